Context: an optimization exercise on an open-source flow, tuned for small area. The choices shown serve that exercise and are no tape-out recipe.
The RTL was checked by simulation tests, not by an equivalence proof against the original design.
The runs stand in the order in which they began. Some may have run side by side, so a run need not build on the results above it, and the first need not be the original design.
Some runs may be left out. An edit can pass the tests and still lose a function that they never use.
The clock port is modelled as an ideal driver; clocking choices that lean on that would not hold on a real chip.
No activity file was given, so power comes from the tool's default toggle rates.

### design/flow/run.sh
#!/bin/bash
# synth_recipe.tcl (not shown) runs the flow's synth.tcl, then flattens the netlist and writes it again
# the make line also repeats each setting of config.mk as NAME=value (left out here)
make -C /OpenROAD-flow-scripts/flow DESIGN_CONFIG=/design/flow/config.mk WORK_HOME=/design/flow/orfs CLKGATE_MAP_FILE= SYNTH_SCRIPT=/design/flow/synth_recipe.tcl finish
### design/flow/config.mk
export PLATFORM = sky130hd
export DESIGN_NAME = davis_240
export DESIGN_NICKNAME = davis_240
export VERILOG_FILES = /design/flow/design.v
export SDC_FILE = /design/flow/constraint.sdc
export NUM_CORES = 4
export LEC_CHECK = 0
export CAP_MARGIN = 20
export CORE_MARGIN = 2
export CORE_UTILIZATION = 40
export SLEW_MARGIN = 20
### design/flow/constraint.sdc
create_clock -name core_clock -period 5.0 [get_ports {clk}]
set_input_delay 1.0000 -clock core_clock [delete_from_list [all_inputs] [get_ports {clk}]]
set_output_delay 1.0000 -clock core_clock [all_outputs]
set_load 0.01 [all_outputs]
### design/flow/design.v
module davis_240(
input wire clk,
input wire rst,
input wire[8:0]AER_bus,
input wire REQ,
input wire SEL,
input wire ts_load,
input wire [31:0]ts_value,
output wire ACK,
output reg [31:0]data_out,
output reg [31:0]data_out_time
    );
parameter TIMESTAMP_RESOLUTION = 100; 
parameter  X_DELAY_TIME    = 40; 
parameter  Y_DELAY_TIME    = 40;
parameter  X_EXTEND_TIME    = 10;
parameter  Y_EXTEND_TIME    = 10;
parameter  ACK_HOLD_TIME    = 10;
wire [7:0]AER_Y;
wire [8:0]AER_X;
reg ack;
reg [8:0]X_addr_p;
reg [7:0]Y_addr;
reg [31:0] y_delay_counter;
reg [31:0] x_delay_counter;
reg [31:0] ack_hold_counter;
reg [31:0] time_stamp;
reg [31:0] time_register;
parameter WAIT_REQ = 0;
parameter DELAY_Y = 1;
parameter GET_Y = 2;
parameter SEND_ACK = 3;
parameter DELAY_X = 4;
parameter GET_X = 5;
reg [3:0] state;
reg y_done;
reg x_done;
assign ACK = ack;
assign AER_Y[0] = AER_bus[0];
assign AER_Y[1] = AER_bus[1];
assign AER_Y[2] = AER_bus[2];
assign AER_Y[3] = AER_bus[3];
assign AER_Y[4] = AER_bus[4];
assign AER_Y[5] = AER_bus[5];
assign AER_Y[6] = AER_bus[6];
assign AER_Y[7] = AER_bus[7];
assign AER_X[0] = AER_bus[0];
assign AER_X[1] = AER_bus[1];
assign AER_X[2] = AER_bus[2];
assign AER_X[3] = AER_bus[3];
assign AER_X[4] = AER_bus[4];
assign AER_X[5] = AER_bus[5];
assign AER_X[6] = AER_bus[6];
assign AER_X[7] = AER_bus[7];
assign AER_X[8] = AER_bus[8];
reg [6:0]counter;
always@(posedge clk)
begin
    if (rst)
    begin
        counter <= 0;
        time_stamp <= 0;
    end
    else if (ts_load)
    begin
        counter <= 0;
        time_stamp <= ts_value;
    end
    else if (counter == TIMESTAMP_RESOLUTION)
    begin
        counter <= 0;
        time_stamp <= time_stamp + 1;
    end
    else begin counter <= counter + 1; end
end
always @ (posedge clk)
begin
  if (rst) begin
    state <= WAIT_REQ;
    ack <= 1;
    X_addr_p <= 0;
    Y_addr <= 0;
    y_delay_counter <= 0;
    x_delay_counter <= 0;
    ack_hold_counter <= 0;
    time_register <= 0;
    y_done <= 0;
    x_done <= 0;
  end else
  case(state)
    WAIT_REQ : begin
                if (REQ == 0) begin  
                    if (SEL == 0) begin  
                        state <= DELAY_Y;
                    end else begin
                        state <= DELAY_X;
                    end
                end else begin
                    y_done <= 0;
                    x_done <= 0;
                    ack <= 1;
                    state <= WAIT_REQ;
                end
               end
   GET_Y :  begin
                   Y_addr <= AER_Y;
                   state <= SEND_ACK;
            end
   DELAY_Y :  begin
                   if (y_delay_counter == Y_DELAY_TIME) begin
                    y_delay_counter <= 0;
                    state <= GET_Y;
                   end else begin
                    y_delay_counter <= y_delay_counter + 1;
                    state <= DELAY_Y;
                   end
            end
   GET_X : begin
                   X_addr_p <= AER_X;
                   time_register <= time_stamp;
                   x_done <= 1;
                   state <= SEND_ACK;
            end
   DELAY_X :  begin
                   if (x_delay_counter == X_DELAY_TIME) begin
                    x_delay_counter <= 0;
                    state <= GET_X;
                   end else begin
                    x_delay_counter <= x_delay_counter + 1;
                    state <= DELAY_X;
                   end
              end
   SEND_ACK : begin
                  if (ack_hold_counter == ACK_HOLD_TIME) begin
                    ack_hold_counter <= 0;
                    ack <= 0;
                    state <= WAIT_REQ;
                  end else begin
                    ack_hold_counter <= ack_hold_counter + 1;
                    ack <= 0;
                    state <= SEND_ACK;
                  end
                end
   default : begin
                  state <= WAIT_REQ;
             end
  endcase
end
always @(posedge clk)
begin
    if (rst) begin
        data_out <= 0;
        data_out_time <= 0;
    end else if (state == GET_X && !x_done) begin
        data_out[7:0] <= Y_addr;
        data_out[16:8] <= AER_X;
        data_out[31:17] <= 0;
        data_out_time[31:0] <= time_stamp;
    end
end
endmodule
==> metrics.md, run 1 <==
| Metric | Value |
|---|---|
| Outcome | `complete, no violations` |
| Worst Hold Path EP | `Y_addr[2]` |
| Reg2Reg Launch Point | `state[0]` |
| Hold Startpoint | `Y_addr[2]` |
| EDFF count, synth | `0` |
| Seq cells post-synth | `197` |
| CP Data Arrival Time | `about 3.2 ns` |
| CTS tree | `done` |
| Setup bufs post-CTS | `0` |
| CTS Hold Bufs | `0` |
| Reg-to-reg setup timing slack | `2.44 ns` |
| Largest net degree at the start of global routing | `91` |
| I/O pin count | `about 110` |
| Worst-case vdd ir drop | `between 0.0002 and 0.00025 V` |
| Async set-reset flop share out of synthesis | `0%` |
| Cts repair resizes | `0` |
| Longest Clk Path Bufs | `2` |
| Router iterations before antenna repair | `4` |
| Dpl ws | `roughly 1.6 ns` |
| IO Port Bufs | `between 90 and 100` |
| Antenna violations before repair | `2` |
| Synth Warn # | `1` |
| Fin worst setup slack | `2.13 ns` |
| Sequence of cells on the critical path | `clkdlybuf4s50_1, inv_1, buf_4, nor2_1, a311oi_1` |
| Clk sinks | `around 200` |
| Die height | `about 160 µm` |
| Remaining Overflow, GRT | `0` |
| Setup Skew | `~0.020 ns` |
| Final wirelength | `21000 µm` |
| Vias | `between 7000 and 8000` |
| Final core utilization | `between 40% and 50%` |
| Num rows | `55` |
| Setup_tns | `0 ns` |
| R2r worst-path depth | `5` |
| Synth top area share | `a little over two fifths` |
| Worst hold slack | `roughly 0.46 ns` |
| Layout cells sized above 1 | `a little over 5%` |
| Die ar. | `about 24000 µm²` |
| Reg-to-reg endpoint | `y_delay_counter[31]` |
| CP max FO | `35` |
| Final ANT Viol Nets | `0` |
| Non-Filler Instances | `about 1500` |
| Total power | `~3.1 mW` |
| GRT Util Overall | `roughly 18%` |
| Synthesized area per cell | `roughly 8.2 µm²` |
| Final Cell Area | `approximately 11000 µm²` |
| # diodes | `0` |
| Netlist cell types | `58` |
| Post-Syn Area | `9130 µm²` |
| Synth Flop Type | `dfxtp_1` |
| First-pass GRT wire length | `~35000 µm` |
| Via-per-instance ratio | `approximately 5` |
| Iteration-0 DRC Markers | `roughly 360` |
| Residual DRC count | `0` |
| Cells after DPL | `roughly 1400` |
| Area Overhead vs Synth | `17.6%` |
| Number of CTS-inserted buffers | `17` |
| Pwr dens | `about 290 nW/µm²` |
| Final Hold Viols | `0` |
| RSZ-0062 raised after global routing | `false` |
| Vias in the first global route | `around 7000` |
| Skew-Pair Late Insertion Delay | `0.45 ns` |
| Slew headroom | `28.9%` |
| Nets | `around 1200` |
| Area leader, netlist | `dfxtp_1` |
| Cell count of the worst hold path | `2` |
| Max-slew violation count | `0` |
| Setup crit end kind | `register` |
| Hold Crit Class | `register to register` |
| Fin crit share | `between 50% and 60%` |
| Clk slew on worst S/H paths | `~0.070 ns` |
| Die width | `155 µm` |
| Worst Path Required | `5.35 ns` |
| HPWL after detailed placement | `around 14000 µm` |
| Clock root buffer | `clkbuf_16` |
| CORE AREA | `between 20000 and 25000 µm²` |
| Crit Path Class | `input pin to register` |
| Wire per inst | `14.3 µm` |
| Synth area leaders | `dfxtp_1, xnor2_1, nand2_1` |
| Startpoint Class | `input pin` |
| Max-cap violations | `0` |
| Initial Util | `between 40% and 50%` |
| Peak Freq | `around 0.35 GHz` |
| Worst path slowest cell | `inv_1` |
| Critical path's largest stage delay | `0.88 ns` |
| Gpl congestion | `around 0.77` |
| Seq/Total Area, Yosys | `a little over two fifths` |
| Mapped Cells | `about 1100` |
| Static Leakage | `3.44 nW` |
| Area post-placement | `~10000 µm²` |
| Max H-tree Level | `4` |
| Setup violators final | `0` |
| Minimum clock period | `between 2 and 3 ns` |
| Worst slew pin tran | `roughly 1.1 ns` |
-- flip-flops by register name (all words and copies together) (netlist names) --
signal	count
y_delay_counter	32
x_done	1
ack	1
state	3
ack_hold_counter	32
time_stamp	32
data_out	17
Y_addr	8
x_delay_counter	32
counter	7
data_out_time	32
-- worst max-delay path: cells and delay by family --
| family | cells | cell delay, ns |
|---|---|---|
| buf+inv | 3 | 1.90 |
| compound gates | 1 | 0.24 |
| simple gates | 1 | 0.08 |
-- synth_stat cells (11+ instances only) --
| cell | n |
|---|---|
| clkbuf_1 | 49 |
| buf_4 | 15 |
| dfxtp_1 | 197 |
| a21oi_1 | 77 |
| o21ai_0 | 12 |
| nand3_1 | 42 |
| or3_1 | 11 |
| xnor2_1 | 90 |
| nand4_1 | 29 |
| nor4_1 | 44 |
| inv_1 | 31 |
| nor2_1 | 145 |
| xor2_1 | 23 |
| nand2_1 | 173 |
| and4_1 | 17 |
| a211oi_1 | 17 |
| nor3_1 | 33 |
-- cell usage in the layout (no fill, tap or decap), types with 5 or more instances in the layout --
cell type        count
a211oi_1            17
clkbuf_16           17
nor4_1              44
dfxtp_1            197
a21oi_1             77
and2_1               9
nor2_1             145
nand2_1            173
nor3_1              33
or4_1                6
or3_1               11
xnor2_1             90
xor2_1              23
clkdlybuf4s50_1     94
conb_1              15
and4_1              17
o21ai_0             12
a311oi_1             7
nor4b_1              9
inv_1               31
buf_4                5
ha_1                 9
nand3_1             42
o31ai_1              5
nand4_1             29
and3_1               7
-- power by group --
group | switching (mW) | internal (mW)
Sequential | 0.0354 | 1.59
Combinational | 0.0891 | 0.0764
Clock | 0.671 | 0.661
-- kinds of logic (layout without fill, tap and decap cells) --
family	after synthesis	in the layout	share of synthesized area, %
compound gates	131	131	8.59
fa+ha+maj	9	9	1.23
simple gates	553	553	30.6
xor+xnor	113	113	10.8
mux	2	2	0.233
buf+inv	106	162	5.28
flops	197	197	43.2
other cells	1	15	0.0411
-- cell type report --
type	instances	area, µm²
Clock buffer	17	425
Multi-Input combinational cell	823	4770
Tap cell	285	357
Fill cell	2201	11800
Clock inverter	15	145
Inverter	31	116
Timing Repair Buffer	99	978
Sequential cell	197	3940
-- routing by layer --
metal | wire, µm | GRT usage [%] | vias up
met1 | 10400 | 24.5 | 3469
met3 | 942 | 4.85 | 16
li1 | - | - | 3893
met2 | 9450 | 27.6 | 116
met4 | 195 | 4.67 | 2
met5 | 13 | 0 | -
-- how the worst max path moves through the flow --
stage / from / end / cells after the start
detailed placement: ts_load / time_stamp[6] / 5
CTS: ts_load / time_stamp[8] / 5
finish: ts_load / time_stamp[6] / 5
global route: ts_load / time_stamp[8] / 5
global placement: ts_load / time_stamp[6] / 5
floorplan: ts_load / time_stamp[3] / 6
==> inputs of run 2 (changes only) <==
==> design/flow/design.v (replaced) <==
module davis_240_ao22(input wire a, input wire b, input wire c, input wire d, output wire y);
    assign y = (a & b) | (c & d);
endmodule
module davis_240_ha(input wire a, input wire b, output wire s, output wire co);
    assign {co, s} = {1'b0, a} + {1'b0, b};
endmodule
module davis_240(
input wire clk,
input wire rst,
input wire[8:0]AER_bus,
input wire REQ,
input wire SEL,
input wire ts_load,
input wire [31:0]ts_value,
output wire ACK,
output wire [31:0]data_out,
output reg [31:0]data_out_time
    );
reg [6:0] presc;
wire presc_end = (presc[4:0] == 5'b10110);
wire presc_clr = rst | ts_load | presc_end;
wire [6:0] presc_nxt = {presc[5:0], presc[0] ^ presc[6]};
always @(posedge clk)
    presc <= presc_clr ? 7'd18 : presc_nxt;
reg [31:0] time_stamp;
wire e_ld   = ts_load & ~rst;
wire e_keep = ~ts_load & ~rst;
wire [32:0] ts_c;
wire [31:0] ts_s;
wire [31:0] ts_d;
assign ts_c[0] = presc_end;
genvar i;
generate for (i = 0; i < 32; i = i + 1) begin : g_ts
    davis_240_ha u_ha(.a(time_stamp[i]), .b(ts_c[i]), .s(ts_s[i]), .co(ts_c[i+1]));
    davis_240_ao22 u_mx(.a(e_ld), .b(ts_value[i]), .c(e_keep), .d(ts_s[i]), .y(ts_d[i]));
end endgenerate
always @(posedge clk)
    time_stamp <= ts_d;
reg [5:0] st;
reg xsel;
reg ack;
reg x_done;
reg [7:0] y_addr;
reg [16:0] dout;
wire st_wait  = ~st[0] & ~st[3] & ~st[4] & ~st[5];
wire st_get   = (st[4:0] == 5'b00010);           
wire st_send1 = (st[4:0] == 5'b00101);           
wire st_end   = ({st[5], st[3:0]} == 5'b00100);  
wire st_clr   = rst | st_end;
wire go       = st_wait & ~REQ;
wire [5:0] st_nxt = {st[4:3], st[2] | go, st[1:0], st[0] ^ st[5]};
always @(posedge clk)
    st <= st_nxt & {6{~st_clr}};
always @(posedge clk)
    if (st_wait) xsel <= SEL;
wire idle_req = st_wait & REQ;
always @(posedge clk) begin
    ack    <= rst | idle_req | (ack & ~st_send1);
    x_done <= ~rst & ((st_get & xsel) | (x_done & ~idle_req));
end
wire ld_y = st_get & ~xsel;
wire e_y  = ld_y & ~rst;
wire h_y  = ~ld_y & ~rst;
wire [7:0] y_d;
generate for (i = 0; i < 8; i = i + 1) begin : g_y
    davis_240_ao22 u_mx(.a(e_y), .b(AER_bus[i]), .c(h_y), .d(y_addr[i]), .y(y_d[i]));
end endgenerate
always @(posedge clk)
    y_addr <= y_d;
wire ld_o = st_get & xsel & ~x_done;
wire e_o  = ld_o & ~rst;
wire h_o  = ~ld_o & ~rst;
wire [16:0] dout_n = {AER_bus[8:0], y_addr};
wire [16:0] dout_d;
wire [31:0] dot_d;
generate for (i = 0; i < 17; i = i + 1) begin : g_do
    davis_240_ao22 u_mx(.a(e_o), .b(dout_n[i]), .c(h_o), .d(dout[i]), .y(dout_d[i]));
end
for (i = 0; i < 32; i = i + 1) begin : g_dt
    davis_240_ao22 u_mx(.a(e_o), .b(time_stamp[i]), .c(h_o), .d(data_out_time[i]), .y(dot_d[i]));
end endgenerate
always @(posedge clk) begin
    dout <= dout_d;
    data_out_time <= dot_d;
end
assign ACK = ack;
assign data_out = {15'd0, dout};
endmodule
--- a/design/flow/config.mk
+++ b/design/flow/config.mk
@@ -9,3 +9,5 @@
 export CORE_MARGIN = 2
 export CORE_UTILIZATION = 40
 export SLEW_MARGIN = 20
+export SYNTH_HIERARCHICAL = 1
+export SYNTH_MINIMUM_KEEP_SIZE = 0
==> run 2 against run 1 <==
Against the previous run:
- now fails the layout checks on negative setup slack
- via count decreased by 65%
- sequential cell count decreased by 92
- non-clock buffer count rose by 3
- clock power shrank about 60%
- register-to-register slack lost 3.2 ns
- final area is 50% lower
- first-iteration DRC count down 86%
- worst hold slack lost 0.015 ns
- final cell count fell by 65%
- clock-buffer cell count down 8
- fmax shrank 50%
- total power fell by 51%
- critical path type is now register to register
- critical endpoint is now time_stamp[31]
==> metrics.md, run 2 <==
| Metric | Value |
|---|---|
| Outcome | `finished with violations` |
| SO Viols | `negative setup slack` |
| Seq/Total Area, Yosys | `57.3% (+14 points)` |
| CP Data Arrival Time | `6.01 ns (+2.79 ns)` |
| Via-per-instance ratio | `5.09 (-0.42%)` |
| Fill count | `765 (-65%)` |
| Residual DRC count | `0 (unchanged)` |
| Most common cell after layout, fill and taps aside | `dfxtp_1` |
| HPWL after detailed placement | `5470 µm (-61%)` |
| Synth area leaders | `dfxtp_1, a22o_1, ha_1` |
| Number of CTS-inserted buffers | `9 (-8)` |
| RSZ-0062 raised after global routing | `true` |
| Max-slew violation count | `0 (unchanged)` |
| Vias | `2595 (-65%)` |
| Area post-placement | `5160 µm² (-49%)` |
| Final Cell Area | `5390 µm² (-50%)` |
| # diodes | `0 (unchanged)` |
| Largest net degree at the start of global routing | `50 (-45%)` |
| Pwr dens | `282 nW/µm² (-3.1%)` |
| Most frequent cells in the layout | `dfxtp_1, clkdlybuf4s50_1, a22o_1` |
| Final core utilization | `59.2% (+11 points)` |
| Die height | `100 µm (-36%)` |
| Remaining Overflow, GRT | `0 (unchanged)` |
| Longest Clk Path Bufs | `2 (unchanged)` |
| Startpoint Class | `register` |
| Fin worst setup slack | `-0.754 ns (-2.88 ns)` |
| Synth top area share | `56.5% (+13 points)` |
| Num rows | `35 (-36%)` |
| Worst hold slack | `0.440 ns (-0.0149 ns)` |
| Die ar. | `10000 µm² (-58%)` |
| Worst Path Required | `5.25 ns (-0.10 ns)` |
| Setup crit end kind | `register` |
| Minimum clock period | `5.75 ns (+2.88 ns)` |
| Layout cells sized above 1 | `17.0% (+12 points)` |
| CORE AREA | `9110 µm² (-60%)` |
| Setup Skew | `0.0140 ns (-0.00629 ns)` |
| Wire per inst | `16.0 µm (+12%)` |
| First-pass GRT wire length | `13400 µm (-62%)` |
| Mapped Cells | `283 (-75%)` |
| Setup_tns | `-2.22 ns (-2.22 ns)` |
| Largest regs | `data_out_time: 32 flops, time_stamp: 32 flops, dout: 17 flops` |
| Post-Syn Area | `3680 µm² (-60%)` |
| Max-cap violations | `0 (unchanged)` |
| Async set-reset flop share out of synthesis | `0% (unchanged)` |
| Non-Filler Instances | `510 (-65%)` |
| Most frequent cell after synthesis | `dfxtp_1` |
| Slew headroom | `41.5% (+13 points)` |
| CTS Hold Bufs | `0 (unchanged)` |
| Die width | `100 µm (-36%)` |
| Seq cells post-synth | `105 (-47%)` |
| Vias in the first global route | `2630 (-62%)` |
| Dpl ws | `-0.807 ns (-2.46 ns)` |
| EDFF count, synth | `1 (+1)` |
| Clk slew on worst S/H paths | `0.10 ns (+0.03 ns)` |
| I/O pin count | `111 (unchanged)` |
| Nets | `472 (-61%)` |
| Fin crit share | `115% (+58 points)` |
| Skew-Pair Late Insertion Delay | `0.36 ns (-0.09 ns)` |
| Area Overhead vs Synth | `46.3%` |
| Synth Flop Type | `dfxtp_1` |
| Setup violators final | `5 (+5)` |
| Max H-tree Level | `3 (-1)` |
| Critical path's largest stage delay | `0.33 ns (-0.55 ns)` |
| Worst-case vdd ir drop | `0.000159 V (-23%)` |
| Synthesized area per cell | `13.0 µm² (+59%)` |
| IO Port Bufs | `95 (unchanged)` |
| GRT Util Overall | `17.2% (-0.62 points)` |
| Final wirelength | `8160 µm (-61%)` |
| Worst slew pin tran | `0.870 ns (-0.195 ns)` |
| Hold Crit Class | `register to register` |
| CP max FO | `2 (-94%)` |
| Static Leakage | `2.05 nW (-40%)` |
| Cells after DPL | `493 (-66%)` |
| Antenna violations before repair | `0 (-2)` |
| Top cells by count, synth | `dfxtp_1, a22o_1, ha_1` |
| Gpl congestion | `0.716 (-6.7%)` |
| Peak Freq | `0.174 GHz (-50%)` |
| Area leader, netlist | `dfxtp_1` |
| Initial Util | `40.5% (-0.12 points)` |
| Total power | `1.52 mW (-51%)` |
| Router iterations before antenna repair | `4 (unchanged)` |
| Crit Path Class | `register to register` |
| Worst path slowest cell | `dfxtp_1` |
| Synth Warn # | `7 (+6)` |
| Iteration-0 DRC Markers | `51 (-86%)` |
| Clk sinks | `105 (-47%)` |
| CP most frequent cell | `ha_4` |
| Final Hold Viols | `0 (unchanged)` |
| Clock root buffer | `clkbuf_8` |
| CTS tree | `done` |
| Netlist cell types | `30 (-48%)` |
| Final ANT Viol Nets | `0 (unchanged)` |
==> run 2: cells by family after synthesis <==
| logic type | Yosys count | share of synthesized area, % |
|---|---|---|
| other | 1 | 0.102 |
| and+or+nand+nor | 28 | 5.03 |
| adders and majority gates | 32 | 10.9 |
| DFF | 105 | 57.3 |
| buffers and inverters | 18 | 3.36 |
| xor gates and xnor gates | 2 | 0.475 |
| AOI/OAI and AO/OA | 97 | 22.9 |
==> run 2: metal layers <==
metal | track usage [%] | wire (µm) | up-vias
met5 | 0 | 0 | -
met4 | 4.11 | 38 | 0
met3 | 5.64 | 412 | 2
li1 | - | - | 1286
met2 | 28.4 | 3900 | 70
met1 | 21.8 | 3810 | 1237
==> run 2: per-module statistics from Yosys (local to each module, per instance) <==
| module | area [µm²] | cells inside | times used |
|---|---|---|---|
| davis_240_ha | 12.5 | 1 | 32 |
| davis_240 | 2500 | 162 | 1 |
| davis_240_ao22 | 8.76 | 1 | 89 |
==> run 2: power by group <==
group | internal, mW | switching [mW]
registers | 0.860 | 0.0220
logic | 0.0646 | 0.0472
clock network | 0.236 | 0.293
total | 1.16 | 0.362
==> run 2: final timing paths <==
path,end,slack (ns),from,cells after the start
setup / recovery,time_stamp[31],-0.75,presc[2],35
hold / removal,presc[6],0.44,presc[5],1
setup reg to reg,time_stamp[31],-0.75,presc[2],35
hold reg to reg,presc[6],0.44,presc[5],1
==> run 2: timing repair <==
item,4_1_cts,5_1_grt
pin swaps,4,1
gates resized for setup,4,1
buffers inserted,1,0
setup endpoints to repair,6,6
==> run 2: critical path: cells and delay by family (launching register included) <==
family | cells | cell delay (ns)
and+or+nand+nor | 2 | 0.13
AOI/OAI and AO/OA | 1 | 0.17
DFF | 1 | 0.33
adders and majority gates | 32 | 4.95
==> run 2: layout make-up <==
class,count,area (µm²),share of cell area [%]
clock inverter,7,77.6,1.44
multi-input combinational,174,1930,35.7
clock buffer,9,124,2.30
tap,111,139,2.58
timing repair buffer,102,1000,18.6
inverter,2,7.51,0.139
sequential,105,2120,39.2
==> inputs of run 3 (changes only) <==
--- a/design/flow/design.v
+++ b/design/flow/design.v
@@ -28,10 +28,16 @@
 wire [32:0] ts_c;
 wire [31:0] ts_s;
 wire [31:0] ts_d;
+wire lo_ones = &time_stamp[15:0];
 assign ts_c[0] = presc_end;
 genvar i;
 generate for (i = 0; i < 32; i = i + 1) begin : g_ts
-    davis_240_ha u_ha(.a(time_stamp[i]), .b(ts_c[i]), .s(ts_s[i]), .co(ts_c[i+1]));
+    if (i == 15 || i == 31) begin : g_x
+        assign ts_s[i] = time_stamp[i] ^ ts_c[i];
+        assign ts_c[i+1] = (i == 15) ? (presc_end & lo_ones) : 1'b0;
+    end else begin : g_h
+        davis_240_ha u_ha(.a(time_stamp[i]), .b(ts_c[i]), .s(ts_s[i]), .co(ts_c[i+1]));
+    end
     davis_240_ao22 u_mx(.a(e_ld), .b(ts_value[i]), .c(e_keep), .d(ts_s[i]), .y(ts_d[i]));
 end endgenerate
 always @(posedge clk)
==> design/flow/flow/run.sh (new file) <==
#!/bin/bash
# Own layout flow: the standard ORFS flow, with
#  - port buffers of the smallest buffer cell (buf_1) instead of the default choice,
#  - a clock tree of small clock buffers without dummy loads.
set -euo pipefail
bash standard.sh \
  "BUFFER_PORTS_ARGS=-buffer_cell sky130_fd_sc_hd__buf_1" \
  "CTS_ARGS=-sink_clustering_enable -repair_clock_nets -dont_use_dummy_load -buf_list sky130_fd_sc_hd__clkbuf_4 -root_buf sky130_fd_sc_hd__clkbuf_8 -sink_clustering_size 10 -sink_clustering_max_diameter 40" \
  finish > flow_make.log 2>&1
==> design/flow/standard.sh (new file) <==
#!/bin/bash
# synth_recipe.tcl (not shown) runs the flow's synth.tcl, then flattens the netlist and writes it again
# the make line also repeats each setting of config.mk as NAME=value (left out here)
make -C /OpenROAD-flow-scripts/flow DESIGN_CONFIG=/design/flow/config.mk WORK_HOME=/design/flow/orfs CLKGATE_MAP_FILE= SYNTH_SCRIPT=/design/flow/synth_recipe.tcl "${@:-finish}"
removed: design/flow/run.sh
==> run 3 against run 2 <==
Against the previous run:
- now clean on timing, DRC and antenna
- area after synthesis up 0.54%
- final area decreased by 20%
- combinational power is 29% lower
- sequential share of layout area up 9.8 points
- global-route usage is 1.8 points lower
- sequential power decreased by 0.7%
- die area rose by 0.52%
- register-to-register slack improved by 1.9 ns
==> metrics.md, run 3 <==
| Metric | Value |
|---|---|
| Peak Freq | `0.258 GHz (+49%)` |
| Clk sinks | `105 (unchanged)` |
| Die width | `100 µm (+0.26%)` |
| CP most frequent cell | `ha_1` |
| Final Hold Viols | `0 (unchanged)` |
| Nets | `472 (unchanged)` |
| CTS Hold Bufs | `0 (unchanged)` |
| Cts repair resizes | `0 (-4)` |
| Skew-Pair Late Insertion Delay | `0.36 ns (about the same)` |
| HPWL after detailed placement | `5220 µm (-4.5%)` |
| Synth Warn # | `7 (unchanged)` |
| Max-cap violations | `0 (unchanged)` |
| CTS tree | `done` |
| Mapped Cells | `288 (+1.8%)` |
| Final wirelength | `7490 µm (-8.1%)` |
| CP max FO | `3 (+1)` |
| Async set-reset flop share out of synthesis | `0% (unchanged)` |
| Iteration-0 DRC Markers | `75 (+47%)` |
| Most frequent cell after synthesis | `dfxtp_1` |
| Router iterations before antenna repair | `4 (unchanged)` |
| Seq cells post-synth | `105 (unchanged)` |
| Hold Crit Class | `register to register` |
| CORE AREA | `9110 µm² (unchanged)` |
| Max H-tree Level | `3 (unchanged)` |
| Antenna violations before repair | `0 (unchanged)` |
| Cells after DPL | `496 (+0.61%)` |
| Outcome | `complete, no violations` |
| Crit-path leading delay family | `adder cells` |
| Minimum clock period | `3.87 ns (-1.88 ns)` |
| Seq/Total Area, Yosys | `57.0% (-0.31 points)` |
| Number of CTS-inserted buffers | `9 (unchanged)` |
| Worst slew pin tran | `0.857 ns (-0.0138 ns)` |
| Clk slew on worst S/H paths | `0.11 ns (about the same)` |
| Residual DRC count | `0 (unchanged)` |
| Crit path buffers/inverters | `0 (unchanged)` |
| Netlist cell types | `30 (unchanged)` |
| IO Port Bufs | `95 (unchanged)` |
| Die height | `100 µm (+0.26%)` |
| Synth top area share | `56.2% (-0.31 points)` |
| Vias | `2618 (+0.89%)` |
| Post-Syn Area | `3700 µm² (+0.54%)` |
| Largest net degree at the start of global routing | `50 (unchanged)` |
| # diodes | `0 (unchanged)` |
| Worst path slowest cell | `dfxtp_1` |
| Final ANT Viol Nets | `0 (unchanged)` |
| Largest regs | `data_out_time: 32 flops, time_stamp: 32 flops, dout: 17 flops` |
| Startpoint Class | `register` |
| Most frequent cells in the layout | `dfxtp_1, buf_1, a22o_1` |
| GRT Util Overall | `15.4% (-1.8 points)` |
| Layout cells sized above 1 | `4.82% (-12 points)` |
| Initial Util | `40.7% (+0.22 points)` |
| Wire per inst | `14.8 µm (-7.2%)` |
| Area leader, netlist | `dfxtp_1` |
| Max-slew violation count | `0 (unchanged)` |
| RSZ-0062 raised after global routing | `false` |
| Clock root buffer | `clkbuf_8` |
| EDFF count, synth | `1 (unchanged)` |
| I/O pin count | `111 (unchanged)` |
| Worst-case vdd ir drop | `0.000138 V (-13%)` |
| Synth area leaders | `dfxtp_1, a22o_1, ha_1` |
| Area Overhead vs Synth | `16.2%` |
| Via-per-instance ratio | `5.18 (+1.9%)` |
| Gpl congestion | `0.806 (+13%)` |
| First-pass GRT wire length | `12100 µm (-9.3%)` |
| Dpl ws | `1.18 ns (+1.99 ns)` |
| Fin worst setup slack | `1.13 ns (+1.88 ns)` |
| Setup bufs post-CTS | `0 (-1)` |
| Setup_tns | `0 ns (+2.22 ns)` |
| Sequence of cells on the critical path | `nand4_1, or4_1, nor3_2, ha_1, ha_1, ha_1, ha_1, ha_1, ha_1, ha_1, ha_1, ha_1, ha_1, ha_1, ha_1, ha_1, ha_1, ha_1, xor2_1, a22o_1` |
| Fin crit share | `77.4% (-38 points)` |
| Synthesized area per cell | `12.9 µm² (-1.2%)` |
| Non-Filler Instances | `505 (-0.98%)` |
| Pwr dens | `316 nW/µm² (+12%)` |
| Num rows | `35 (unchanged)` |
| Slew headroom | `42.5% (+0.93 points)` |
| CP Data Arrival Time | `4.10 ns (-1.91 ns)` |
| Synth Flop Type | `dfxtp_1` |
| Static Leakage | `1.83 nW (-11%)` |
| Critical path's largest stage delay | `0.35 ns (+0.02 ns)` |
| Setup crit end kind | `register` |
| Longest Clk Path Bufs | `2 (unchanged)` |
| Worst Path Required | `5.22 ns (-0.03 ns)` |
| Setup violators final | `0 (-5)` |
| Crit Path Class | `register to register` |
| Remaining Overflow, GRT | `0 (unchanged)` |
| Most common cell after layout, fill and taps aside | `dfxtp_1` |
| Top cells by count, synth | `dfxtp_1, a22o_1, ha_1` |
| Setup Skew | `0.0297 ns (+0.0156 ns)` |
| Die ar. | `10000 µm² (+0.52%)` |
| Vias in the first global route | `2520 (-4.2%)` |
==> run 3: cell type report <==
| cell class | instances | area (µm²) |
|---|---|---|
| Sequential cell | 105 | 2110 |
| Multi-Input combinational cell | 180 | 1540 |
| Clock buffer | 9 | 124 |
| Timing Repair Buffer | 99 | 387 |
| Tap cell | 111 | 139 |
| Fill cell | 861 | 4800 |
| Inverter | 1 | 3.75 |
==> run 3: cell families after synthesis <==
kind of cell,Yosys count,share of synthesized area (%)
DFF,105,57.0
AOI/OAI and AO/OA,97,22.6
adders and majority gates,30,10.1
other,1,0.101
xor gates and xnor gates,4,0.946
buffers and inverters,17,3.24
and+or+nand+nor,34,5.94
==> run 3: layer usage <==
metal / vias up / track usage (%) / share of wire [%]
li1: 1295 / - / -
met1: 1227 / 20.3 / 48
met2: 86 / 24.1 / 44
met3: 10 / 3.90 / 6.1
met4: 0 / 6.32 / 1.5
met5: - / 0 / 0
==> run 3: worst paths after layout <==
| kind | to | cells after the start | slack, ns | start |
|---|---|---|---|---|
| max | time_stamp[31] | 20 | 1.13 | time_stamp[15] |
| min | presc[4] | 1 | 0.43 | presc[3] |
| max reg2reg | time_stamp[31] | 20 | 1.13 | time_stamp[15] |
| min reg2reg | presc[4] | 1 | 0.43 | presc[3] |
==> run 3: per-stage QoR <==
step | util (%) | power, mW | hold WS, ns | cell area (µm²)
after detailed placement | 45.9 | 0.976 | 0.416 | 4180
after global placement | 45.9 | 0.974 | 0.414 | 4180
after CTS | 47.2 | 1.38 | 0.435 | 4300
after floorplan | - | 0.949 | 0.401 | 3760
after global routing | 47.3 | 1.42 | 0.462 | 4310
final | 47.3 | 1.36 | 0.431 | 4310
==> run 3: worst register-to-register path, cell delays in order, from the launching register on <==
cell and delay [ns]:
dfxtp_1 0.35, nand4_1 0.11, or4_1 0.14, nor3_2 0.04
ha_1 0.18, ha_1 0.18, ha_1 0.18, ha_1 0.18
ha_1 0.18, ha_1 0.18, ha_1 0.19, ha_1 0.18
ha_1 0.19, ha_1 0.19, ha_1 0.18, ha_1 0.19
ha_1 0.19, ha_1 0.18, ha_1 0.19, xor2_1 0.16
a22o_1 0.19
==> run 3: Yosys stat by module (local to each module, per instance) <==
module / area, µm² / flip-flops and latches / cells inside
davis_240: 2550 / 105 / 169
davis_240_ao22: 8.76 / 0 / 1
davis_240_ha: 12.5 / 0 / 1
==> run 3: where the power goes <==
part | total (mW) | leakage (nW) | switching [mW] | internal, mW
logic | 0.0800 | 0.910 | 0.0455 | 0.0345
registers | 0.876 | 0.856 | 0.0161 | 0.859
clock network | 0.404 | 0.0647 | 0.241 | 0.162
==> inputs of run 4 (changes only) <==
==> design/flow/flow/run.sh (replaced) <==
#!/bin/bash
# Own layout flow: the standard ORFS flow, with
#  - port buffers of the smallest buffer cell (buf_1) instead of the default choice,
#  - a clock tree of small clock buffers without dummy loads.
set -euo pipefail
bash standard.sh \
  "BUFFER_PORTS_ARGS=-buffer_cell sky130_fd_sc_hd__buf_1" \
  "CTS_ARGS=-sink_clustering_enable -repair_clock_nets -dont_use_dummy_load -buf_list sky130_fd_sc_hd__clkbuf_8 -root_buf sky130_fd_sc_hd__clkbuf_8" \
  finish > flow_make.log 2>&1
==> run 4 against run 3 <==
Against the previous run:
- non-clock buffer count is the same
- sequential share of layout area is the same
- largest power group unchanged
- highest routed layer unchanged
- clock-buffer cell count is the same
- final area is the same
- largest cell class unchanged
- still clean
- utilization is the same
- worst setup slack is the same
- total power is the same
- clock power is essentially flat
- via count is the same
==> metrics.md, run 4 <==
| Metric | Value |
|---|---|
| Outcome | `complete, no violations` |
| Area Overhead vs Synth | `16.2% (unchanged)` |
| Crit Path Class | `register to register` |
| Post-Syn Area | `3700 µm² (unchanged)` |
| R2r worst-path depth | `20 (unchanged)` |
| Skew-Pair Late Insertion Delay | `0.36 ns (about the same)` |
| Worst slew pin tran | `0.857 ns (unchanged)` |
| Cells after DPL | `496 (unchanged)` |
| Number of CTS-inserted buffers | `9 (unchanged)` |
| Antenna violations before repair | `0 (unchanged)` |
| Async set-reset flop share out of synthesis | `0% (unchanged)` |
| HPWL after detailed placement | `5220 µm (unchanged)` |
| RSZ-0062 raised after global routing | `false` |
| EDFF count, synth | `1 (unchanged)` |
| Mapped Cells | `288 (unchanged)` |
| Final ANT Viol Nets | `0 (unchanged)` |
| Fin worst setup slack | `1.13 ns (unchanged)` |
| Reg-to-reg endpoint | `time_stamp[31]` |
| Residual DRC count | `0 (unchanged)` |
| Final Hold Viols | `0 (unchanged)` |
| Die height | `100 µm (unchanged)` |
| Synth Flop Type | `dfxtp_1` |
| Worst Hold Path EP | `presc[4]` |
| Minimum clock period | `3.87 ns (unchanged)` |
| Pwr dens | `316 nW/µm² (unchanged)` |
| Slew headroom | `42.5% (unchanged)` |
| CP max FO | `3 (unchanged)` |
| Hold Startpoint | `presc[3]` |
| Most frequent cells in the layout | `dfxtp_1, buf_1, a22o_1` |
| Setup violators final | `0 (unchanged)` |
| Most common cell after layout, fill and taps aside | `dfxtp_1` |
| CP Data Arrival Time | `4.10 ns (about the same)` |
| Clock root buffer | `clkbuf_8` |
| Synthesized area per cell | `12.9 µm² (unchanged)` |
| Worst-case vdd ir drop | `0.000138 V (unchanged)` |
| Gpl congestion | `0.806 (unchanged)` |
| Wire per inst | `14.8 µm (unchanged)` |
| CORE AREA | `9110 µm² (unchanged)` |
| Fin crit share | `77.4% (unchanged)` |
| Dpl ws | `1.18 ns (unchanged)` |
| Largest net degree at the start of global routing | `50 (unchanged)` |
| Max H-tree Level | `3 (unchanged)` |
| Via-per-instance ratio | `5.18 (unchanged)` |
| Seq/Total Area, Yosys | `57.0% (unchanged)` |
| CTS Hold Bufs | `0 (unchanged)` |
| Seq cells post-synth | `105 (unchanged)` |
| Synth area leaders | `dfxtp_1, a22o_1, ha_1` |
| Synth top area share | `56.2% (unchanged)` |
| # diodes | `0 (unchanged)` |
| Final wirelength | `7490 µm (unchanged)` |
| Vias in the first global route | `2520 (unchanged)` |
| Vias | `2618 (unchanged)` |
| Die width | `100 µm (unchanged)` |
| Largest regs | `data_out_time: 32 flops, time_stamp: 32 flops, dout: 17 flops` |
| Peak Freq | `0.258 GHz (unchanged)` |
| Reg-to-reg setup timing slack | `1.13 ns (about the same)` |
| Router iterations before antenna repair | `4 (unchanged)` |
| Num rows | `35 (unchanged)` |
| Remaining Overflow, GRT | `0 (unchanged)` |
| Startpoint Class | `register` |
| Initial Util | `40.7% (unchanged)` |
| Worst Path Required | `5.22 ns (about the same)` |
| I/O pin count | `111 (unchanged)` |
| Area post-placement | `4180 µm² (unchanged)` |
| Total power | `1.36 mW (unchanged)` |
| Worst setup path start | `time_stamp[15]` |
| Non-Filler Instances | `505 (unchanged)` |
| Die ar. | `10000 µm² (unchanged)` |
| Cell count of the worst hold path | `1 (unchanged)` |
| Most frequent cell after synthesis | `dfxtp_1` |
| Max-slew violation count | `0 (unchanged)` |
| IO Port Bufs | `95 (unchanged)` |
| Synth Warn # | `7 (unchanged)` |
| Setup Skew | `0.0297 ns (unchanged)` |
| Layout cells sized above 1 | `4.82% (unchanged)` |
| CTS tree | `done` |
| Reg2Reg Launch Point | `time_stamp[15]` |
| First-pass GRT wire length | `12100 µm (unchanged)` |
| Longest Clk Path Bufs | `2 (unchanged)` |
| Iteration-0 DRC Markers | `75 (unchanged)` |
| Final Cell Area | `4310 µm² (unchanged)` |
| Area leader, netlist | `dfxtp_1` |
| GRT Util Overall | `15.4% (unchanged)` |
| Cts repair resizes | `0 (unchanged)` |
| Static Leakage | `1.83 nW (unchanged)` |
| Clk slew on worst S/H paths | `0.11 ns (about the same)` |
| Max-cap violations | `0 (unchanged)` |
| Nets | `472 (unchanged)` |
| Netlist cell types | `30 (unchanged)` |
| Top cells by count, synth | `dfxtp_1, a22o_1, ha_1` |
| Setup bufs post-CTS | `0 (unchanged)` |
| Setup_tns | `0 ns (unchanged)` |
| Hold Crit Class | `register to register` |
| Setup crit end kind | `register` |
| Clk sinks | `105 (unchanged)` |
-- run 4: cell counts after synthesis --
Identical to the previous run, type by type.
-- run 4: logic make-up after synthesis --
family | after synthesis | share of synthesized area (%)
AOI/OAI and AO/OA | 97 | 22.6
xor gates and xnor gates | 4 | 0.946
adders and majority gates | 30 | 10.1
buffers and inverters | 17 | 3.24
DFF | 105 | 57.0
other | 1 | 0.101
and+or+nand+nor | 34 | 5.94
-- run 4: layout make-up --
type	count	area, µm²
clock buffers	9	124
well taps	111	139
flip-flops and latches	105	2110
repair buffers	99	387
multi-input cells	180	1540
inverters	1	3.75
fillers	861	4800
-- run 4: worst max-delay path, stage by stage, from the launching register on --
cell	delay, ns
dfxtp_1	0.35
nand4_1	0.11
or4_1	0.14
nor3_2	0.04
ha_1	0.18
ha_1	0.18
ha_1	0.18
ha_1	0.18
ha_1	0.18
ha_1	0.18
ha_1	0.19
ha_1	0.18
ha_1	0.19
ha_1	0.19
ha_1	0.18
ha_1	0.19
ha_1	0.19
ha_1	0.18
ha_1	0.19
xor2_1	0.16
a22o_1	0.19
-- run 4: worst max-delay path by stage --
stage | to | slack, ns | cells past startpoint
after global placement | time_stamp[31] | 1.22 | 20
after detailed placement | time_stamp[31] | 1.18 | 20
final | time_stamp[31] | 1.13 | 20
after global routing | time_stamp[31] | 0.83 | 20
after CTS | time_stamp[31] | 1.10 | 20
after floorplan | data_out_time[0] | 0.81 | 3
-- run 4: per-module statistics from Yosys (local to each module, per instance) --
module | flip-flops and latches | times used
davis_240 | 105 | 1
davis_240_ha | 0 | 30
davis_240_ao22 | 0 | 89
-- run 4: where the power goes --
| group | internal, mW | total, mW | switching, mW |
|---|---|---|---|
| clock network | 0.162 | 0.404 | 0.241 |
| logic | 0.0345 | 0.0800 | 0.0455 |
| registers | 0.859 | 0.876 | 0.0161 |
-- run 4: through the flow --
step                hold slack, ns  utilization, %
detailed placement           0.416            45.9
floorplan                    0.401               -
CTS                          0.435            47.2
global route                 0.462            47.3
global placement             0.414            45.9
finish                       0.431            47.3
-- run 4: per-layer routing --
metal | up-vias | GRT usage, % | routed length (µm)
met5 | - | 0 | 0
met4 | 0 | 6.32 | 116
met3 | 10 | 3.90 | 457
met2 | 86 | 24.1 | 3320
met1 | 1227 | 20.3 | 3600
li1 | 1295 | - | -
==> inputs of run 5 (changes only) <==
==> design/flow/flow/run.sh (replaced) <==
#!/bin/bash
# Own layout flow: the standard ORFS flow, with
#  - port buffers of the smallest buffer cell (buf_1) instead of the default choice,
#  - one tie cell for all constant outputs,
#  - a clock tree of small clock buffers without dummy loads.
set -euo pipefail
bash standard.sh \
  "BUFFER_PORTS_ARGS=-buffer_cell sky130_fd_sc_hd__buf_1" \
  "SKIP_REPAIR_TIE_FANOUT=1" \
  "CTS_ARGS=-sink_clustering_enable -repair_clock_nets -dont_use_dummy_load -buf_list sky130_fd_sc_hd__clkbuf_4 -root_buf sky130_fd_sc_hd__clkbuf_8" \
  finish > flow_make.log 2>&1
--- a/design/flow/config.mk
+++ b/design/flow/config.mk
@@ -7,7 +7,7 @@
 export LEC_CHECK = 0
 export CAP_MARGIN = 20
 export CORE_MARGIN = 2
-export CORE_UTILIZATION = 40
+export CORE_UTILIZATION = 70
 export SLEW_MARGIN = 20
 export SYNTH_HIERARCHICAL = 1
 export SYNTH_MINIMUM_KEEP_SIZE = 0
==> run 5 against run 4 <==
Against the previous run:
- still clean
- first-iteration DRC count grew 92%
- clock power is essentially flat
- clock skew shrank 0.015 ns
- sequential power is essentially flat
- register-to-register slack lost 0.02 ns
- combinational power grew 0.9%
- via count grew 2.5%
- synthesized cell count is the same
- worst hold slack gained 0.016 ns
- die area shrank 41%
- sequential cell count is the same
- largest cell class unchanged
==> metrics.md, run 5 <==
| Metric | Value |
|---|---|
| Fill count | `327 (-62%)` |
| RSZ-0062 raised after global routing | `false` |
| Clock power share | `29.5% (-0.2 points)` |
| I/O pin count | `111 (unchanged)` |
| Synth Flop Type | `dfxtp_1` |
| Clk slew on worst S/H paths | `0.09 ns (-0.02 ns)` |
| Seq. cell area | `2110 µm² (unchanged)` |
| Die width | `76.8 µm (-23%)` |
| Clock root buffer | `clkbuf_8` |
| Die height | `76.8 µm (-23%)` |
| Net Sw Power | `302 µW (-0.27%)` |
| Synth top area share | `56.2% (unchanged)` |
| Max-slew violation count | `0 (unchanged)` |
| Synthesized area per cell | `12.9 µm² (unchanged)` |
| Largest net degree at the start of global routing | `50 (unchanged)` |
| Most common cell after layout, fill and taps aside | `dfxtp_1` |
| Logic gate share of total power | `5.9% (about the same)` |
| Setup bufs post-CTS | `0 (unchanged)` |
| Top cells by count, synth | `dfxtp_1, a22o_1, ha_1` |
| First-pass GRT wire length | `12700 µm (+4.5%)` |
| Synth area leaders | `dfxtp_1, a22o_1, ha_1` |
| Synth Warn # | `7 (unchanged)` |
| Setup crit end kind | `register` |
| Nets | `458 (-3.0%)` |
| Residual DRC count | `0 (unchanged)` |
| CP Data Arrival Time | `4.14 ns (+0.04 ns)` |
| Gpl congestion | `0.763 (-5.3%)` |
| EDFF count, synth | `1 (unchanged)` |
| Antenna violations before repair | `0 (unchanged)` |
| CORE AREA | `5110 µm² (-44%)` |
| Wire per inst | `17.1 µm (+16%)` |
| Total power | `1.36 mW (about the same)` |
| Seq/Total Area, Yosys | `57.0% (unchanged)` |
| Area leader, netlist | `dfxtp_1` |
| Iteration-0 DRC Markers | `144 (+92%)` |
| Via-per-instance ratio | `5.96 (+15%)` |
| Final Hold Viols | `0 (unchanged)` |
| Worst slew pin tran | `0.972 ns (+0.116 ns)` |
| Static Leakage | `1.78 nW (-2.5%)` |
| CTS tree | `done` |
| GRT Util Overall | `26.9% (+12 points)` |
| Multi-input gate area | `1490 µm² (-3.4%)` |
| Most frequent cells in the layout | `dfxtp_1, buf_1, a22o_1` |
| Hold Crit Class | `register to register` |
| Initial Util | `72.5% (+32 points)` |
| Vias in the first global route | `2642 (+4.8%)` |
| # diodes | `0 (unchanged)` |
| IO Port Bufs | `95 (unchanged)` |
| Fin crit share | `77.8% (+0.34 points)` |
| Skew-Pair Late Insertion Delay | `0.35 ns (about the same)` |
| Area Overhead vs Synth | `13.4%` |
| Cts repair resizes | `0 (unchanged)` |
| Netlist cell types | `30 (unchanged)` |
| Sw Share | `22.2% (-0.045 points)` |
| Die ar. | `5890 µm² (-41%)` |
| Num rows | `26 (-26%)` |
| Setup_tns | `0 ns (unchanged)` |
| Mapped Cells | `288 (unchanged)` |
| Setup violators final | `0 (unchanged)` |
| CTS Hold Bufs | `0 (unchanged)` |
| Final ANT Viol Nets | `0 (unchanged)` |
| Crit Path Class | `register to register` |
| Int Power | `1.06 mW (about the same)` |
| Slew headroom | `34.7% (-7.8 points)` |
| Number of CTS-inserted buffers | `9 (unchanged)` |
| Final wirelength | `7720 µm (+3.0%)` |
| Max H-tree Level | `3 (unchanged)` |
| Layout cells sized above 1 | `5.00% (+0.18 points)` |
| Max-cap violations | `0 (unchanged)` |
| Seq pwr share | `64.5% (about the same)` |
| Outcome | `complete, no violations` |
| CP max FO | `3 (unchanged)` |
| Vias | `2684 (+2.5%)` |
| Pwr dens | `323 nW/µm² (+2.4%)` |
| Minimum clock period | `3.89 ns (+0.0169 ns)` |
| Setup Skew | `0.0144 ns (-0.0153 ns)` |
| Worst Path Required | `5.25 ns (+0.03 ns)` |
| Startpoint Class | `register` |
| Remaining Overflow, GRT | `0 (unchanged)` |
| Peak Freq | `0.257 GHz (-0.44%)` |
| Clk sinks | `105 (unchanged)` |
| Longest Clk Path Bufs | `2 (unchanged)` |
| Post-Syn Area | `3700 µm² (unchanged)` |
| Most frequent cell after synthesis | `dfxtp_1` |
| Async set-reset flop share out of synthesis | `0% (unchanged)` |
| HPWL after detailed placement | `5300 µm (+1.5%)` |
| Worst-case vdd ir drop | `0.000258 V (+87%)` |
| Router iterations before antenna repair | `4 (unchanged)` |
| Seq cells post-synth | `105 (unchanged)` |
| Largest regs | `data_out_time: 32 flops, time_stamp: 32 flops, dout: 17 flops` |
run 5: critical path, cell delays in order, from the launching register on:
cell	delay [ns]
dfxtp_1	0.34
nand4_1	0.11
or4_1	0.13
nor3_2	0.04
ha_1	0.19
ha_1	0.18
ha_1	0.18
ha_1	0.18
ha_1	0.19
ha_1	0.19
ha_1	0.19
ha_1	0.18
ha_1	0.21
ha_1	0.22
ha_1	0.19
ha_1	0.19
ha_1	0.19
ha_1	0.18
ha_1	0.18
xor2_1	0.16
a22o_1	0.17
run 5: kinds of logic after synthesis:
group	count (synthesis)	synth area share, %
buffers and inverters	17	3.24
DFF	105	57.0
other	1	0.101
xor gates and xnor gates	4	0.946
AOI/OAI and AO/OA	97	22.6
adders and majority gates	30	10.1
and+or+nand+nor	34	5.94
run 5: metal layers:
layer / vias up / wire [µm] / GRT usage, %
met5: - / 0 / 0
met1: 1280 / 3250 / 33.1
met3: 6 / 551 / 8.00
met4: 0 / 57 / 8.55
met2: 119 / 3860 / 45.4
li1: 1279 / - / -
run 5: Yosys stat by module, one instance, submodules excluded:
module          area [µm²]  flip-flops and latches  times used
davis_240_ha          12.5                       0          30
davis_240_ao22        8.76                       0          89
davis_240             2550                     105           1
run 5: final timing paths:
kind	slack, ns	to	depth (start not counted)	startpoint
worst max register to register	1.11	time_stamp[31]	20	time_stamp[7]
worst min register to register	0.45	presc[6]	1	presc[5]
worst max-delay path	1.11	time_stamp[31]	20	time_stamp[7]
worst min-delay path	0.45	presc[6]	1	presc[5]
run 5: metrics by stage:
stage          std cells  utilization, %  hold WS, ns  instance area (µm²)  setup slack [ns]
2_1_floorplan        288               -        0.401                 3700             0.807
3_5_place_dp         441            79.7        0.427                 4070              1.14
6_report             450            82.3        0.447                 4200              1.11
3_3_place_gp         441            79.7        0.412                 4070              1.28
5_1_grt              450            82.3        0.483                 4200             0.885
4_1_cts              450            82.2        0.441                 4200              1.12
run 5: cell type report:
| cell class | instances | share of cell area, % |
|---|---|---|
| clock buffer | 9 | 2.95 |
| inverter | 1 | 0.0893 |
| tap | 70 | 2.08 |
| timing repair buffer | 99 | 9.20 |
| multi-input combinational | 166 | 35.4 |
| sequential | 105 | 50.3 |
run 5: power groups by stage:
stage	sequential, mW	clock (mW)	combinational, mW
after floorplan	0.891	0	0.0580
after global placement	0.895	0	0.0767
after detailed placement	0.896	0	0.0797
after CTS	0.876	0.406	0.0804
after global routing	0.879	0.437	0.0899
final	0.877	0.401	0.0807
==> inputs of run 6 (changes only) <==
==> design/flow/config.mk (replaced) <==
export PLATFORM = sky130hd
export DESIGN_NAME = davis_240
export DESIGN_NICKNAME = davis_240
export VERILOG_FILES = /design/flow/design.v
export SDC_FILE = /design/flow/constraint.sdc
export NUM_CORES = 4
export LEC_CHECK = 0
export CAP_MARGIN = 0
export CORE_MARGIN = 2
export CORE_UTILIZATION = 85
export SLEW_MARGIN = 0
export SYNTH_HIERARCHICAL = 1
export SYNTH_MINIMUM_KEEP_SIZE = 0
==> run 6 against run 5 <==
Against the previous run:
- sequential cell count unchanged
- utilization up 15 points
- fmax down 12%
- clock skew up 0.011 ns
- non-clock buffer count down 1
- worst hold slack better by 0.047 ns
- wire length up 77%
- sequential share of layout area up 0.44 points
- total power up 3.8%
- sequential power up 0.7%
- combinational power up 18%
- largest power group unchanged
==> metrics.md, run 6 <==
| Metric | Value |
|---|---|
| Num rows | `24 (-7.7%)` |
| Most frequent cell after synthesis | `dfxtp_1` |
| RSZ-0062 raised after global routing | `false` |
| Total power | `1.41 mW (+3.8%)` |
| Outcome | `complete, no violations` |
| Static Leakage | `1.78 nW (-0.52%)` |
| Clock root buffer | `clkbuf_8` |
| Remaining Overflow, GRT | `0 (unchanged)` |
| Gr busiest metal | `met2` |
| Router iterations before antenna repair | `6 (+2)` |
| Netlist cell types | `30 (unchanged)` |
| Cell count of the worst hold path | `1 (unchanged)` |
| Met2 Usage GRT | `88.5% (+43 points)` |
| CORE AREA | `4260 µm² (-17%)` |
| CTS tree | `done` |
| Top cells by count, synth | `dfxtp_1, a22o_1, ha_1` |
| Cts repair resizes | `0 (unchanged)` |
| Die height | `70.0 µm (-8.8%)` |
| Levels on crit path | `20 (unchanged)` |
| EDFF count, synth | `1 (unchanged)` |
| Met3 Use GR | `24.5% (+17 points)` |
| Async set-reset flop share out of synthesis | `0% (unchanged)` |
| HPWL after detailed placement | `6780 µm (+28%)` |
| # diodes | `0 (unchanged)` |
| Max-cap violations | `0 (unchanged)` |
| Crit Path Class | `register to register` |
| Final ANT Viol Nets | `0 (unchanged)` |
| Worst Path Required | `5.30 ns (+0.05 ns)` |
| Fill count | `56 (-83%)` |
| Synth Flop Type | `dfxtp_1` |
| Nets | `457 (-0.22%)` |
| Iteration-0 DRC Markers | `446 (+210%)` |
| Fin crit share | `88.5% (+11 points)` |
| Setup Skew | `0.0254 ns (+0.0110 ns)` |
| Startpoint Class | `register` |
| Setup crit end kind | `register` |
| Setup bufs post-CTS | `0 (unchanged)` |
| Vias in the first global route | `3551 (+34%)` |
| Area Overhead vs Synth | `12.5%` |
| Minimum clock period | `4.42 ns (+0.534 ns)` |
| GRT Util Overall | `57.3% (+30 points)` |
| Crit-path leading delay family | `adder cells` |
| Residual DRC count | `0 (unchanged)` |
| Grt met1 use | `54.9% (+22 points)` |
| Layout cells sized above 1 | `4.75% (-0.25 points)` |
| Sequence of cells on the critical path | `nand4_1, or4_1, nor3_2, ha_1, ha_1, ha_1, ha_1, ha_1, ha_1, ha_1, ha_1, ha_1, ha_1, ha_1, ha_1, ha_1, ha_1, ha_1, xor2_1, a22o_1` |
| Reg2Reg Launch Point | `time_stamp[9]` |
| Skew-Pair Late Insertion Delay | `0.38 ns (+0.03 ns)` |
| Wire per inst | `31.6 µm (+84%)` |
| R2r worst-path depth | `20 (unchanged)` |
| Worst Hold Path EP | `data_out_time[15]` |
| Synth area leaders | `dfxtp_1, a22o_1, ha_1` |
| Via-per-instance ratio | `7.96 (+33%)` |
| Reg-to-reg setup timing slack | `0.58 ns (-0.53 ns)` |
| Slew headroom | `20.8% (-14 points)` |
| CP max FO | `3 (unchanged)` |
| Synthesized area per cell | `12.9 µm² (unchanged)` |
| Most common cell after layout, fill and taps aside | `dfxtp_1` |
| Largest regs | `data_out_time: 32 flops, time_stamp: 32 flops, dout: 17 flops` |
| Peak Freq | `0.226 GHz (-12%)` |
| Gpl congestion | `0.836 (+9.6%)` |
| Final Hold Viols | `0 (unchanged)` |
| Hold Crit Class | `register to register` |
| Synth Warn # | `7 (unchanged)` |
| Critical path's largest stage delay | `0.54 ns (+0.20 ns)` |
| Most frequent cells in the layout | `dfxtp_1, buf_1, a22o_1` |
| Clk sinks | `105 (unchanged)` |
| Number of CTS-inserted buffers | `9 (unchanged)` |
| Initial Util | `86.9% (+14 points)` |
| CP Data Arrival Time | `4.72 ns (+0.58 ns)` |
| Reg-to-reg endpoint | `time_stamp[31]` |
| Seq/Total Area, Yosys | `57.0% (unchanged)` |
| CP most frequent cell | `ha_1` |
| Seq cells post-synth | `105 (unchanged)` |
| Hold Startpoint | `data_out_time[15]` |
| Largest net degree at the start of global routing | `50 (unchanged)` |
| Max-slew violation count | `0 (unchanged)` |
| Worst-case vdd ir drop | `0.000326 V (+26%)` |
| Die width | `70.0 µm (-8.8%)` |
| Clk slew on worst S/H paths | `0.09 ns (about the same)` |
| Post-Syn Area | `3700 µm² (unchanged)` |
| Final wirelength | `13600 µm (+77%)` |
| CTS Hold Bufs | `0 (unchanged)` |
| I/O pin count | `111 (unchanged)` |
| Longest Clk Path Bufs | `2 (unchanged)` |
| First-pass GRT wire length | `20600 µm (+62%)` |
| Crit path buffers/inverters | `0 (unchanged)` |
| Setup_tns | `0 ns (unchanged)` |
| Multi-input gate area | `1480 µm² (-0.42%)` |
| Mapped Cells | `288 (unchanged)` |
| Synth top area share | `56.2% (unchanged)` |
| Worst path slowest cell | `or4_1` |
| Max H-tree Level | `3 (unchanged)` |
| IO Port Bufs | `95 (unchanged)` |
| Area leader, netlist | `dfxtp_1` |
| Vias | `3429 (+28%)` |
| Worst slew pin tran | `1.18 ns (+0.209 ns)` |
| Antenna violations before repair | `0 (unchanged)` |
| Die ar. | `4900 µm² (-17%)` |
| Setup violators final | `0 (unchanged)` |
| Seq. cell area | `2110 µm² (unchanged)` |
| Pwr dens | `338 nW/µm² (+4.7%)` |
[run 6: cell types whose count changed in the layout (fill, tap and decap cells not counted), sizes merged]
cell,delta
buf,-1
[run 6: stage by stage]
step | setup slack, ns | hold WS [ns] | cells | cell area, µm² | utilization, %
floorplan | 0.807 | 0.401 | 288 | 3700 | -
global placement | 1.30 | 0.411 | 422 | 4040 | 94.8
detailed placement | 1.15 | 0.424 | 422 | 4040 | 94.8
CTS | 0.807 | 0.462 | 431 | 4170 | 97.7
global route | 0.516 | 0.504 | 431 | 4170 | 97.7
finish | 0.577 | 0.494 | 431 | 4170 | 97.7
[run 6: layer usage]
layer  wire length (µm)  part of all wire, %
met5                  0                    0
met4               1880                   14
met3               1630                   12
met2               6040                   44
met1               4080                   30
[run 6: cell families after synthesis]
group	count (synthesis)	synth area share (%)
adders and majority gates	30	10.1
other	1	0.101
DFF	105	57.0
buffers and inverters	17	3.24
and+or+nand+nor	34	5.94
xor gates and xnor gates	4	0.946
AOI/OAI and AO/OA	97	22.6
[run 6: modules after synthesis, one instance, submodules excluded]
| module | times used | flip-flops and latches | cell area (µm²) | cells |
|---|---|---|---|---|
| davis_240 | 1 | 105 | 2550 | 169 |
| davis_240_ha | 30 | 0 | 12.5 | 1 |
| davis_240_ao22 | 89 | 0 | 8.76 | 1 |
[run 6: worst max-delay path by stage]
stage,endpoint,startpoint
floorplan,data_out_time[0],rst
global placement,time_stamp[31],time_stamp[4]
detailed placement,time_stamp[31],time_stamp[15]
CTS,time_stamp[30],time_stamp[10]
global route,time_stamp[31],time_stamp[14]
finish,time_stamp[31],time_stamp[9]
[run 6: power breakdown]
group          internal, mW  total [mW]  switching [mW]
clock network         0.163       0.431           0.268
registers             0.859       0.883          0.0239
logic                0.0356      0.0954          0.0598
total                  1.06        1.41           0.352
[run 6: cell type report]
cell class / count / share of cell area, %
Clock buffer: 9 / 2.97
Inverter: 1 / 0.0901
Multi-Input combinational cell: 166 / 35.6
Sequential cell: 105 / 50.7
Tap cell: 52 / 1.56
Timing Repair Buffer: 98 / 9.10
[run 6: worst reg2reg max path, cell delays in order, from the launching register on]
cell	delay, ns
dfxtp_1	0.42
nand4_1	0.16
or4_1	0.54
nor3_2	0.22
ha_1	0.20
ha_1	0.20
ha_1	0.16
ha_1	0.17
ha_1	0.21
ha_1	0.21
ha_1	0.16
ha_1	0.17
ha_1	0.20
ha_1	0.17
ha_1	0.17
ha_1	0.16
ha_1	0.16
ha_1	0.17
ha_1	0.18
xor2_1	0.17
a22o_1	0.16
==> inputs of run 7 (changes only) <==
--- a/design/flow/config.mk
+++ b/design/flow/config.mk
@@ -7,7 +7,7 @@
 export LEC_CHECK = 0
 export CAP_MARGIN = 0
 export CORE_MARGIN = 2
-export CORE_UTILIZATION = 85
+export CORE_UTILIZATION = 70
 export SLEW_MARGIN = 0
 export SYNTH_HIERARCHICAL = 1
 export SYNTH_MINIMUM_KEEP_SIZE = 0
==> run 7 against run 6 <==
Against the previous run:
- die area is 20% higher
- total power down 3.8%
- utilization shrank 16 points
- critical endpoint unchanged
- final area rose by 0.72%
- still clean on timing, DRC and antenna
- register-to-register slack better by 0.54 ns
==> metrics.md, run 7 <==
| Metric | Value |
|---|---|
| Outcome | `complete, no violations` |
| Num rows | `26 (+8.3%)` |
| Sequence of cells on the critical path | `nand4_1, or4_1, nor3_2, ha_1, ha_1, ha_1, ha_1, ha_1, ha_1, ha_1, ha_1, ha_1, ha_1, ha_1, ha_1, ha_1, ha_1, ha_1, xor2_1, a22o_1` |
| Skew-Pair Late Insertion Delay | `0.35 ns (-0.03 ns)` |
| CTS tree | `done` |
| Worst-case vdd ir drop | `0.000257 V (-21%)` |
| CP most frequent cell | `ha_1` |
| Residual DRC count | `0 (unchanged)` |
| Reg-to-reg endpoint | `time_stamp[31]` |
| First-pass GRT wire length | `12700 µm (-38%)` |
| Post-synthesis adder-cell area fraction | `10.1% (unchanged)` |
| Router iterations before antenna repair | `4 (-2)` |
| Nets | `458 (+0.22%)` |
| Crit path buffers/inverters | `0 (unchanged)` |
| Via-per-instance ratio | `5.91 (-26%)` |
| Seq. cell area | `2110 µm² (unchanged)` |
| Clk sinks | `105 (unchanged)` |
| Final wirelength | `7730 µm (-43%)` |
| Most frequent cell after synthesis | `dfxtp_1` |
| GRT Util Overall | `26.9% (-30 points)` |
| Net Sw Power | `301 µW (-14%)` |
| I/O pin count | `111 (unchanged)` |
| Final Hold Viols | `0 (unchanged)` |
| Reg-to-reg setup timing slack | `1.12 ns (+0.54 ns)` |
| Clock power share | `29.5% (-1.1 points)` |
| Cells after DPL | `441 (+4.5%)` |
| Seq/Total Area, Yosys | `57.0% (unchanged)` |
| Most frequent cells in the layout | `dfxtp_1, buf_1, a22o_1` |
| Critical path's largest stage delay | `0.34 ns (-0.20 ns)` |
| R2r worst-path depth | `20 (unchanged)` |
| Startpoint Class | `register` |
| Largest family of logic cells by synthesized area | `compound AO/OA/AOI/OAI gates` |
| Peak Freq | `0.258 GHz (+14%)` |
| Post-Synth XOR/XNOR Area | `0.946% (unchanged)` |
| HPWL after detailed placement | `5300 µm (-22%)` |
| Cts repair resizes | `0 (unchanged)` |
| Fill count | `329 (+490%)` |
| Max H-tree Level | `3 (unchanged)` |
| Non-Filler Instances | `450 (+4.4%)` |
| Synth area leaders | `dfxtp_1, a22o_1, ha_1` |
| Final core utilization | `82.2% (-16 points)` |
| Iteration-0 DRC Markers | `135 (-70%)` |
| Die height | `76.8 µm (+9.6%)` |
| # diodes | `0 (unchanged)` |
| Area leader, netlist | `dfxtp_1` |
| Int Power | `1.06 mW (-0.19%)` |
| Slew headroom | `25.4% (+4.6 points)` |
| Logic gate share of total power | `5.9% (-0.9 points)` |
| Worst path slowest cell | `dfxtp_1` |
| Die width | `76.8 µm (+9.6%)` |
| Vias | `2661 (-22%)` |
| Layout cells sized above 1 | `5.00% (+0.25 points)` |
| Async set-reset flop share out of synthesis | `0% (unchanged)` |
| Largest regs | `data_out_time: 32 flops, time_stamp: 32 flops, dout: 17 flops` |
| Setup Skew | `0.0154 ns (-0.00998 ns)` |
| EDFF count, synth | `1 (unchanged)` |
| Final ANT Viol Nets | `0 (unchanged)` |
| Synth Warn # | `7 (unchanged)` |
| Initial Util | `72.5% (-14 points)` |
| Hold Crit Class | `register to register` |
| Hold Startpoint | `presc[5]` |
| Setup_tns | `0 ns (unchanged)` |
| Top cells by count, synth | `dfxtp_1, a22o_1, ha_1` |
| Crit-path leading delay family | `adder cells` |
| Number of CTS-inserted buffers | `9 (unchanged)` |
| Max-cap violations | `0 (unchanged)` |
| Post-Syn Area | `3700 µm² (unchanged)` |
| Synth Flop Type | `dfxtp_1` |
| Netlist cell types | `30 (unchanged)` |
| Sw Share | `22.2% (-2.8 points)` |
| Total power | `1.36 mW (-3.8%)` |
| Cell count of the worst hold path | `1 (unchanged)` |
| Synthesized area per cell | `12.9 µm² (unchanged)` |
| Area Overhead vs Synth | `13.3%` |
| Clock root buffer | `clkbuf_8` |
| Setup bufs post-CTS | `0 (unchanged)` |
| Max-slew violation count | `0 (unchanged)` |
| Reg2Reg Launch Point | `time_stamp[7]` |
| Worst slew pin tran | `1.12 ns (-0.0628 ns)` |
| Static Leakage | `1.78 nW (+0.31%)` |
| Gpl congestion | `0.763 (-8.7%)` |
| Levels on crit path | `20 (unchanged)` |
| IO Port Bufs | `95 (unchanged)` |
| Seq cells post-synth | `105 (unchanged)` |
| Wire per inst | `17.2 µm (-46%)` |
| Pwr dens | `323 nW/µm² (-4.4%)` |
| Multi-input gate area | `1480 µm² (unchanged)` |
| CORE AREA | `5110 µm² (+20%)` |
| Most common cell after layout, fill and taps aside | `dfxtp_1` |
| Minimum clock period | `3.88 ns (-0.541 ns)` |
| Largest net degree at the start of global routing | `50 (unchanged)` |
| Crit Path Class | `register to register` |
| Longest Clk Path Bufs | `2 (unchanged)` |
| Simple-gate portion of the synthesized area | `5.94% (unchanged)` |
| CP max FO | `3 (unchanged)` |
| Clk slew on worst S/H paths | `0.09 ns (about the same)` |
| Die ar. | `5890 µm² (+20%)` |
| Setup violators final | `0 (unchanged)` |
| Antenna violations before repair | `0 (unchanged)` |
| Worst Path Required | `5.25 ns (-0.05 ns)` |
| Synth top area share | `56.2% (unchanged)` |
| RSZ-0062 raised after global routing | `false` |
| CTS Hold Bufs | `0 (unchanged)` |
| Setup crit end kind | `register` |
| CP Data Arrival Time | `4.13 ns (-0.59 ns)` |
| Seq pwr share | `64.6% (+1.9 points)` |
| Mapped Cells | `288 (unchanged)` |
| Worst Hold Path EP | `presc[6]` |
| Fin crit share | `77.6% (-11 points)` |
| Vias in the first global route | `2642 (-26%)` |
| Remaining Overflow, GRT | `0 (unchanged)` |
| Post-synthesis mux area share | `0% (unchanged)` |
| Synth Area in Compound Gates | `22.6% (unchanged)` |
[run 7: power by group through the flow]
| stage | registers, mW | logic (mW) | clock network [mW] |
|---|---|---|---|
| floorplan | 0.891 | 0.0580 | 0 |
| global placement | 0.895 | 0.0767 | 0 |
| detailed placement | 0.896 | 0.0797 | 0 |
| CTS | 0.876 | 0.0804 | 0.406 |
| global route | 0.879 | 0.0894 | 0.437 |
| finish | 0.877 | 0.0802 | 0.400 |
[run 7: through the flow]
stage	setup WS [ns]	cell area, µm²	hold slack, ns
2_1_floorplan	0.807	3700	0.401
3_3_place_gp	1.28	4070	0.412
3_5_place_dp	1.14	4070	0.427
4_1_cts	1.12	4200	0.441
5_1_grt	0.885	4200	0.483
6_report	1.12	4200	0.445
[run 7: final cells by class]
cell class | count | share of cell area [%]
clock buffers | 9 | 2.95
flip-flops and latches | 105 | 50.3
multi-input cells | 166 | 35.3
inverters | 1 | 0.0894
repair buffers | 99 | 9.21
well taps | 70 | 2.09
[run 7: worst max path at each step]
stage | endpoint | start
final | time_stamp[31] | time_stamp[7]
after CTS | time_stamp[31] | time_stamp[7]
after global placement | time_stamp[15] | presc[3]
after detailed placement | time_stamp[31] | time_stamp[7]
after floorplan | data_out_time[0] | rst
after global routing | time_stamp[30] | time_stamp[1]
[run 7: cells by family (layout without fill, tap and decap cells)]
group,after synthesis,after routing
AND/OR/NAND/NOR,34,34
XOR/XNOR,4,4
AO/OA/AOI/OAI,97,97
other,1,1
adder cells (fa/ha/maj),30,30
buffers and inverters,17,109
flip-flops,105,105
[run 7: worst register-to-register path, cell delays in order, from the launching register on]
cell and delay (ns):
dfxtp_1 0.34, nand4_1 0.11, or4_1 0.13, nor3_2 0.04, ha_1 0.19, ha_1 0.18
ha_1 0.18, ha_1 0.18, ha_1 0.19, ha_1 0.19, ha_1 0.19, ha_1 0.18
ha_1 0.21, ha_1 0.22, ha_1 0.19, ha_1 0.19, ha_1 0.19, ha_1 0.18
ha_1 0.18, xor2_1 0.16, a22o_1 0.17
[run 7: layer usage]
| layer | track usage [%] | routed length [µm] |
|---|---|---|
| met4 | 8.55 | 76 |
| met2 | 45.4 | 3890 |
| met3 | 8.00 | 475 |
| met5 | 0 | 0 |
| met1 | 33.1 | 3280 |
[run 7: Yosys stat by module, one instance, submodules excluded]
module,times used,cells inside
davis_240_ha,30,1
davis_240_ao22,89,1
davis_240,1,169
==> inputs of run 8 (changes only) <==
==> design/flow/flow/run.sh (replaced) <==
#!/bin/bash
# Own layout flow: the standard ORFS flow, with
#  - port buffers of the smallest buffer cell (buf_1) instead of the default choice,
#  - one tie cell for all constant outputs,
#  - placement that is not timing-driven, after removing synthesis's buffers,
#  - a clock tree without dummy loads whose buffers are then shrunk while the
#    register clock-pin slew stays low.
set -euo pipefail
here=$(pwd)
bash standard.sh \
  "BUFFER_PORTS_ARGS=-buffer_cell sky130_fd_sc_hd__buf_1" \
  "SKIP_REPAIR_TIE_FANOUT=1" \
  "GPL_TIMING_DRIVEN=0" \
  "PRE_GLOBAL_PLACE_TCL=$here/flow/rmbuf.tcl" \
  "POST_CTS_TCL=$here/flow/clk_shrink.tcl" \
  "CTS_ARGS=-sink_clustering_enable -repair_clock_nets -dont_use_dummy_load -buf_list sky130_fd_sc_hd__clkbuf_8 -root_buf sky130_fd_sc_hd__clkbuf_8" \
  finish > flow_make.log 2>&1
==> design/flow/flow/clk_shrink.tcl (new file) <==
# Shrink clock buffers while the worst register clock-pin slew stays under a limit.
proc my_worst_clk_slew {} {
  set worst 0
  foreach pin [get_pins -hierarchical */CLK] {
    set s [get_property $pin slew_max]
    if {$s > $worst} { set worst $s }
  }
  return $worst
}
set limit [expr {[info exists ::env(CLK_SLEW_LIMIT)] ? $::env(CLK_SLEW_LIMIT) : 0.100}]
estimate_parasitics -placement
puts "clock slew before shrink: [my_worst_clk_slew]"
set bufs {}
foreach inst [[ord::get_db_block] getInsts] {
  if {[string match "sky130_fd_sc_hd__clkbuf_*" [[$inst getMaster] getName]]} { lappend bufs [$inst getName] }
}
# leaves first, the root last
foreach pass {1 2} {
foreach name $bufs {
  set inst [get_cells $name]
  set orig [get_property [get_lib_cells -of_objects $inst] name]
  foreach size {1 2 4 8} {
    set cell sky130_fd_sc_hd__clkbuf_$size
    if {$cell eq $orig} break
    replace_cell $inst $cell
    estimate_parasitics -placement
    if {[my_worst_clk_slew] <= $limit} {
      puts "clock buffer $name: $orig -> $cell"
      break
    }
    replace_cell $inst $orig
    estimate_parasitics -placement
  }
}
}
puts "clock slew after shrink: [my_worst_clk_slew]"
==> design/flow/flow/rmbuf.tcl (new file) <==
# Before global placement: remove the buffers synthesis inserted (the standard
# flow does this only for timing-driven placement).
remove_buffers
==> run 8 against run 7 <==
Against the previous run:
- non-clock buffer count is 1 higher
- clock-buffer cell count unchanged
- synthesized cell count did not move
- register-to-register slack barely moved
- via count is 0.79% lower
- still clean
- global-route usage down 0.40 points
- fmax shrank 0.19%
- critical path type unchanged
- largest cell class unchanged
- critical path depth unchanged
- worst hold slack lost 0.0075 ns
- first-iteration DRC count down 19%
==> metrics.md, run 8 <==
| Metric | Value |
|---|---|
| Most common cell after layout, fill and taps aside | `dfxtp_1` |
| Setup violators final | `0 (unchanged)` |
| Largest net degree at the start of global routing | `50 (unchanged)` |
| Largest regs | `data_out_time: 32 flops, time_stamp: 32 flops, dout: 17 flops` |
| Area post-placement | `4110 µm² (+0.83%)` |
| GRT Util Overall | `26.5% (-0.40 points)` |
| Die width | `76.8 µm (unchanged)` |
| Non-Filler Instances | `451 (+0.22%)` |
| Clk sinks | `105 (unchanged)` |
| Reg-to-reg setup timing slack | `1.11 ns (about the same)` |
| Max-cap violations | `0 (unchanged)` |
| Most frequent cell after synthesis | `dfxtp_1` |
| Critical path's largest stage delay | `0.34 ns (about the same)` |
| Most frequent cells in the layout | `dfxtp_1, buf_1, a22o_1` |
| Worst Path Required | `5.42 ns (+0.17 ns)` |
| Cell count of the worst hold path | `1 (unchanged)` |
| Via-per-instance ratio | `5.85 (-1.0%)` |
| Sw Share | `22.2% (about the same)` |
| Final Hold Viols | `0 (unchanged)` |
| Net Sw Power | `296 µW (-1.5%)` |
| Remaining Overflow, GRT | `0 (unchanged)` |
| Post-Syn Area | `3700 µm² (unchanged)` |
| Synth Flop Type | `dfxtp_1` |
| Cells after DPL | `442 (+0.23%)` |
| Setup Skew | `0.0199 ns (+0.00448 ns)` |
| First-pass GRT wire length | `12600 µm (-1.0%)` |
| Synth Warn # | `7 (unchanged)` |
| EDFF count, synth | `1 (unchanged)` |
| Residual DRC count | `0 (unchanged)` |
| I/O pin count | `111 (unchanged)` |
| Area Overhead vs Synth | `13.9%` |
| Async set-reset flop share out of synthesis | `0% (unchanged)` |
| Synth Area in Compound Gates | `22.6% (unchanged)` |
| Worst slew pin tran | `1.08 ns (-0.0369 ns)` |
| Logic gate share of total power | `6.0% (about the same)` |
| Initial Util | `72.5% (unchanged)` |
| Total power | `1.34 mW (-1.4%)` |
| Startpoint Class | `register` |
| Setup crit end kind | `register` |
| Sequence of cells on the critical path | `nand4_1, or4_1, nor3_2, ha_1, ha_1, ha_1, ha_1, ha_1, ha_1, ha_1, ha_1, ha_1, ha_1, ha_1, ha_1, ha_1, ha_1, ha_1, xor2_1, a22o_1` |
| Post-Synth XOR/XNOR Area | `0.946% (unchanged)` |
| Clk slew on worst S/H paths | `0.09 ns (about the same)` |
| Final Cell Area | `4220 µm² (+0.60%)` |
| Nets | `459 (+0.22%)` |
| Seq/Total Area, Yosys | `57.0% (unchanged)` |
| Slew headroom | `27.9% (+2.5 points)` |
| Vias | `2640 (-0.79%)` |
| Peak Freq | `0.257 GHz (-0.19%)` |
| Int Power | `1.04 mW (-1.4%)` |
| Outcome | `complete, no violations` |
| Largest family of logic cells by synthesized area | `compound AO/OA/AOI/OAI gates` |
| Router iterations before antenna repair | `4 (unchanged)` |
| IO Port Bufs | `95 (unchanged)` |
| Worst-case vdd ir drop | `0.000297 V (+15%)` |
| Pwr dens | `317 nW/µm² (-2.0%)` |
| Iteration-0 DRC Markers | `110 (-19%)` |
| Layout cells sized above 1 | `5.25% (+0.25 points)` |
| Clock power share | `28.4% (-1.1 points)` |
| R2r worst-path depth | `20 (unchanged)` |
| CP max FO | `3 (unchanged)` |
| CP most frequent cell | `ha_1` |
| Crit Path Class | `register to register` |
| Mapped Cells | `288 (unchanged)` |
| Post-synthesis mux area share | `0% (unchanged)` |
| RSZ-0062 raised after global routing | `false` |
| CP Data Arrival Time | `4.31 ns (+0.18 ns)` |
| Num rows | `26 (unchanged)` |
| Crit-path leading delay family | `adder cells` |
| Top cells by count, synth | `dfxtp_1, a22o_1, ha_1` |
| Hold Crit Class | `register to register` |
| Simple-gate portion of the synthesized area | `5.94% (unchanged)` |
| Synth area leaders | `dfxtp_1, a22o_1, ha_1` |
| Static Leakage | `1.79 nW (+0.52%)` |
| Wire per inst | `16.1 µm (-6.3%)` |
| Fill count | `326 (-0.91%)` |
| Setup_tns | `0 ns (unchanged)` |
| Worst hold slack | `0.438 ns (-0.00746 ns)` |
| Synth top area share | `56.2% (unchanged)` |
| # diodes | `0 (unchanged)` |
| Skew-Pair Late Insertion Delay | `0.52 ns (+0.17 ns)` |
| Final wirelength | `7260 µm (-6.1%)` |
| Seq cells post-synth | `105 (unchanged)` |
| Crit path buffers/inverters | `0 (unchanged)` |
| Synthesized area per cell | `12.9 µm² (unchanged)` |
| Final ANT Viol Nets | `0 (unchanged)` |
| Gpl congestion | `0.744 (-2.5%)` |
| Max-slew violation count | `0 (unchanged)` |
| CORE AREA | `5110 µm² (unchanged)` |
| Antenna violations before repair | `0 (unchanged)` |
| Area leader, netlist | `dfxtp_1` |
| Post-synthesis adder-cell area fraction | `10.1% (unchanged)` |
| Die height | `76.8 µm (unchanged)` |
| Die ar. | `5890 µm² (unchanged)` |
| CTS tree | `done` |
| Netlist cell types | `30 (unchanged)` |
| HPWL after detailed placement | `5260 µm (-0.79%)` |
| Vias in the first global route | `2620 (-0.83%)` |
| Worst path slowest cell | `dfxtp_1` |
| Fin crit share | `77.8% (+0.15 points)` |
| Seq pwr share | `65.5% (+0.9 points)` |
| Minimum clock period | `3.89 ns (+0.00737 ns)` |
| Levels on crit path | `20 (unchanged)` |
-- run 8: cell counts after synthesis --
Identical to the previous run, type by type.
-- run 8: final cells by class --
class                      count  area (µm²)  share of cell area [%]
tap                           70        87.6                    2.07
inverter                       1        3.75                  0.0889
multi-input combinational    166        1480                    35.1
sequential                   105        2110                    50.0
clock buffer                   9         115                    2.73
timing repair buffer         100         420                    9.96
-- run 8: worst paths after layout --
| kind | start | endpoint |
|---|---|---|
| min | presc[5] | presc[6] |
| max | time_stamp[15] | time_stamp[31] |
| max reg2reg | time_stamp[15] | time_stamp[31] |
| min reg2reg | presc[5] | presc[6] |
-- run 8: through the flow --
stage | util [%] | worst slack (ns)
2_1_floorplan | - | 0.807
3_3_place_gp | 79.0 | -0.986
3_5_place_dp | 80.4 | 1.12
5_1_grt | 82.7 | 0.902
6_report | 82.7 | 1.11
-- run 8: cells by family (layout without fill, tap and decap cells) --
family / after synthesis / in the layout
flip-flops: 105 / 105
AO/OA/AOI/OAI: 97 / 97
AND/OR/NAND/NOR: 34 / 34
adder cells (fa/ha/maj): 30 / 30
buffers and inverters: 17 / 110
XOR/XNOR: 4 / 4
other: 1 / 1
-- run 8: power by group through the flow --
stage          Sequential, mW  Combinational, mW  Clock, mW
2_1_floorplan           0.891             0.0580          0
3_3_place_gp            0.894             0.0745          0
3_5_place_dp            0.895             0.0806          0
5_1_grt                 0.879             0.0912      0.422
6_report                0.876             0.0808      0.380
-- run 8: layer usage --
layer / track usage [%] / up-vias / wire (µm)
li1: - / 1282 / -
met1: 34.2 / 1263 / 3210
met2: 42.9 / 89 / 3550
met3: 7.76 / 6 / 431
met4: 8.36 / 0 / 69
met5: 0 / - / 0
-- run 8: Yosys stat by module (local to each module, per instance) --
module	cell area, µm²	copies in the design	flip-flops and latches
davis_240	2550	1	105
davis_240_ha	12.5	30	0
davis_240_ao22	8.76	89	0
==> inputs of run 9 (changes only) <==
--- a/design/flow/design.v
+++ b/design/flow/design.v
@@ -17,11 +17,11 @@
 output reg [31:0]data_out_time
     );
 reg [6:0] presc;
-wire presc_end = (presc[4:0] == 5'b10110);
+wire presc_end = ~presc[5] & ~presc[4] & ~presc[3] & ~presc[2] & ~presc[0];
 wire presc_clr = rst | ts_load | presc_end;
-wire [6:0] presc_nxt = {presc[5:0], presc[0] ^ presc[6]};
+wire [6:0] presc_nxt = {presc[5:0], presc[5] ^ presc[6]};
 always @(posedge clk)
-    presc <= presc_clr ? 7'd18 : presc_nxt;
+    presc <= presc_clr ? 7'd100 : presc_nxt;
 reg [31:0] time_stamp;
 wire e_ld   = ts_load & ~rst;
 wire e_keep = ~ts_load & ~rst;
@@ -48,13 +48,13 @@
 reg x_done;
 reg [7:0] y_addr;
 reg [16:0] dout;
-wire st_wait  = ~st[0] & ~st[3] & ~st[4] & ~st[5];
-wire st_get   = (st[4:0] == 5'b00010);           
-wire st_send1 = (st[4:0] == 5'b00101);           
-wire st_end   = ({st[5], st[3:0]} == 5'b00100);  
+wire st_wait  = ~st[5] & ~st[4] & ~st[3] & ~st[0];
+wire st_get   = ~st[4] & ~st[3] & ~st[2] & st[1] & ~st[0];
+wire st_send1 = ~st[5] & ~st[4] & ~st[3] & st[2] & ~st[1];
+wire st_end   = ~st[5] & ~st[3] & st[2] & ~st[1] & ~st[0];
 wire st_clr   = rst | st_end;
 wire go       = st_wait & ~REQ;
-wire [5:0] st_nxt = {st[4:3], st[2] | go, st[1:0], st[0] ^ st[5]};
+wire [5:0] st_nxt = {st[4], st[3], (st[2]) | go, st[1], st[0], st[0] ^ st[5]};
 always @(posedge clk)
     st <= st_nxt & {6{~st_clr}};
 always @(posedge clk)
==> design/flow/flow/run.sh (replaced) <==
#!/bin/bash
# Own layout flow: the standard ORFS flow, with
#  - port buffers of the smallest buffer cell (buf_1) instead of the default choice,
#  - one tie cell for all constant outputs,
#  - a clock tree without dummy loads whose buffers are then shrunk while the
#    register clock-pin slew stays low (flow/clk_shrink.tcl).
set -euo pipefail
here=$(pwd)
bash standard.sh \
  "BUFFER_PORTS_ARGS=-buffer_cell sky130_fd_sc_hd__buf_1" \
  "SKIP_REPAIR_TIE_FANOUT=1" \
  "POST_CTS_TCL=$here/flow/clk_shrink.tcl" \
  "CTS_ARGS=-sink_clustering_enable -repair_clock_nets -dont_use_dummy_load -buf_list sky130_fd_sc_hd__clkbuf_8 -root_buf sky130_fd_sc_hd__clkbuf_8" \
  finish > flow_make.log 2>&1
removed: design/flow/flow/rmbuf.tcl
==> run 9 against run 8 <==
Against the previous run:
- sequential share of layout area increased by 0.78 points
- die area decreased by 0.61%
- clock power about the same
- non-clock buffer count decreased by 2
- final cell count decreased by 0.67%
- via count increased by 1.1%
- area after synthesis decreased by 0.64%
- worst setup slack improved by 0.070 ns
- largest cell class unchanged
- sequential power about the same
- total power about the same
- wire length increased by 4.6%
- worst hold slack got worse by 0.0048 ns
==> metrics.md, run 9 <==
| Metric | Value |
|---|---|
| Worst Path Required | `5.46 ns (+0.04 ns)` |
| Layout cells sized above 1 | `5.03% (-0.22 points)` |
| Final wirelength | `7590 µm (+4.6%)` |
| # diodes | `0 (unchanged)` |
| Seq cells post-synth | `105 (unchanged)` |
| Netlist cell types | `28 (-6.7%)` |
| Via-per-instance ratio | `5.96 (+1.8%)` |
| Area leader, netlist | `dfxtp_1` |
| Final Cell Area | `4160 µm² (-1.5%)` |
| Worst path slowest cell | `or4_1` |
| Seq/Total Area, Yosys | `57.4% (+0.37 points)` |
| Synth area leaders | `dfxtp_1, a22o_1, ha_1` |
| Critical path's largest stage delay | `0.52 ns (+0.18 ns)` |
| First-pass GRT wire length | `12900 µm (+2.6%)` |
| Die height | `76.5 µm (-0.31%)` |
| Max-slew violation count | `0 (unchanged)` |
| Largest regs | `data_out_time: 32 flops, time_stamp: 32 flops, dout: 17 flops` |
| Most frequent cells in the layout | `dfxtp_1, buf_1, a22o_1` |
| Synthesized area per cell | `12.8 µm² (-0.30%)` |
| Worst-case vdd ir drop | `0.000225 V (-24%)` |
| Hold Crit Class | `register to register` |
| Reg2Reg Launch Point | `time_stamp[11]` |
| Crit Path Class | `register to register` |
| Area Overhead vs Synth | `12.9%` |
| Mapped Cells | `287 (-0.35%)` |
| HPWL after detailed placement | `5190 µm (-1.3%)` |
| Synth Warn # | `7 (unchanged)` |
| I/O pin count | `111 (unchanged)` |
| Die width | `76.5 µm (-0.31%)` |
| Pwr dens | `322 nW/µm² (+1.6%)` |
| Post-Syn Area | `3680 µm² (-0.64%)` |
| Router iterations before antenna repair | `4 (unchanged)` |
| Setup Skew | `0.0157 ns (-0.00416 ns)` |
| Area post-placement | `4040 µm² (-1.6%)` |
| Outcome | `complete, no violations` |
| Most frequent cell after synthesis | `dfxtp_1` |
| Synth top area share | `56.6% (+0.36 points)` |
| Die ar. | `5850 µm² (-0.61%)` |
| Clk slew on worst S/H paths | `0.09 ns (about the same)` |
| Final Hold Viols | `0 (unchanged)` |
| CP max FO | `3 (unchanged)` |
| Final core utilization | `81.9% (-0.75 points)` |
| Remaining Overflow, GRT | `0 (unchanged)` |
| Sequence of cells on the critical path | `nand4_1, or4_1, nor3_1, ha_1, ha_1, ha_1, ha_1, ha_1, ha_1, ha_1, ha_1, ha_1, ha_1, ha_1, ha_1, ha_1, ha_1, ha_1, xor2_1, a22o_1` |
| Final ANT Viol Nets | `0 (unchanged)` |
| Gpl congestion | `0.792 (+6.4%)` |
| Antenna violations before repair | `0 (unchanged)` |
| CORE AREA | `5070 µm² (-0.64%)` |
| Setup crit end kind | `register` |
| Skew-Pair Late Insertion Delay | `0.52 ns (about the same)` |
| Initial Util | `72.5% (about the same)` |
| RSZ-0062 raised after global routing | `false` |
| Slew headroom | `27.4% (-0.47 points)` |
| CP Data Arrival Time | `4.28 ns (-0.03 ns)` |
| Hold Startpoint | `presc[1]` |
| Clk sinks | `105 (unchanged)` |
| Async set-reset flop share out of synthesis | `0% (unchanged)` |
| Minimum clock period | `3.82 ns (-0.0701 ns)` |
| Largest net degree at the start of global routing | `50 (unchanged)` |
| Worst slew pin tran | `1.09 ns (+0.00704 ns)` |
| Synth Flop Type | `dfxtp_1` |
| Fin crit share | `76.4% (-1.4 points)` |
| CP most frequent cell | `ha_1` |
| CTS tree | `done` |
| Vias in the first global route | `2669 (+1.9%)` |
| Residual DRC count | `0 (unchanged)` |
| Setup violators final | `0 (unchanged)` |
| Setup_tns | `0 ns (unchanged)` |
| Startpoint Class | `register` |
| Wire per inst | `17.0 µm (+5.3%)` |
| Peak Freq | `0.262 GHz (+1.8%)` |
| Worst setup path start | `time_stamp[11]` |
| Vias | `2670 (+1.1%)` |
| GRT Util Overall | `27.7% (+1.2 points)` |
| Worst hold slack | `0.433 ns (-0.00476 ns)` |
| IO Port Bufs | `95 (unchanged)` |
| Most common cell after layout, fill and taps aside | `dfxtp_1` |
| Top cells by count, synth | `dfxtp_1, a22o_1, ha_1` |
| EDFF count, synth | `1 (unchanged)` |
| Num rows | `26 (unchanged)` |
| Nets | `456 (-0.65%)` |
| Static Leakage | `1.75 nW (-2.3%)` |
| Iteration-0 DRC Markers | `118 (+7.3%)` |
| Max-cap violations | `0 (unchanged)` |
[run 9: layout make-up]
cell class / count / area [µm²]
well taps: 70 / 87.6
multi-input cells: 165 / 1460
repair buffers: 98 / 379
clock buffers: 9 / 115
flip-flops and latches: 105 / 2110
fillers: 345 / 918
inverters: 1 / 3.75
[run 9: power by group]
group	switching (mW)	internal, mW	leakage [nW]
Sequential	0.0164	0.859	0.856
Combinational	0.0456	0.0335	0.831
Clock	0.238	0.146	0.0617
[run 9: metal layers]
layer,global-route usage [%],vias to the layer above,wire [µm]
met3,7.94,10,394
li1,-,1273,-
met4,8.55,0,97
met1,34.5,1291,3160
met5,0,-,0
met2,46.6,96,3940
[run 9: worst max-delay path: cells and delay by family, from the launching register on]
family | cells | cell delay [ns]
simple gates | 3 | 0.83
flops | 1 | 0.38
fa+ha+maj | 15 | 2.24
xor+xnor | 1 | 0.16
compound gates | 1 | 0.15
[run 9: through the flow]
stage	total power, mW	std cells	setup WS, ns
2_1_floorplan	0.947	287	0.811
3_5_place_dp	0.973	439	1.18
6_report	1.34	448	1.18
5_1_grt	1.39	448	0.830
3_3_place_gp	0.969	439	1.27
[run 9: worst paths after layout]
check                           cells after the start  slack (ns)             end
worst min-delay path                                1        0.43        presc[2]
worst max register to register                     20        1.18  time_stamp[31]
worst max-delay path                               20        1.18  time_stamp[31]
worst min register to register                      1        0.43        presc[2]
[run 9: kinds of logic after synthesis]
group	Yosys count	synth area share, %
XOR/XNOR	4	0.952
AO/OA/AOI/OAI	96	22.7
AND/OR/NAND/NOR	34	5.40
flip-flops	105	57.4
adder cells (fa/ha/maj)	30	10.2
other	1	0.102
buffers and inverters	17	3.26
[run 9: Yosys stat by module, one instance, submodules excluded]
module	cells inside	flops+latches	copies in the design	area [µm²]
davis_240	168	105	1	2530
davis_240_ha	1	0	30	12.5
davis_240_ao22	1	0	89	8.76
==> inputs of run 10 (changes only) <==
--- a/design/flow/design.v
+++ b/design/flow/design.v
@@ -28,13 +28,13 @@
 wire [32:0] ts_c;
 wire [31:0] ts_s;
 wire [31:0] ts_d;
-wire lo_ones = &time_stamp[15:0];
+wire lo_ones = &time_stamp[11:0];
 assign ts_c[0] = presc_end;
 genvar i;
 generate for (i = 0; i < 32; i = i + 1) begin : g_ts
-    if (i == 15 || i == 31) begin : g_x
+    if (i == 11 || i == 31) begin : g_x
         assign ts_s[i] = time_stamp[i] ^ ts_c[i];
-        assign ts_c[i+1] = (i == 15) ? (presc_end & lo_ones) : 1'b0;
+        assign ts_c[i+1] = (i == 11) ? (presc_end & lo_ones) : 1'b0;
     end else begin : g_h
         davis_240_ha u_ha(.a(time_stamp[i]), .b(ts_c[i]), .s(ts_s[i]), .co(ts_c[i+1]));
     end
==> run 10 against run 9 <==
Against the previous run:
- still clean
- clock power is essentially flat
- synthesized cell count shrank 0.35%
- final cell count shrank 0.22%
- register-to-register slack lost 0.80 ns
- final area shrank 0.27%
- via count shrank 2.6%
- sequential cell count is the same
- worst setup slack lost 0.80 ns
- worst hold slack lost 0.0050 ns
- combinational power shrank 3%
- area after synthesis shrank 0.31%
- global-route usage shrank 2.8 points
- largest power group unchanged
==> metrics.md, run 10 <==
| Metric | Value |
|---|---|
| Outcome | `complete, no violations` |
| Clk slew on worst S/H paths | `0.08 ns (about the same)` |
| Die width | `76.4 µm (-0.14%)` |
| RSZ-0062 raised after global routing | `false` |
| Area post-placement | `4030 µm² (-0.28%)` |
| Setup crit end kind | `register` |
| Worst-case vdd ir drop | `0.000184 V (-18%)` |
| Nets | `455 (-0.22%)` |
| I/O pin count | `111 (unchanged)` |
| Via-per-instance ratio | `5.82 (-2.4%)` |
| Gpl congestion | `0.818 (+3.3%)` |
| Final ANT Viol Nets | `0 (unchanged)` |
| Most frequent cell after synthesis | `dfxtp_1` |
| CP most frequent cell | `ha_1` |
| Crit-path leading delay family | `adder cells` |
| Reg-to-reg setup timing slack | `0.39 ns (-0.80 ns)` |
| Area leader, netlist | `dfxtp_1` |
| CP max FO | `3 (unchanged)` |
| Simple-gate portion of the synthesized area | `5.22% (-0.19 points)` |
| Largest net degree at the start of global routing | `50 (unchanged)` |
| Top cells by count, synth | `dfxtp_1, a22o_1, ha_1` |
| Crit path buffers/inverters | `0 (unchanged)` |
| Synthesized area per cell | `12.8 µm² (about the same)` |
| CORE AREA | `5070 µm² (unchanged)` |
| Largest family of logic cells by synthesized area | `compound AO/OA/AOI/OAI gates` |
| Worst path slowest cell | `or4_4` |
| Fill count | `327 (-5.2%)` |
| CP Data Arrival Time | `5.03 ns (+0.75 ns)` |
| Post-synthesis mux area share | `0% (unchanged)` |
| Reg2Reg Launch Point | `presc[5]` |
| Reg-to-reg endpoint | `time_stamp[30]` |
| Pwr dens | `322 nW/µm² (about the same)` |
| Synth Area in Compound Gates | `22.7% (-0.033 points)` |
| Seq cells post-synth | `105 (unchanged)` |
| Remaining Overflow, GRT | `0 (unchanged)` |
| Final Cell Area | `4150 µm² (-0.27%)` |
| Worst Path Required | `5.41 ns (-0.05 ns)` |
| Final wirelength | `7120 µm (-6.2%)` |
| Max-cap violations | `0 (unchanged)` |
| GRT Util Overall | `24.9% (-2.8 points)` |
| IO Port Bufs | `95 (unchanged)` |
| Post-Syn Area | `3670 µm² (-0.31%)` |
| Non-Filler Instances | `447 (-0.22%)` |
| Startpoint Class | `register` |
| Setup_tns | `0 ns (unchanged)` |
| Final Hold Viols | `0 (unchanged)` |
| Die ar. | `5840 µm² (-0.29%)` |
| Hold Crit Class | `register to register` |
| EDFF count, synth | `1 (unchanged)` |
| Seq/Total Area, Yosys | `57.6% (+0.18 points)` |
| Iteration-0 DRC Markers | `130 (+10%)` |
| Clk sinks | `105 (unchanged)` |
| Wire per inst | `15.9 µm (-6.0%)` |
| Synth Flop Type | `dfxtp_1` |
| Vias | `2601 (-2.6%)` |
| Worst Hold Path EP | `presc[2]` |
| R2r worst-path depth | `23 (+15%)` |
| Hold Startpoint | `presc[1]` |
| Total power | `1.33 mW (-0.35%)` |
| Sequence of cells on the critical path | `or4_4, or4_1, nor2_1, ha_1, ha_1, ha_1, ha_1, ha_1, ha_1, ha_1, ha_1, ha_1, ha_1, ha_1, ha_1, ha_1, ha_1, ha_1, ha_1, ha_1, ha_1, ha_1, a22o_1` |
| Static Leakage | `1.75 nW (about the same)` |
| Antenna violations before repair | `0 (unchanged)` |
| Area Overhead vs Synth | `13.0% (about the same)` |
| Router iterations before antenna repair | `4 (unchanged)` |
| First-pass GRT wire length | `11600 µm (-10%)` |
| HPWL after detailed placement | `4940 µm (-4.8%)` |
| Die height | `76.4 µm (-0.14%)` |
| Critical path's largest stage delay | `0.55 ns (+0.03 ns)` |
| Setup violators final | `0 (unchanged)` |
| Setup Skew | `0.0138 ns (-0.00194 ns)` |
| Num rows | `26 (unchanged)` |
| Post-Synth XOR/XNOR Area | `0.955% (+0.0029 points)` |
| Most frequent cells in the layout | `dfxtp_1, buf_1, a22o_1` |
| Crit Path Class | `register to register` |
| Most common cell after layout, fill and taps aside | `dfxtp_1` |
| Initial Util | `72.3% (-0.22 points)` |
| Fin crit share | `92.3% (+16 points)` |
| Worst slew pin tran | `1.04 ns (-0.0485 ns)` |
| Residual DRC count | `0 (unchanged)` |
| Post-synthesis adder-cell area fraction | `10.2% (+0.031 points)` |
| Minimum clock period | `4.61 ns (+0.796 ns)` |
| Vias in the first global route | `2464 (-7.7%)` |
| Synth area leaders | `dfxtp_1, a22o_1, ha_1` |
| Peak Freq | `0.217 GHz (-17%)` |
| Cell count of the worst hold path | `1 (unchanged)` |
| Async set-reset flop share out of synthesis | `0% (unchanged)` |
| Cells after DPL | `438 (-0.23%)` |
| Layout cells sized above 1 | `5.57% (+0.54 points)` |
| # diodes | `0 (unchanged)` |
| Mapped Cells | `286 (-0.35%)` |
| Max-slew violation count | `0 (unchanged)` |
| Netlist cell types | `28 (unchanged)` |
| CTS tree | `done` |
| Synth top area share | `56.7% (+0.17 points)` |
| Skew-Pair Late Insertion Delay | `0.53 ns (about the same)` |
| Slew headroom | `30.6% (+3.2 points)` |
| Synth Warn # | `7 (unchanged)` |
| Largest regs | `data_out_time: 32 flops, time_stamp: 32 flops, dout: 17 flops` |
## run 10: cells by family (layout without fill, tap and decap cells)
family | after synthesis | after routing
other | 1 | 1
AOI/OAI and AO/OA | 96 | 96
xor gates and xnor gates | 4 | 4
and+or+nand+nor | 33 | 33
DFF | 105 | 105
adders and majority gates | 30 | 30
buffers and inverters | 17 | 108
## run 10: worst max path at each step
| stage | from | end | slack (ns) | cells after the start |
|---|---|---|---|---|
| 6_report | presc[5] | time_stamp[30] | 0.39 | 23 |
| 5_1_grt | presc[5] | time_stamp[30] | 0.03 | 23 |
| 3_5_place_dp | presc[5] | time_stamp[30] | 0.41 | 23 |
| 3_3_place_gp | presc[5] | time_stamp[30] | 0.61 | 23 |
| 2_1_floorplan | presc[5] | time_stamp[30] | 0.71 | 23 |
## run 10: stage by stage
stage	hold WS [ns]	utilization [%]	setup slack, ns
finish	0.428	81.7	0.385
global route	0.457	81.7	0.0334
detailed placement	0.407	79.4	0.413
global placement	0.413	79.4	0.608
floorplan	0.393	-	0.710
## run 10: final cells by class
| class | instances | area, µm² | share of cell area (%) |
|---|---|---|---|
| clock buffer | 9 | 115 | 2.78 |
| inverter | 1 | 3.75 | 0.0906 |
| multi-input combinational | 164 | 1450 | 34.9 |
| sequential | 105 | 2110 | 51.0 |
| tap | 70 | 87.6 | 2.11 |
| timing repair buffer | 98 | 379 | 9.15 |
## run 10: per-module statistics from Yosys, one instance, submodules excluded
module | copies in the design | flops+latches | cells | area, µm²
davis_240 | 1 | 105 | 167 | 2510
davis_240_ao22 | 89 | 0 | 1 | 8.76
davis_240_ha | 30 | 0 | 1 | 12.5
## run 10: power by group
group / switching, mW / internal (mW) / total [mW] / leakage, nW
registers: 0.0161 / 0.859 / 0.875 / 0.856
logic: 0.0437 / 0.0334 / 0.0771 / 0.832
clock network: 0.235 / 0.146 / 0.381 / 0.0617
## run 10: layer usage
| metal | track usage (%) | part of all wire (%) | vias to the layer above |
|---|---|---|---|
| li1 | - | - | 1269 |
| met1 | 33.3 | 46 | 1232 |
| met2 | 38.9 | 47 | 94 |
| met3 | 5.92 | 6.7 | 6 |
| met4 | 10.4 | 1.0 | 0 |
| met5 | 0 | 0 | - |
==> inputs of run 11 (changes only) <==
--- a/design/flow/flow/run.sh
+++ b/design/flow/flow/run.sh
@@ -6,6 +6,7 @@
 #    register clock-pin slew stays low (flow/clk_shrink.tcl).
 set -euo pipefail
 here=$(pwd)
+export CLK_SLEW_LIMIT=0.110
 bash standard.sh \
   "BUFFER_PORTS_ARGS=-buffer_cell sky130_fd_sc_hd__buf_1" \
   "SKIP_REPAIR_TIE_FANOUT=1" \
--- a/design/flow/flow/clk_shrink.tcl
+++ b/design/flow/flow/clk_shrink.tcl
@@ -1,4 +1,4 @@
-# Shrink clock buffers while the worst register clock-pin slew stays under a limit.
+# Shrink clock buffers (to smaller clock buffers or buf_6) while the worst register clock-pin slew stays under a limit.
 proc my_worst_clk_slew {} {
   set worst 0
   foreach pin [get_pins -hierarchical */CLK] {
@@ -19,8 +19,7 @@
 foreach name $bufs {
   set inst [get_cells $name]
   set orig [get_property [get_lib_cells -of_objects $inst] name]
-  foreach size {1 2 4 8} {
-    set cell sky130_fd_sc_hd__clkbuf_$size
+  foreach cell {sky130_fd_sc_hd__clkbuf_1 sky130_fd_sc_hd__clkbuf_2 sky130_fd_sc_hd__clkbuf_4 sky130_fd_sc_hd__buf_6 sky130_fd_sc_hd__clkbuf_8} {
     if {$cell eq $orig} break
     replace_cell $inst $cell
     estimate_parasitics -placement
==> run 11 against run 10 <==
Against the previous run:
- clock power fell by 4%
- clock-buffer cell count is the same
- critical path depth stayed put
- area after synthesis stayed put
- wire length shrank 0.56%
- utilization is 0.37 points lower
- die area unchanged
- global-route usage rose by 0.076 points
- final area down 0.45%
- worst hold slack worse by 0.056 ns
==> metrics.md, run 11 <==
| Metric | Value |
|---|---|
| Outcome | `complete, no violations` |
| Clk sinks | `105 (unchanged)` |
| HPWL after detailed placement | `4940 µm (unchanged)` |
| Synth Flop Type | `dfxtp_1` |
| Router iterations before antenna repair | `5 (+1)` |
| Most common cell after layout, fill and taps aside | `dfxtp_1` |
| Fin crit share | `92.4% (+0.15 points)` |
| R2r worst-path depth | `23 (unchanged)` |
| Num rows | `26 (unchanged)` |
| Gpl congestion | `0.818 (unchanged)` |
| Final wirelength | `7080 µm (-0.56%)` |
| Die width | `76.4 µm (unchanged)` |
| Final Hold Viols | `0 (unchanged)` |
| Vias in the first global route | `2464 (unchanged)` |
| Netlist cell types | `28 (unchanged)` |
| Hold Startpoint | `AER_bus[8]` |
| Iteration-0 DRC Markers | `135 (+3.8%)` |
| Minimum clock period | `4.62 ns (+0.00733 ns)` |
| Levels on crit path | `23 (unchanged)` |
| Synth Warn # | `7 (unchanged)` |
| Hold Crit Class | `input pin to register` |
| Int Power | `1.02 mW (-1.7%)` |
| Slew headroom | `30.9% (+0.22 points)` |
| Area Overhead vs Synth | `12.4%` |
| Worst Path Required | `5.66 ns (+0.25 ns)` |
| Largest family of logic cells by synthesized area | `compound AO/OA/AOI/OAI gates` |
| Crit-path leading delay family | `adder cells` |
| Seq/Total Area, Yosys | `57.6% (unchanged)` |
| Worst-case vdd ir drop | `0.000190 V (+3.4%)` |
| I/O pin count | `111 (unchanged)` |
| Post-synthesis adder-cell area fraction | `10.2% (unchanged)` |
| Simple-gate portion of the synthesized area | `5.22% (unchanged)` |
| Reg2Reg Launch Point | `presc[5]` |
| Net Sw Power | `296 µW (+0.46%)` |
| Synth area leaders | `dfxtp_1, a22o_1, ha_1` |
| Sequence of cells on the critical path | `or4_4, or4_1, nor2_1, ha_1, ha_1, ha_1, ha_1, ha_1, ha_1, ha_1, ha_1, ha_1, ha_1, ha_1, ha_1, ha_1, ha_1, ha_1, ha_1, ha_1, ha_1, ha_1, a22o_1` |
| Cell count of the worst hold path | `2 (+1)` |
| Final Cell Area | `4130 µm² (-0.45%)` |
| Skew-Pair Late Insertion Delay | `0.85 ns (+0.32 ns)` |
| Area leader, netlist | `dfxtp_1` |
| Synth top area share | `56.7% (unchanged)` |
| CORE AREA | `5070 µm² (unchanged)` |
| Cells after DPL | `438 (unchanged)` |
| Vias | `2591 (-0.38%)` |
| Remaining Overflow, GRT | `0 (unchanged)` |
| Mapped Cells | `286 (unchanged)` |
| Critical path's largest stage delay | `0.55 ns (about the same)` |
| Non-Filler Instances | `447 (unchanged)` |
| Largest regs | `data_out_time: 32 flops, time_stamp: 32 flops, dout: 17 flops` |
| Post-Synth XOR/XNOR Area | `0.955% (unchanged)` |
| Crit path buffers/inverters | `0 (unchanged)` |
| Pwr dens | `319 nW/µm² (-0.74%)` |
| Nets | `455 (unchanged)` |
| Async set-reset flop share out of synthesis | `0% (unchanged)` |
| CP Data Arrival Time | `5.28 ns (+0.25 ns)` |
| Max-slew violation count | `0 (unchanged)` |
| Peak Freq | `0.216 GHz (-0.16%)` |
| RSZ-0062 raised after global routing | `false` |
| Die ar. | `5840 µm² (unchanged)` |
| Residual DRC count | `0 (unchanged)` |
| Static Leakage | `1.74 nW (-0.63%)` |
| Die height | `76.4 µm (unchanged)` |
| Final ANT Viol Nets | `0 (unchanged)` |
| Most frequent cells in the layout | `dfxtp_1, buf_1, a22o_1` |
| # diodes | `0 (unchanged)` |
| Most frequent cell after synthesis | `dfxtp_1` |
| GRT Util Overall | `25.0% (+0.076 points)` |
| Largest net degree at the start of global routing | `50 (unchanged)` |
| Initial Util | `72.3% (unchanged)` |
| Worst path slowest cell | `or4_4` |
| Post-synthesis mux area share | `0% (unchanged)` |
| Max-cap violations | `0 (unchanged)` |
| Top cells by count, synth | `dfxtp_1, a22o_1, ha_1` |
| Layout cells sized above 1 | `5.31% (-0.27 points)` |
| CP max FO | `3 (unchanged)` |
| First-pass GRT wire length | `11600 µm (+0.11%)` |
| Wire per inst | `15.8 µm (-0.56%)` |
| Seq cells post-synth | `105 (unchanged)` |
| Antenna violations before repair | `0 (unchanged)` |
| Worst slew pin tran | `1.04 ns (-0.00326 ns)` |
| Seq pwr share | `66.5% (+0.8 points)` |
| Setup crit end kind | `register` |
| Setup Skew | `0.0880 ns (+0.0742 ns)` |
| Startpoint Class | `register` |
| Crit Path Class | `register to register` |
| Logic gate share of total power | `5.9% (about the same)` |
| Clock power share | `27.6% (-1.0 points)` |
| CTS tree | `done` |
| Via-per-instance ratio | `5.80 (-0.38%)` |
| Post-Syn Area | `3670 µm² (unchanged)` |
| Setup violators final | `0 (unchanged)` |
| Worst setup path start | `presc[5]` |
| EDFF count, synth | `1 (unchanged)` |
| Setup_tns | `0 ns (unchanged)` |
| CP most frequent cell | `ha_1` |
| IO Port Bufs | `95 (unchanged)` |
| Area post-placement | `4030 µm² (unchanged)` |
| Synthesized area per cell | `12.8 µm² (unchanged)` |
| Clk slew on worst S/H paths | `0.11 ns (+0.03 ns)` |
| Synth Area in Compound Gates | `22.7% (unchanged)` |
| Sw Share | `22.5% (+0.37 points)` |
[run 11: layout make-up]
cell class,count,area [µm²]
Sequential cell,105,2110
Fill cell,331,948
Inverter,1,3.75
Multi-Input combinational cell,164,1450
Tap cell,70,87.6
Timing Repair Buffer,98,379
Clock buffer,9,96.3
[run 11: path summary, 6_finish.rpt]
path	endpoint	slack [ns]
worst min-delay path	dout[16]	0.37
worst max register to register	time_stamp[30]	0.38
worst min register to register	presc[2]	0.43
worst max-delay path	time_stamp[30]	0.38
[run 11: power by group through the flow]
stage / Clock [mW] / Sequential [mW] / Combinational [mW]
after detailed placement: 0 / 0.895 / 0.0768
final: 0.364 / 0.876 / 0.0772
after floorplan: 0 / 0.890 / 0.0565
after global routing: 0.408 / 0.878 / 0.0865
after global placement: 0 / 0.893 / 0.0752
[run 11: kinds of logic after synthesis]
family,Yosys count
simple gates,33
xor+xnor,4
fa+ha+maj,30
buf+inv,17
flops,105
compound gates,96
other cells,1
[run 11: Yosys stat by module (local to each module, per instance)]
module	copies in the design	flip-flops and latches	cells inside	area (µm²)
davis_240	1	105	167	2510
davis_240_ao22	89	0	1	8.76
davis_240_ha	30	0	1	12.5
[run 11: per-layer routing]
| metal | share of wire, % | wire (µm) | track usage, % | vias up |
|---|---|---|---|---|
| li1 | - | - | - | 1271 |
| met4 | 1.5 | 106 | 10.9 | 0 |
| met5 | 0 | 0 | 0 | - |
| met1 | 46 | 3250 | 33.4 | 1217 |
| met2 | 46 | 3250 | 38.8 | 95 |
| met3 | 6.7 | 477 | 5.92 | 8 |
[run 11: stage by stage]
stage	setup slack [ns]	hold WS (ns)	utilization, %	power, mW
finish	0.378	0.372	81.3	1.32
global placement	0.608	0.413	79.4	0.968
detailed placement	0.413	0.407	79.4	0.971
global route	0.0323	0.329	81.3	1.37
floorplan	0.710	0.393	-	0.947
==> inputs of run 12 (changes only) <==
==> design/flow/flow/run.sh (replaced) <==
#!/bin/bash
# Own layout flow: the standard ORFS flow, with
#  - port buffers of the smallest buffer cell (buf_1) instead of the default choice,
#  - one tie cell for all constant outputs,
#  - logic gates set back to drive strength 1 before placement (flow/downsize.tcl),
#  - a clock tree without dummy loads whose buffers are then shrunk while the
#    register clock-pin slew stays low (flow/clk_shrink.tcl).
set -euo pipefail
here=$(pwd)
export CLK_SLEW_LIMIT=0.110
bash standard.sh \
  "BUFFER_PORTS_ARGS=-buffer_cell sky130_fd_sc_hd__buf_1" \
  "SKIP_REPAIR_TIE_FANOUT=1" \
  "PRE_GLOBAL_PLACE_TCL=$here/flow/downsize.tcl" \
  "POST_CTS_TCL=$here/flow/clk_shrink.tcl" \
  "CTS_ARGS=-sink_clustering_enable -repair_clock_nets -dont_use_dummy_load -buf_list sky130_fd_sc_hd__clkbuf_8 -root_buf sky130_fd_sc_hd__clkbuf_8" \
  finish > flow_make.log 2>&1
==> design/flow/flow/downsize.tcl (new file) <==
# Before global placement: put every logic gate synthesis sized up back to its
# drive-strength-1 variant; the flow's repair_design then sizes or buffers only
# where slew or capacitance needs it.
foreach inst [[ord::get_db_block] getInsts] {
  set m [[$inst getMaster] getName]
  if {![regexp {^(sky130_fd_sc_hd__[a-z0-9]+)_([0-9]+)$} $m -> base drive]} continue
  if {$drive <= 1} continue
  if {[regexp {__(df|edf|sdf|dl|clk|buf|tap|fill|decap|conb)} $base]} continue
  set small ${base}_1
  if {[[ord::get_db] findMaster $small] eq "NULL"} continue
  replace_cell [get_cells [$inst getName]] $small
  puts "downsize [$inst getName]: $m -> $small"
}
==> run 12 against run 11 <==
Against the previous run:
- critical endpoint unchanged
- die area is the same
- highest routed layer unchanged
- via count grew 1.5%
- non-clock buffer count is the same
==> metrics.md, run 12 <==
| Metric | Value |
|---|---|
| Worst slew pin tran | `1.09 ns (+0.0530 ns)` |
| Most frequent cells in the layout | `dfxtp_1, buf_1, a22o_1` |
| Clk slew on worst S/H paths | `0.11 ns (about the same)` |
| CORE AREA | `5070 µm² (unchanged)` |
| Layout cells sized above 1 | `8.75% (+3.4 points)` |
| Hold Crit Class | `register to register` |
| Fin crit share | `96.2% (+3.8 points)` |
| Die width | `76.4 µm (unchanged)` |
| Final Cell Area | `4200 µm² (+1.7%)` |
| IO Port Bufs | `95 (unchanged)` |
| Int Power | `1.01 mW (-1.0%)` |
| Router iterations before antenna repair | `4 (-1)` |
| Most frequent cell after synthesis | `dfxtp_1` |
| Largest regs | `data_out_time: 32 flops, time_stamp: 32 flops, dout: 17 flops` |
| Static Leakage | `1.71 nW (-1.9%)` |
| Pwr dens | `312 nW/µm² (-2.2%)` |
| GRT Util Overall | `26.0% (+1.0 points)` |
| Wire per inst | `16.8 µm (+5.8%)` |
| Clk sinks | `105 (unchanged)` |
| Final Hold Viols | `0 (unchanged)` |
| Minimum clock period | `4.81 ns (+0.188 ns)` |
| I/O pin count | `111 (unchanged)` |
| Gpl congestion | `0.831 (+1.5%)` |
| Setup_tns | `0 ns (unchanged)` |
| Num rows | `26 (unchanged)` |
| Worst Path Required | `5.37 ns (-0.29 ns)` |
| Top cells by count, synth | `dfxtp_1, a22o_1, ha_1` |
| Synth area leaders | `dfxtp_1, a22o_1, ha_1` |
| CP Data Arrival Time | `5.18 ns (-0.10 ns)` |
| Area leader, netlist | `dfxtp_1` |
| Logic gate share of total power | `6.0% (about the same)` |
| Sw Share | `22.8% (+0.34 points)` |
| Seq cells post-synth | `105 (unchanged)` |
| Initial Util | `72.3% (unchanged)` |
| Residual DRC count | `0 (unchanged)` |
| Mapped Cells | `286 (unchanged)` |
| Iteration-0 DRC Markers | `174 (+29%)` |
| Via-per-instance ratio | `5.89 (+1.5%)` |
| Die ar. | `5840 µm² (unchanged)` |
| Net Sw Power | `299 µW (+0.95%)` |
| EDFF count, synth | `1 (unchanged)` |
| Die height | `76.4 µm (unchanged)` |
| Worst-case vdd ir drop | `0.000239 V (+25%)` |
| Peak Freq | `0.208 GHz (-3.9%)` |
| Crit Path Class | `register to register` |
| Outcome | `complete, no violations` |
| Final ANT Viol Nets | `0 (unchanged)` |
| # diodes | `0 (unchanged)` |
| Async set-reset flop share out of synthesis | `0% (unchanged)` |
| Startpoint Class | `register` |
| Area post-placement | `4030 µm² (about the same)` |
| CP max FO | `3 (unchanged)` |
| Remaining Overflow, GRT | `0 (unchanged)` |
| Total power | `1.31 mW (-0.57%)` |
| Setup Skew | `0.0806 ns (-0.00744 ns)` |
| Most common cell after layout, fill and taps aside | `dfxtp_1` |
| Vias | `2631 (+1.5%)` |
| Synthesized area per cell | `12.8 µm² (unchanged)` |
| Setup crit end kind | `register` |
| Skew-Pair Late Insertion Delay | `0.55 ns (-0.30 ns)` |
| Seq pwr share | `66.9% (+0.4 points)` |
| Netlist cell types | `28 (unchanged)` |
| Setup violators final | `0 (unchanged)` |
| Slew headroom | `27.3% (-3.5 points)` |
| Largest net degree at the start of global routing | `50 (unchanged)` |
| Clock power share | `27.0% (-0.6 points)` |
| Synth Flop Type | `dfxtp_1` |
| Post-Syn Area | `3670 µm² (unchanged)` |
| Synth top area share | `56.7% (unchanged)` |
| Final wirelength | `7490 µm (+5.8%)` |
| Area Overhead vs Synth | `14.3%` |
| Seq/Total Area, Yosys | `57.6% (unchanged)` |
| Synth Warn # | `7 (unchanged)` |
| Vias in the first global route | `2532 (+2.8%)` |
| CTS tree | `done` |
| Max-slew violation count | `0 (unchanged)` |
| HPWL after detailed placement | `5010 µm (+1.4%)` |
| Nets | `455 (unchanged)` |
| Antenna violations before repair | `0 (unchanged)` |
| First-pass GRT wire length | `12100 µm (+4.2%)` |
| Max-cap violations | `0 (unchanged)` |
-- run 12: cell counts after synthesis --
Identical to the previous run, type by type.
-- run 12: metal layers --
metal	wire length [µm]	up-vias	GRT usage, %
met3	460	15	5.92
met1	3450	1239	34.0
met5	0	-	0
li1	-	1271	-
met2	3450	106	41.8
met4	138	0	10.9
-- run 12: layout make-up --
cell class,count,area [µm²]
sequential,105,2110
multi-input combinational,164,1520
fill,317,880
timing repair buffer,98,379
clock buffer,9,90.1
tap,70,87.6
inverter,1,3.75
-- run 12: power groups by stage --
stage | Combinational, mW | Clock [mW] | Sequential, mW
finish | 0.0791 | 0.354 | 0.877
global route | 0.0890 | 0.390 | 0.880
detailed placement | 0.0768 | 0 | 0.894
global placement | 0.0746 | 0 | 0.893
floorplan | 0.0565 | 0 | 0.890
-- run 12: path summary, 6_finish.rpt --
| check | startpoint | end | slack [ns] | depth (start not counted) |
|---|---|---|---|---|
| max | presc[5] | time_stamp[30] | 0.19 | 23 |
| min | presc[1] | presc[2] | 0.38 | 1 |
| max reg2reg | presc[5] | time_stamp[30] | 0.19 | 23 |
| min reg2reg | presc[1] | presc[2] | 0.38 | 1 |
-- run 12: modules after synthesis (local to each module, per instance) --
module	copies in the design	flops+latches	area, µm²
davis_240	1	105	2510
davis_240_ha	30	0	12.5
davis_240_ao22	89	0	8.76
-- run 12: kinds of logic after synthesis --
group | share of synthesized area [%]
flip-flops | 57.6
other | 0.102
buffers and inverters | 3.27
AND/OR/NAND/NOR | 5.22
XOR/XNOR | 0.955
AO/OA/AOI/OAI | 22.7
adder cells (fa/ha/maj) | 10.2
-- run 12: stage by stage --
| stage | setup WS [ns] | util, % | hold slack (ns) | std cells |
|---|---|---|---|---|
| after floorplan | 0.710 | - | 0.393 | 286 |
| after global routing | -0.0155 | 82.7 | 0.411 | 447 |
| after global placement | 0.587 | 79.3 | 0.416 | 438 |
| after detailed placement | 0.365 | 79.3 | 0.418 | 438 |
| final | 0.190 | 82.7 | 0.378 | 447 |
-- run 12: worst max-delay path: stages, from the launching register on --
cell     delay [ns]
dfxtp_2        0.35
or4_4          0.54
or4_4          0.51
nor2_4         0.10
ha_2           0.17
ha_2           0.16
ha_1           0.14
ha_1           0.14
ha_1           0.14
ha_2           0.16
ha_1           0.14
ha_1           0.15
ha_2           0.17
ha_2           0.17
ha_2           0.16
ha_1           0.14
ha_2           0.16
ha_2           0.18
ha_4           0.14
ha_4           0.13
ha_4           0.12
ha_2           0.16
ha_2           0.26
a22o_1         0.17
==> inputs of run 13 (changes only) <==
==> design/flow/flow/run.sh (replaced) <==
#!/bin/bash
# Own layout flow: the standard ORFS flow, with
#  - port buffers of the smallest buffer cell (buf_1) instead of the default choice,
#  - one tie cell for all constant outputs,
#  - a clock tree without dummy loads whose buffers are then shrunk while the
#    register clock-pin slew stays low (flow/clk_shrink.tcl).
set -euo pipefail
here=$(pwd)
export CLK_SLEW_LIMIT=0.118
bash standard.sh \
  "BUFFER_PORTS_ARGS=-buffer_cell sky130_fd_sc_hd__buf_1" \
  "SKIP_REPAIR_TIE_FANOUT=1" \
  "POST_CTS_TCL=$here/flow/clk_shrink.tcl" \
  "CTS_ARGS=-sink_clustering_enable -repair_clock_nets -dont_use_dummy_load -buf_list sky130_fd_sc_hd__clkbuf_8 -root_buf sky130_fd_sc_hd__clkbuf_8" \
  finish > flow_make.log 2>&1
removed: design/flow/flow/downsize.tcl
==> run 13 against run 12 <==
Against the previous run:
- first-iteration DRC count down 16%
- clock-buffer cell count unchanged
- sequential share of layout area up 0.76 points
- clock skew up 0.0034 ns
- highest routed layer unchanged
- clock power down 1%
- synthesized cell count unchanged
- worst hold slack better by 0.061 ns
- critical path depth unchanged
==> metrics.md, run 13 <==
| Metric | Value |
|---|---|
| Worst Path Required | `5.37 ns (about the same)` |
| Synth area leaders | `dfxtp_1, a22o_1, ha_1` |
| Most common cell after layout, fill and taps aside | `dfxtp_1` |
| Final Hold Viols | `0 (unchanged)` |
| Async set-reset flop share out of synthesis | `0% (unchanged)` |
| Max-slew violation count | `0 (unchanged)` |
| Critical path's largest stage delay | `0.54 ns (about the same)` |
| CP max FO | `3 (unchanged)` |
| Post-Syn Area | `3670 µm² (unchanged)` |
| CORE AREA | `5070 µm² (unchanged)` |
| Synth top area share | `56.7% (unchanged)` |
| Fin crit share | `93.3% (-2.9 points)` |
| Synth Flop Type | `dfxtp_1` |
| Pwr dens | `315 nW/µm² (+0.94%)` |
| Slew headroom | `30.1% (+2.7 points)` |
| Reg2Reg Launch Point | `presc[5]` |
| Sw Share | `22.6% (-0.26 points)` |
| Area leader, netlist | `dfxtp_1` |
| Final wirelength | `7100 µm (-5.3%)` |
| Crit Path Class | `register to register` |
| Antenna violations before repair | `0 (unchanged)` |
| Static Leakage | `1.74 nW (+2.2%)` |
| Logic gate share of total power | `6.0% (about the same)` |
| Layout cells sized above 1 | `6.61% (-2.1 points)` |
| Seq cells post-synth | `105 (unchanged)` |
| Clock power share | `26.8% (-0.2 points)` |
| CP Data Arrival Time | `5.04 ns (-0.14 ns)` |
| Sequence of cells on the critical path | `or4_4, or4_4, nor2_2, ha_1, ha_1, ha_1, ha_1, ha_1, ha_1, ha_1, ha_1, ha_1, ha_1, ha_1, ha_1, ha_1, ha_1, ha_1, ha_1, ha_1, ha_1, ha_1, a22o_1` |
| Die width | `76.4 µm (unchanged)` |
| Worst setup path start | `presc[5]` |
| Outcome | `complete, no violations` |
| Setup violators final | `0 (unchanged)` |
| Worst-case vdd ir drop | `0.000178 V (-26%)` |
| Router iterations before antenna repair | `4 (unchanged)` |
| Most frequent cell after synthesis | `dfxtp_1` |
| First-pass GRT wire length | `11600 µm (-3.9%)` |
| Minimum clock period | `4.67 ns (-0.143 ns)` |
| HPWL after detailed placement | `4940 µm (-1.4%)` |
| Nets | `456 (+0.22%)` |
| Max-cap violations | `0 (unchanged)` |
| Via-per-instance ratio | `5.79 (-1.6%)` |
| R2r worst-path depth | `23 (unchanged)` |
| Skew-Pair Late Insertion Delay | `0.55 ns (about the same)` |
| Fill count | `335 (+5.7%)` |
| Vias in the first global route | `2463 (-2.7%)` |
| Die ar. | `5840 µm² (unchanged)` |
| Wire per inst | `15.8 µm (-5.5%)` |
| Hold Crit Class | `register to register` |
| Worst path slowest cell | `or4_4` |
| Setup Skew | `0.0839 ns (+0.00337 ns)` |
| Reg-to-reg setup timing slack | `0.33 ns (+0.14 ns)` |
| Int Power | `1.01 mW (-0.23%)` |
| IO Port Bufs | `95 (unchanged)` |
| Setup crit end kind | `register` |
| Total power | `1.30 mW (-0.56%)` |
| Mapped Cells | `286 (unchanged)` |
| # diodes | `0 (unchanged)` |
| Iteration-0 DRC Markers | `146 (-16%)` |
| Remaining Overflow, GRT | `0 (unchanged)` |
| Synthesized area per cell | `12.8 µm² (unchanged)` |
| Clk slew on worst S/H paths | `0.11 ns (about the same)` |
| Final ANT Viol Nets | `0 (unchanged)` |
| Residual DRC count | `0 (unchanged)` |
| Top cells by count, synth | `dfxtp_1, a22o_1, ha_1` |
| Net Sw Power | `294 µW (-1.7%)` |
| Seq pwr share | `67.2% (+0.3 points)` |
| RSZ-0062 raised after global routing | `false` |
| Vias | `2594 (-1.4%)` |
| CTS tree | `done` |
| Peak Freq | `0.214 GHz (+3.1%)` |
| Die height | `76.4 µm (unchanged)` |
| Gpl congestion | `0.818 (-1.5%)` |
| Worst slew pin tran | `1.05 ns (-0.0409 ns)` |
| GRT Util Overall | `25.0% (-0.98 points)` |
| Setup_tns | `0 ns (unchanged)` |
| Initial Util | `72.3% (unchanged)` |
| Seq/Total Area, Yosys | `57.6% (unchanged)` |
| I/O pin count | `111 (unchanged)` |
| Largest regs | `data_out_time: 32 flops, time_stamp: 32 flops, dout: 17 flops` |
| Startpoint Class | `register` |
| Num rows | `26 (unchanged)` |
| Most frequent cells in the layout | `dfxtp_1, buf_1, a22o_1` |
| Netlist cell types | `28 (unchanged)` |
| Area Overhead vs Synth | `12.6%` |
| Clk sinks | `105 (unchanged)` |
| Largest net degree at the start of global routing | `50 (unchanged)` |
| Synth Warn # | `7 (unchanged)` |
| CP Capture Point | `time_stamp[30]` |
| Reg-to-reg endpoint | `time_stamp[30]` |
| CP most frequent cell | `ha_1` |
| EDFF count, synth | `1 (unchanged)` |
-- run 13: changes by cell type in the layout (fill, tap and decap cells not counted), sizes merged --
cell / delta
buf: +2
clkbuf: -1
-- run 13: metal layers --
layer  share of wire (%)  wire (µm)  GRT usage [%]
met1                  45       3210           33.5
met2                  46       3270           38.8
met3                 7.5        533           5.92
met4                 1.2         85           10.9
met5                   0          0              0
-- run 13: modules after synthesis, one instance, submodules excluded --
module	flops+latches	area, µm²
davis_240_ha	0	12.5
davis_240	105	2510
davis_240_ao22	0	8.76
-- run 13: worst min path at each step --
stage / start / endpoint / slack, ns / depth (start not counted)
final: presc[1] / presc[2] / 0.44 / 1
after global routing: presc[4] / presc[5] / 0.46 / 1
after detailed placement: presc[1] / presc[2] / 0.41 / 1
after global placement: presc[1] / presc[2] / 0.41 / 1
after floorplan: presc[1] / presc[2] / 0.39 / 1
-- run 13: power by group through the flow --
stage / Clock (mW) / Sequential, mW / Combinational (mW)
floorplan: 0 / 0.890 / 0.0565
global placement: 0 / 0.893 / 0.0752
detailed placement: 0 / 0.895 / 0.0768
global route: 0.393 / 0.878 / 0.0875
finish: 0.349 / 0.876 / 0.0782
-- run 13: final cells by class --
| cell class | count | area (µm²) | share of cell area (%) |
|---|---|---|---|
| tap | 70 | 87.6 | 2.12 |
| sequential | 105 | 2110 | 51.1 |
| clock buffer | 9 | 87.6 | 2.12 |
| multi-input combinational | 164 | 1450 | 35.2 |
| timing repair buffer | 99 | 387 | 9.36 |
| inverter | 1 | 3.75 | 0.0908 |
-- run 13: cell families after synthesis --
| group | synth area share [%] |
|---|---|
| AOI/OAI and AO/OA | 22.7 |
| xor gates and xnor gates | 0.955 |
| adders and majority gates | 10.2 |
| buffers and inverters | 3.27 |
| DFF | 57.6 |
| other | 0.102 |
| and+or+nand+nor | 5.22 |
-- run 13: worst max-delay path: cells and delay by family (launching register included) --
kind / cells / cell delay [ns]
DFF: 1 / 0.34
AOI/OAI and AO/OA: 1 / 0.17
and+or+nand+nor: 3 / 1.16
adders and majority gates: 19 / 2.82
-- run 13: stage by stage --
step | hold WS (ns) | instance area, µm² | cells | setup WS [ns] | utilization, %
after floorplan | 0.393 | 3670 | 286 | 0.710 | -
after global placement | 0.413 | 4030 | 438 | 0.608 | 79.4
after detailed placement | 0.407 | 4030 | 438 | 0.413 | 79.4
after global routing | 0.461 | 4130 | 448 | 0.00803 | 81.4
final | 0.439 | 4130 | 448 | 0.333 | 81.4

-- afterwards: timing with drivers on the ports --
The flow's constraints put no driver on any port. The routed layouts listed below were extracted and timed again, unchanged, in two steps.
Step 1, drivers: a clkbuf_16 drives clk and a buf_2 each remaining input, both assumed.
Step 2, shift: input delay + t, output delay - t, t = (earliest + latest rising clock arrival at the registers) / 2. This alone moves slack from input paths to output paths.
a / b / c = no drivers / after step 1 / after step 2; a / b = the first two.
| run | t, ns | setup slack, ns | worst setup path at the end | clock arrival spread, ns | pins driven straight from the clock port |
|---|---|---|---|---|---|
| run 1 | 0.484 | 2.125 / 2.152 / 1.667 | input to register | 0.020 / 0.021 | 1 |
| run 2 | 0.383 | -0.754 / -0.754 / -0.754 | register to register | 0.014 / 0.014 | 1 |
| run 3 | 0.376 | 1.129 / 1.129 / 1.129 | register to register | 0.030 / 0.030 | 1 |
| run 4 | 0.376 | 1.129 / 1.129 / 1.129 | register to register | 0.030 / 0.030 | 1 |
| run 5 | 0.369 | 1.112 / 1.112 / 1.112 | register to register | 0.015 / 0.015 | 1 |
| run 6 | 0.394 | 0.577 / 0.577 / 0.577 | register to register | 0.026 / 0.025 | 1 |
| run 7 | 0.372 | 1.119 / 1.119 / 1.119 | register to register | 0.015 / 0.016 | 1 |
| run 8 | 0.541 | 1.111 / 1.111 / 1.111 | register to register | 0.020 / 0.020 | 1 |
| run 9 | 0.540 | 1.182 / 1.182 / 1.182 | register to register | 0.016 / 0.015 | 1 |
| run 10 | 0.544 | 0.385 / 0.385 / 0.385 | register to register | 0.022 / 0.021 | 1 |
| run 11 | 0.828 | 0.378 / 0.378 / 0.378 | register to register | 0.098 / 0.099 | 1 |
| run 12 | 0.535 | 0.190 / 0.190 / 0.190 | register to register | 0.081 / 0.080 | 1 |
| run 13 | 0.537 | 0.333 / 0.333 / 0.333 | register to register | 0.084 / 0.084 | 1 |
For run 1, which loses most, drivers alone change the setup slack by +0.027 ns; drivers and shift together by -0.458 ns.
